Source: an optimization exercise on an open RTL-to-GDS flow (aim: small area and a short achievable clock period). Production flows keep margins and buffers that such runs may drop.
The RTL was checked by simulation tests, not by an equivalence proof against the original design.
Order is by start time. A run may have started before the one above it ended, and the first run may already hold edits.
Some runs may be left out. An edit can pass the tests and still lose a function that they never use.

==> flow/design.v <==
module Pipeline_reg #(
    parameter WIDTH = 32,
    reset = 32'h13
) (
    input logic clk,
    input logic flush,
    stall,
    input logic [WIDTH-1:0] in,
    output logic [WIDTH-1:0] out
);
  always_ff @(posedge clk) begin
    if (flush) out <= WIDTH'(reset);
    else if (!stall) out <= in;
  end
endmodule
module mux11x1 (
    input  logic [31:0] i1,
    i2,
    i3,
    i4,
    i5,
    i6,
    i7,
    i8,
    i9,
    i10,
    i11,
    input  logic [ 3:0] s,
    output logic [31:0] y
);
  always_comb begin
    case (s)
      4'd0:  y = i1;
      4'd1:  y = i2;
      4'd2:  y = i3;
      4'd3:  y = i4;
      4'd4:  y = i5;
      4'd5:  y = i6;
      4'd6:  y = i7;
      4'd7:  y = i8;
      4'd8:  y = i9;
      4'd9:  y = i10;
      4'd10: y = i11;
      default: y = 32'b0;
    endcase
  end
endmodule
module Regfile (
    input logic rst,
    clk,
    write_en,
    input logic [4:0] rs1_in,
    rs2_in,
    rd,
    input logic [31:0] write_data,
    output logic [31:0] rs1_out,
    rs2_out
);
  logic [31:0] mem[0:31];
  logic [31:0] result;
  assign result = mem[12];
  logic valid_add1, valid_add2, valid_write_en;
  assign valid_add1 = |rs1_in;
  assign valid_add2 = |rs2_in;
  assign valid_write_en = |rd & write_en;
  assign rs1_out = valid_add1 ? mem[rs1_in] : '0;
  assign rs2_out = valid_add2 ? mem[rs2_in] : '0;
  always_ff @(negedge clk)
    if (write_en) mem[rd] <= write_data;
endmodule
module timer #(
    parameter WIDTH = 4
) (
    input clk,
    input rst,
    en,
    output logic ovf
);
  logic [WIDTH-1:0] count;
  assign ovf = count[WIDTH-1];
  always_ff @(posedge clk) begin
    if (rst) count <= '0;
    else if (ovf) count <= '0;
    else if (en) count <= count + 1'b1;
  end
endmodule
module ALU (
    input  logic [31:0] a_in,
    b_in,
    input  logic [ 3:0] ALUctrl,
    output logic [31:0] result_o
);
  logic [31:0]
      and_res, or_res, xor_res, add_sub_res, SLT_res, SLTU_res, t, SLL_res, SRL_res, SRA_res;
  logic [31:0] mux1_o;
  logic C_out, N, V, W, C;   
  assign N = add_sub_res[31];
  assign C = C_out;
  assign V = (add_sub_res[31] ^ a_in[31]) & (~(a_in[31] ^ b_in[31] ^ ALUctrl[0]));
  assign W = add_sub_res[31] ^ V;
  assign t = ~b_in;
  assign mux1_o = ALUctrl[0] ? t : b_in;
  assign {C_out, add_sub_res} = a_in + mux1_o + ALUctrl[0];
  assign and_res = a_in & b_in;
  assign or_res = a_in | b_in;
  assign xor_res = a_in ^ b_in;
  assign SLT_res = {30'd0, W};
  assign SLTU_res = {30'd0, ~C};
  assign SRA_res = a_in >>> b_in;
  assign SRL_res = a_in >> b_in;
  assign SLL_res = a_in << b_in;
  mux11x1 ALU_mux (
      .i1 (add_sub_res),
      .i2 (add_sub_res),
      .i3 (SLL_res),
      .i4 (SLT_res),
      .i5 (xor_res),
      .i6 (SLTU_res),
      .i7 (SRL_res),
      .i8 (SRA_res),
      .i9 (or_res),
      .i10(and_res),
      .i11(b_in),
      .s  (ALUctrl),
      .y  (result_o)
  );
endmodule
module Branch_block (
    input logic [31:0] op_a,
    op_b,
    input logic [2:0] func3,
    output logic branch_taken
);
  logic [31:0] branch_sub;
  logic overflow, not_zero, neg, carry;
  assign branch_sub = op_a - op_b;
  assign not_zero = |branch_sub;
  assign neg = branch_sub[31];
  assign {carry, overflow} = (op_a ^ op_b) && (op_a ^ branch_sub[31]);
  always_comb begin
    case (func3)
      3'b000:  branch_taken = ~not_zero;
      3'b001:  branch_taken = not_zero;
      3'b100:  branch_taken = branch_sub[31];
      3'b101:  branch_taken = ~branch_sub[31];
      3'b110:  branch_taken = ~carry;
      3'b111:  branch_taken = carry;
      default: branch_taken = 1'b0;
    endcase
  end
endmodule
module LS_controller (
    input  logic [ 2:0] func3,
    input  logic [ 1:0] address,
    input  logic [31:0] rdata2,
    output logic [31:0] wdata_mem,
    output logic [ 2:0] load_ctrl,
    output logic [ 3:0] mask
);
  localparam b = 3'b000;
  localparam h = 3'b001;
  localparam w = 3'b010;
  localparam bu = 3'b100;
  localparam hu = 3'b101;
  always_comb begin
    case (func3)
      b: begin
        case (address)
          2'b00: begin
            mask = 4'b0001;
            wdata_mem = {{24{1'b0}}, {rdata2[7:0]}};
          end
          2'b01: begin
            mask = 4'b0010;
            wdata_mem = {{16{1'b0}}, {rdata2[7:0]}, {8{1'b0}}};
          end
          2'b10: begin
            mask = 4'b0100;
            wdata_mem = {{8{1'b0}}, {rdata2[7:0]}, {16{1'b0}}};
          end
          2'b11: begin
            mask = 4'b1000;
            wdata_mem = {{rdata2[7:0]}, {24{1'b0}}};
          end
          default: begin
            mask = '0;
            wdata_mem = '0;
          end
        endcase
        load_ctrl = 3'b000;
      end
      h: begin
        case (address[1])
          0: begin
            mask = 4'b0011;
            wdata_mem = {{16{1'b0}}, {rdata2[15:0]}};
          end
          1: begin
            mask = 4'b1100;
            wdata_mem = {{rdata2[15:0]}, {16{1'b0}}};
          end
          default: begin
            mask = '0;
            wdata_mem = '0;
          end
        endcase
        load_ctrl = 3'b001;
      end
      w: begin
        mask = 4'b1111;
        wdata_mem = rdata2;
        load_ctrl = 3'b010;
      end
      bu: begin
        mask = '0;
        wdata_mem = rdata2;
        load_ctrl = 3'b011;
      end
      hu: begin
        mask = '0;
        wdata_mem = rdata2;
        load_ctrl = 3'b100;
      end
      default: begin
        mask = '0;
        wdata_mem = rdata2;
        load_ctrl = 3'b100;
      end
    endcase
  end
endmodule
module data_mem (
    input clk,
    input rst,
    mem_wr,
    mem_read,
    input logic [31:0] addr,
    data_wr,
    input logic [2:0] func3,
    input logic [1:0] mem_col,
    output logic [31:0] mem_data,
    output logic [31:0] result
);
  logic [ 3:0] mask;
  logic [ 2:0] load_ctrl;
  logic [31:0] data_wr_gen;
  LS_controller LS_controller_instance (
      .func3(func3),
      .address(mem_col),
      .rdata2(data_wr),
      .wdata_mem(data_wr_gen),
      .load_ctrl(load_ctrl),
      .mask(mask)
  );
  logic [31:0] mem_data_read;
  logic [31:0] mem[0:31];
  assign mem_data_read = mem_read ? mem[addr[6:2]] : '0;
  assign result = mem[0];
  always_ff @(posedge clk) begin
    if (rst) begin
      for (int i = 0; i < 32; i++) mem[i] <= '0;
    end
    else if (mem_wr) begin
      if (mask[0]) begin
        mem[addr[6:2]][7:0] <= data_wr_gen[7:0];
      end
      if (mask[1]) begin
        mem[addr[6:2]][15:8] <= data_wr_gen[15:8];
      end
      if (mask[2]) begin
        mem[addr[6:2]][23:16] <= data_wr_gen[23:16];
      end
      if (mask[3]) begin
        mem[addr[6:2]][31:24] <= data_wr_gen[31:24];
      end
    end
  end
  always_comb begin
    case (load_ctrl)
      3'b000: begin
        case (addr[1:0])
          2'b00:   mem_data = {{24{mem_data_read[7]}}, mem_data_read[7:0]};
          2'b01:   mem_data = {{24{mem_data_read[15]}}, mem_data_read[15:8]};
          2'b10:   mem_data = {{24{mem_data_read[23]}}, mem_data_read[23:16]};
          2'b11:   mem_data = {{24{mem_data_read[31]}}, mem_data_read[31:24]};
          default: mem_data = '0;
        endcase
      end
      3'b001: begin
        case (addr[1])
          0: mem_data = {{16{mem_data_read[15]}}, mem_data_read[15:0]};
          1: mem_data = {{16{mem_data_read[31]}}, mem_data_read[31:16]};
          default: mem_data = '0;
        endcase
      end
      3'b010: begin
        mem_data = mem_data_read;
      end
      3'b011: begin
        case (addr[1:0])
          2'b00:   mem_data = {{24{1'b0}}, mem_data_read[7:0]};
          2'b01:   mem_data = {{24{1'b0}}, mem_data_read[15:8]};
          2'b10:   mem_data = {{24{1'b0}}, mem_data_read[23:16]};
          2'b11:   mem_data = {{24{1'b0}}, mem_data_read[31:24]};
          default: mem_data = '0;
        endcase
      end
      3'b100: begin
        case (addr[1])
          1'b0: mem_data = {{16{1'b0}}, mem_data_read[15:0]};
          1'b1: mem_data = {{16{1'b0}}, mem_data_read[31:16]};
          default: mem_data = '0;
        endcase
      end
      default: mem_data = '0;
    endcase
  end
endmodule
module CSR_reg (
    input clk,
    input rst,
    reg_wr,
    reg_r,
    input logic [31:0] PC,
    input logic [11:0] addr,
    input logic [3:0] interrupt,
    input logic [31:0] wdata_csr,
    input logic is_mret,
    output logic [31:0] rdata,
    epc,
    output logic epc_taken
);
  logic mie_wr_flag, interupt_taken, mstatus_wr_flag, mtvec_wr_flag, timer_inter, external_inter;
  logic [31:0] mepc_q, mie_q, mstatus_q, mtvec_q, mcause_q, mip_q, mcause_d, mip_d, ISR_addr;
  localparam mepc_addr = 12'h341;
  localparam mcause_addr = 12'h342;
  localparam mip_addr = 12'h344;
  localparam mtvec_addr = 12'h305;
  localparam mie_addr = 12'h304;
  localparam mstatus_addr = 12'h300;
  assign timer_inter = mip_q[7] & mie_q[7];
  assign external_inter = mip_q[11] & mie_q[11];
  assign interupt_taken = (timer_inter | external_inter) & mstatus_q[3];
  assign epc_taken = is_mret | interupt_taken;
  assign ISR_addr = mtvec_q[0] ? {mtvec_q[31:2], 2'b00} : {mtvec_q[31:2], 2'b00} + {mcause_q[29:0], 2'b00};
  assign epc = is_mret ? mepc_q : ISR_addr;
  always_ff @(posedge clk) begin
    if (rst) mepc_q <= '0;
    else if (interupt_taken) mepc_q <= PC;
  end
  always_ff @(posedge clk) begin
    if (rst) mie_q <= '0;
    else if (mie_wr_flag) mie_q <= wdata_csr;
  end
  always_ff @(posedge clk) begin
    if (rst) mstatus_q <= '0;
    else if (mstatus_wr_flag) mstatus_q <= wdata_csr;
  end
  always_ff @(posedge clk) begin
    if (rst) mtvec_q <= '0;
    else if (mtvec_wr_flag) mtvec_q <= wdata_csr;
  end
  always_ff @(posedge clk) begin
    if (rst) mcause_q <= '0;
    else mcause_q <= mcause_d;
  end
  always_ff @(posedge clk) begin
    if (rst) mip_q <= '0;
    else if (interupt_taken) mip_q <= '0;
    else mip_q <= mip_d;
  end
  always_comb begin
    case (interrupt)
      4'd1: begin
        mip_d = 32'h80;
        mcause_d = 32'd7;
      end
      4'd2: begin
        mip_d = 32'h800;
        mcause_d = 32'd11;
      end
      default: begin
        mcause_d = '0;
        mip_d = '0;
      end
    endcase
  end
  always_comb begin
    rdata = '0;
    if (reg_r) begin
      case (addr)
        mip_addr: begin
          rdata = mip_q;
        end
        mie_addr: begin
          rdata = mie_q;
        end
        mstatus_addr: begin
          rdata = mstatus_q;
        end
        mcause_addr: begin
          rdata = mcause_q;
        end
        mtvec_addr: begin
          rdata = mtvec_q;
        end
        mepc_addr: begin
          rdata = mepc_q;
        end
        default: rdata = '0;
      endcase
    end
  end
  always_comb begin
    mie_wr_flag = 1'b0;
    mstatus_wr_flag = 1'b0;
    mtvec_wr_flag = 1'b0;
    if (reg_wr) begin
      case (addr)
        mie_addr: begin
          mie_wr_flag = 1'b1;
        end
        mstatus_addr: begin
          mstatus_wr_flag = 1'b1;
        end
        mtvec_addr: begin
          mtvec_wr_flag = 1'b1;
        end
      endcase
    end
  end
endmodule
module wb_stage (
    input logic clk,
    rst,
    mem_wr,
    mem_read,
    csr_reg_wr,
    csr_reg_r,
    is_mret,
    input logic [31:0] ALU_o,
    input logic [1:0] wb_sel,
    input logic [31:0] PC,
    data_to_mem,
    instruction,
    rdata1,
    input logic [3:0] interrupt,
    output logic [31:0] wb_data,
    epc,
    output logic epc_taken,
    loaded,
    output logic [31:0] result
);
  logic [31:0] mem_data, csr_read_data;
  logic [ 2:0] func3;
  logic [ 1:0] mem_col;
  logic [11:0] csr_addr;
  localparam I_type = 5'b00100;
  localparam Load_type = 5'b00000;
  localparam B_type = 5'b11000;
  localparam S_type = 5'b01000;
  localparam J_type = 5'b11011;
  localparam Jalr_type = 5'b11001;
  localparam lui_type = 5'b01101;
  localparam auipc_type = 5'b00101;
  assign func3 = instruction[14:12];
  assign mem_col = ALU_o[1:0];
  assign csr_addr = instruction[31:20];
  always_comb begin
    case (wb_sel)
      2'b00:   wb_data = PC + 4;
      2'b01:   wb_data = ALU_o;
      2'b10:   wb_data = mem_data;
      2'b11:   wb_data = csr_read_data;
      default: wb_data = '0;
    endcase
  end
  always_ff @(posedge clk) begin
    if (rst) loaded <= 1'b0;
    else if (wb_sel == 2'b01) loaded <= 1'b0;
    else loaded <= loaded + 1'b1;
  end
  data_mem data_mem_instance (
      .clk(clk),
      .rst(rst),
      .mem_wr(mem_wr),
      .mem_read(mem_read),
      .addr(ALU_o),
      .data_wr(data_to_mem),
      .func3(func3),
      .mem_col(mem_col),
      .mem_data(mem_data),
      .result(result)
  );
  CSR_reg CSR_reg_instance (
      .clk(clk),
      .rst(rst),
      .reg_wr(csr_reg_wr),
      .reg_r(csr_reg_r),
      .PC(PC),
      .addr(csr_addr),
      .interrupt(interrupt),
      .wdata_csr(rdata1),
      .is_mret(is_mret),
      .rdata(csr_read_data),
      .epc(epc),
      .epc_taken(epc_taken)
  );
endmodule
module Hazard_detection (
    input logic reg_wr,
    mem_read,
    loaded,
    PC_sel,
    epc_taken,
    input logic [4:0] raddr1,
    raddr2,
    rd_wb,
    input logic [1:0] wb_sel,
    input logic wait_for_gemm,
    output logic forw_a,
    forw_b,
    flush,
    stall
);
  logic valid, a1, b1;
  assign valid = |rd_wb;
  assign a1 = (raddr1 == rd_wb);
  assign b1 = (raddr2 == rd_wb);
  assign forw_a = ((raddr1 == rd_wb) & reg_wr) & valid & (wb_sel == 2'b01);
  assign forw_b = ((raddr2 == rd_wb) & reg_wr) & valid & (wb_sel == 2'b01);
  assign stall = ((raddr1 == rd_wb) | (raddr2 == rd_wb)) & valid & (wb_sel != 2'b01) & (~loaded) | wait_for_gemm;
  assign flush = PC_sel | epc_taken;
endmodule
module Fetch (
    input clk,
    input rst,
    PC_sel,
    flush,
    stall,
    epc_taken,
    input logic [31:0] epc,
    input logic [31:0] ALU_o,
    output logic [31:0] instruction_ppl,
    PC_ppl,
    output logic [31:0] imem_addr,
    input logic [31:0] imem_rdata
);
  logic not_stalled;
  logic [31:0] PC, PC_mux_o, PC_ppl_in;
  logic [31:0] instruction;
  assign not_stalled = !stall;
  assign imem_addr = PC;
  assign instruction = imem_rdata;
  always_ff @(posedge clk) begin
    if (rst) PC <= 32'd0;
    else if (not_stalled) PC <= PC_mux_o;
  end
  assign PC_mux_o  = epc_taken ? epc : (PC_sel ? ALU_o : PC + 4);
  assign PC_ppl_in = flush ? ALU_o : PC;
  Pipeline_reg Pipieline_reg_instance (
      .clk(clk),
      .flush(rst),   
      .stall(stall),
      .in(PC_ppl_in),
      .out(PC_ppl)
  );
  Pipeline_reg Pipieline_reg_instance2 (
      .clk(clk),
      .flush(flush),
      .stall(stall),
      .in(instruction),
      .out(instruction_ppl)
  );
endmodule
module Decode (
    input clk,
    input rst,
    flush,
    stall,
    reg_wr,
    A_sel,
    B_sel,
    forw_a,
    forw_b,
    input logic [31:0] instruction,
    PC,
    wdata,
    input logic [3:0] ALUctrl,
    output logic br_taken,
    output logic [31:0] PC_ppl,
    ALU_ppl,
    rdata2_forwarded_ppl,
    rdata1_forwarded_ppl,
    instruction_ppl
);
  localparam I_type = 5'b00100;
  localparam Load_type = 5'b00000;
  localparam B_type = 5'b11000;
  localparam S_type = 5'b01000;
  localparam J_type = 5'b11011;
  localparam Jalr_type = 5'b11001;
  localparam lui_type = 5'b01101;
  localparam auipc_type = 5'b00101;
  logic [31:0]
      rdata1, PC_ppl_in, rdata2, rdata1_forwarded, rdata2_forwarded, imm, ALU_op_b, ALU_op_a, ALU_o;
  logic [4:0] raddr1, raddr2, waddr_ppl;
  logic [2:0] func3;
  assign func3 = instruction[14:12];
  assign raddr1 = instruction[19:15];
  assign raddr2 = instruction[24:20];
  assign rdata1_forwarded = forw_a ? ALU_ppl : rdata1;
  assign rdata2_forwarded = forw_b ? ALU_ppl : rdata2;
  assign ALU_op_a = A_sel ? rdata1_forwarded : PC;
  assign ALU_op_b = B_sel ? imm : rdata2_forwarded;
  assign waddr_ppl = instruction_ppl[11:7];
  assign PC_ppl_in = flush ? ALU_ppl : PC;
  Pipeline_reg decode_exec_PC (
      .clk(clk),
      .flush(rst),
      .stall(stall),
      .in(PC_ppl_in),
      .out(PC_ppl)
  );
  Pipeline_reg #(
      .reset(0)
  ) decode_exec_alu (
      .clk(clk),
      .flush(flush),
      .stall(stall),
      .in(ALU_o),
      .out(ALU_ppl)
  );
  Pipeline_reg DecEXE_rdata2_forwarded (
      .clk(clk),
      .flush(flush),
      .stall(stall),
      .in(rdata2_forwarded),
      .out(rdata2_forwarded_ppl)
  );
  Pipeline_reg DecEXE_rdata1_forwarded (
      .clk(clk),
      .flush(flush),
      .stall(stall),
      .in(rdata1_forwarded),
      .out(rdata1_forwarded_ppl)
  );
  Pipeline_reg DecEXE_Instr (
      .clk(clk),
      .flush(flush),
      .stall(stall),
      .in(instruction),
      .out(instruction_ppl)
  );
  Regfile Regfile_instance (
      .rst(1'b0),
      .clk(clk),
      .write_en(reg_wr),
      .rs1_in(raddr1),
      .rs2_in(raddr2),
      .rd(waddr_ppl),
      .write_data(wdata),
      .rs1_out(rdata1),
      .rs2_out(rdata2)
  );
  ALU ALU_instance (
      .a_in(ALU_op_a),
      .b_in(ALU_op_b),
      .ALUctrl(ALUctrl),
      .result_o(ALU_o)
  );
  Branch_block Branch_block_instance (
      .op_a(rdata1_forwarded),
      .op_b(rdata2_forwarded),
      .func3(func3),
      .branch_taken(br_taken)
  );
  always_comb begin
    casex (instruction[6:2])
      Load_type, I_type: imm = {{20{instruction[31]}}, instruction[31:20]};   
      Jalr_type: imm = {{20{instruction[31]}}, instruction[31:20]};
      S_type: imm = {{20{instruction[31]}}, instruction[31:25], instruction[11:7]};   
      J_type:
      imm = {{12{instruction[31]}}, instruction[19:12], instruction[20], instruction[30:21], 1'b0};
      B_type:
      imm = {{20{instruction[31]}}, instruction[7], instruction[30:25], instruction[11:8], 1'b0};
      lui_type, auipc_type: imm = {{instruction[31:12]}, {12{1'b0}}};
      default: begin
        imm = '0;
      end
    endcase
  end
endmodule
module Rocc_Controller (
    input  logic clk,
    rst,
    is_GemmInstr,
    done,
    output logic stall,
    valid
);
  localparam NORMAL = 1'b0;
  localparam WAIT = 1'b1;
  logic cs, ns;
  always_comb begin
    if (cs == NORMAL) begin
      if (is_GemmInstr) begin
        valid = 1'b1;
        stall = 1'b1;
        ns = WAIT;
      end else if (~is_GemmInstr) begin
        valid = 1'b0;
        stall = 1'b0;
        ns = NORMAL;
      end else begin
        valid = 1'b0;
        stall = 1'b0;
        ns = '0;
      end
    end else if (cs == WAIT) begin
      if (done) begin
        valid = 1'b0;
        stall = 1'b0;
        ns = NORMAL;
      end else if (~done) begin
        valid = 1'b0;
        stall = 1'b1;
        ns = WAIT;
      end else begin
        valid = 1'b0;
        stall = 1'b0;
        ns = '0;
      end
    end else begin
      valid = 1'b0;
      stall = 1'b0;
      ns = '0;
    end
  end
  always_ff @(posedge clk) begin : blockName
    if (rst) cs <= NORMAL;
    else cs <= ns;
  end
endmodule
module datapath (
    input logic clk,
    rst,
    reg_wr,
    A_sel,
    B_sel,
    mem_wr,
    mem_read,
    PC_sel,
    csr_reg_r,
    csr_reg_wr,
    is_mret,
    input logic [3:0] interrupt,
    input logic [1:0] wb_sel,
    input logic [3:0] ALUctrl,
    input logic is_GemmInstr,
    gemm_done,
    output logic [31:0] instruction,
    output logic br_taken,
    main_flush,
    stall,
    output logic [31:0] result,
    data_to_mem,
    rdata1_wb,
    output logic gemm_valid,
    output logic [31:0] gemm_instruction,
    output logic [31:0] imem_addr,
    input logic [31:0] imem_rdata
);
  logic [31:0] PC_decode, PC_wb, ALU_wb, wb_data ;
  logic [4:0] rs2, rs1, rd_wb;
  logic forw_a, forw_b, flush;
  logic [31:0] epc;
  logic epc_taken, loaded;
  assign rs1 = instruction[19:15];
  assign rs2 = instruction[24:20];
  assign rd_wb = gemm_instruction[11:7];
  assign main_flush = flush | rst;
  logic wait_for_gemm;
  Fetch Fetch (
      .clk(clk),
      .rst(rst),
      .PC_sel(PC_sel),
      .flush(main_flush),
      .stall(stall),
      .epc_taken(epc_taken),
      .epc(epc),
      .instruction_ppl(instruction),
      .PC_ppl(PC_decode),
      .ALU_o(ALU_wb),
      .imem_addr(imem_addr),
      .imem_rdata(imem_rdata)
  );
  Decode Decode_instance (
      .clk(clk),
      .rst(rst),
      .flush(main_flush),
      .stall(stall),
      .reg_wr(reg_wr),
      .A_sel(A_sel),
      .B_sel(B_sel),
      .forw_a(forw_a),
      .forw_b(forw_b),
      .instruction(instruction),
      .PC(PC_decode),
      .wdata(wb_data),
      .ALUctrl(ALUctrl),
      .br_taken(br_taken),
      .PC_ppl(PC_wb),
      .ALU_ppl(ALU_wb),
      .rdata2_forwarded_ppl(data_to_mem),
      .rdata1_forwarded_ppl(rdata1_wb),
      .instruction_ppl(gemm_instruction)
  );
  wb_stage wb_stage_instance (
      .clk(clk),
      .rst(rst),
      .mem_wr(mem_wr),
      .mem_read(mem_read),
      .csr_reg_wr(csr_reg_wr),
      .csr_reg_r(csr_reg_r),
      .is_mret(is_mret),
      .ALU_o(ALU_wb),
      .wb_sel(wb_sel),
      .PC(PC_wb),
      .rdata1(rdata1_wb),
      .interrupt(interrupt),
      .data_to_mem(data_to_mem),
      .instruction(gemm_instruction),
      .wb_data(wb_data),
      .epc(epc),
      .epc_taken(epc_taken),
      .loaded(loaded),
      .result(result)
  );
  Hazard_detection Hazard_detection_instance (
      .reg_wr(reg_wr),
      .mem_read(mem_read),
      .loaded(loaded),
      .PC_sel(PC_sel),
      .epc_taken(epc_taken),
      .raddr1(rs1),
      .raddr2(rs2),
      .rd_wb(rd_wb),
      .wb_sel(wb_sel),
      .wait_for_gemm(wait_for_gemm),
      .forw_a(forw_a),
      .forw_b(forw_b),
      .flush(flush),
      .stall(stall)
  );
  Rocc_Controller Rocc_Controller_instance (
      .clk(clk),
      .rst(rst),
      .is_GemmInstr(is_GemmInstr),
      .done(gemm_done),
      .stall(wait_for_gemm),
      .valid(gemm_valid)
  );
endmodule
module Controller (
    input clk,
    input rst,
    stall,
    input logic [31:0] instruction,
    input logic br_taken,
    flush,
    gemm_done,
    output logic [3:0] ALUctrl,
    output logic mem_wr_ppl,
    mem_read_ppl,
    output logic A_sel,
    B_sel,
    reg_wr_ppl,
    PC_sel_ppl,
    is_mret_ppl,
    csr_reg_r_ppl,
    csr_reg_wr_ppl,
    is_GemmInstr_ppl,
    output logic [1:0] wb_sel_ppl
);
  localparam R_type = 5'b01100;
  localparam I_type = 5'b00100;
  localparam Load_type = 5'b00000;
  localparam S_type = 5'b01000;
  localparam B_type = 5'b11000;
  localparam J_type = 5'b11011;
  localparam Jalr_type = 5'b11001;
  localparam lui_type = 5'b01101;
  localparam auipc_type = 5'b00101;
  localparam csr_type = 5'b11100;
  localparam GEMM_type = 5'b00010;
  logic [6:0] opcode;
  logic func7, func7_mret, is_mret, csr_reg_r, csr_reg_wr;
  logic [2:0] func3;
  assign func3 = instruction[14:12];
  assign opcode = instruction[6:0];
  assign func7 = instruction[30];
  assign func7_mret = instruction[29];
  logic [1:0] wb_sel;
  logic PC_sel, reg_wr, mem_wr, mem_read;
  logic is_GemmInstr;
  always_comb begin
    case (opcode[6:2])
      R_type: begin
        casex ({
          func7, func3
        })
          4'b0000: ALUctrl = 4'd0;   
          4'b1000: ALUctrl = 4'd1;   
          4'bX001: ALUctrl = 4'd2;   
          4'bX010: ALUctrl = 4'd3;   
          4'bX100: ALUctrl = 4'd4;   
          4'bX011: ALUctrl = 4'd5;   
          4'b0101: ALUctrl = 4'd6;   
          4'b1101: ALUctrl = 4'd7;   
          4'bX110: ALUctrl = 4'd8;   
          4'bX111: ALUctrl = 4'd9;   
          default: ALUctrl = 4'b0000;
        endcase
        A_sel = 1;
        PC_sel = 0;
        mem_wr = 0;
        mem_read = '0;
        B_sel = 0;
        wb_sel = 2'b01;
        reg_wr = 1;
        csr_reg_r = 1'b0;
        csr_reg_wr = 1'b0;
        is_mret = 1'b0;
        is_GemmInstr = 1'b0;
      end
      I_type: begin
        casex ({
          func7, func3
        })
          4'bX000: ALUctrl = 4'd0;   
          4'bX001: ALUctrl = 4'd2;   
          4'bX010: ALUctrl = 4'd3;   
          4'bX100: ALUctrl = 4'd4;   
          4'bX011: ALUctrl = 4'd5;   
          4'b0101: ALUctrl = 4'd6;   
          4'b1101: ALUctrl = 4'd7;   
          4'bX110: ALUctrl = 4'd8;   
          4'bX111: ALUctrl = 4'd9;   
          default: begin
            ALUctrl = 4'b0000;
          end
        endcase
        mem_wr = 0;
        mem_read = '0;
        A_sel = 1;
        PC_sel = 0;
        B_sel = 1;
        wb_sel = 2'b01;
        reg_wr = 1;
        csr_reg_r = 1'b0;
        csr_reg_wr = 1'b0;
        is_mret = 1'b0;
        is_GemmInstr = 1'b0;
      end
      Load_type: begin
        mem_wr = 0;
        mem_read = 1'b1;
        A_sel = 1;
        PC_sel = 0;
        B_sel = 1;
        wb_sel = 2'b10;
        reg_wr = 1;
        ALUctrl = 4'd0;
        csr_reg_r = 1'b0;
        csr_reg_wr = 1'b0;
        is_mret = 1'b0;
        is_GemmInstr = 1'b0;
      end
      S_type: begin
        mem_wr = 1;
        mem_read = '0;
        A_sel = 1;
        PC_sel = 0;
        B_sel = 1;
        wb_sel = '0;
        reg_wr = 0;
        ALUctrl = 4'd0;
        csr_reg_r = 1'b0;
        csr_reg_wr = 1'b0;
        is_mret = 1'b0;
        is_GemmInstr = 1'b0;
      end
      B_type: begin
        mem_wr = 0;
        mem_read = '0;
        A_sel = 0;
        B_sel = 1;
        wb_sel = '0;
        reg_wr = 0;
        ALUctrl = 4'd0;
        csr_reg_r = 1'b0;
        csr_reg_wr = 1'b0;
        is_mret = 1'b0;
        is_GemmInstr = 1'b0;
        case (br_taken)
          0: PC_sel = 0;
          1: PC_sel = 1;
          default: PC_sel = '0;
        endcase
      end
      J_type: begin
        mem_wr = 0;
        mem_read = '0;
        A_sel = 0;
        B_sel = 1;
        wb_sel = 2'b00;
        reg_wr = 1;
        ALUctrl = 4'd0;
        PC_sel = 1'b1;
        csr_reg_r = 1'b0;
        csr_reg_wr = 1'b0;
        is_mret = 1'b0;
        is_GemmInstr = 1'b0;
      end
      Jalr_type: begin
        mem_wr = 0;
        mem_read = '0;
        A_sel = 1;
        B_sel = 1;
        wb_sel = 2'b00;
        reg_wr = 1'b1;
        ALUctrl = 4'd0;
        PC_sel = 1'b1;
        csr_reg_r = 1'b0;
        csr_reg_wr = 1'b0;
        is_mret = 1'b0;
        is_GemmInstr = 1'b0;
      end
      lui_type: begin
        mem_wr = 0;
        mem_read = '0;
        A_sel = 1'b0;
        B_sel = 1;
        wb_sel = 2'b01;
        reg_wr = 1'b1;
        ALUctrl = 4'd10;
        PC_sel = 1'b0;
        csr_reg_r = 1'b0;
        csr_reg_wr = 1'b0;
        is_mret = 1'b0;
        is_GemmInstr = 1'b0;
      end
      auipc_type: begin
        mem_wr = 0;
        mem_read = '0;
        A_sel = 0;
        B_sel = 1;
        wb_sel = 2'b01;
        reg_wr = 1;
        ALUctrl = 4'd0;
        PC_sel = 1'b0;
        csr_reg_r = 1'b0;
        csr_reg_wr = 1'b0;
        is_mret = 1'b0;
        is_GemmInstr = 1'b0;
      end
      csr_type: begin
        mem_wr = 0;
        mem_read = '0;
        A_sel = 1;
        B_sel = 1'b0;
        wb_sel = 2'b11;
        reg_wr = 1'b1;
        ALUctrl = 4'd0;
        PC_sel = 1'b0;
        is_GemmInstr = 1'b0;
        casex ({
          func7_mret, func3
        })
          4'b1000: begin
            csr_reg_r = 1'b0;
            csr_reg_wr = 1'b0;
            is_mret = 1'b1;
          end
          4'bx001: begin
            csr_reg_r = 1'b1;
            csr_reg_wr = 1'b1;
            is_mret = 1'b0;
          end
          default: begin
            csr_reg_r = 1'b0;
            csr_reg_wr = 1'b0;
            is_mret = 1'b0;
          end
        endcase
      end
      GEMM_type: begin
        ALUctrl = 4'b0000;
        A_sel = 1;
        B_sel = 0;
        PC_sel = 0;
        mem_wr = 0;
        mem_read = '0;
        wb_sel = 2'b01;
        reg_wr = 1'b0;
        csr_reg_r = 1'b0;
        csr_reg_wr = 1'b0;
        is_mret = 1'b0;
        is_GemmInstr = 1'b1;
      end
      default: begin
        mem_wr = '0;
        mem_read = '0;
        B_sel = '0;
        A_sel = '0;
        wb_sel = '0;
        reg_wr = '0;
        ALUctrl = '0;
        PC_sel = '0;
        csr_reg_r = 1'b0;
        csr_reg_wr = 1'b0;
        is_mret = 1'b0;
        is_GemmInstr = 1'b0;
      end
    endcase
  end
  Pipeline_reg #(
      .WIDTH(1),
      .reset(0)
  ) Pipeline1 (
      .clk(clk),
      .flush(flush),
      .stall(stall),
      .in(reg_wr),
      .out(reg_wr_ppl)
  );
  Pipeline_reg #(
      .WIDTH(1),
      .reset(0)
  ) pipeline2 (
      .clk(clk),
      .flush(flush),
      .stall(stall),
      .in(mem_wr),
      .out(mem_wr_ppl)
  );
  Pipeline_reg #(
      .WIDTH(2),
      .reset(0)
  ) pipeline3 (
      .clk(clk),
      .flush(flush),
      .stall(stall),
      .in(wb_sel),
      .out(wb_sel_ppl)
  );
  Pipeline_reg #(
      .WIDTH(1),
      .reset(0)
  ) Pipieline4 (
      .clk(clk),
      .flush(flush),
      .stall(stall),
      .in(PC_sel),
      .out(PC_sel_ppl)
  );
  Pipeline_reg #(
      .WIDTH(1),
      .reset(0)
  ) Pipeline_reg_instance (
      .clk(clk),
      .flush(flush),
      .stall(stall),
      .in(mem_read),
      .out(mem_read_ppl)
  );
  Pipeline_reg #(
      .WIDTH(1),
      .reset(0)
  ) Pipeline_ismret (
      .clk(clk),
      .flush(flush),
      .stall(stall),
      .in(is_mret),
      .out(is_mret_ppl)
  );
  Pipeline_reg #(
      .WIDTH(1),
      .reset(0)
  ) Pipeline_csr_reg_wr (
      .clk(clk),
      .flush(flush),
      .stall(stall),
      .in(csr_reg_r),
      .out(csr_reg_r_ppl)
  );
  Pipeline_reg #(
      .WIDTH(1),
      .reset(0)
  ) Pipeline_csr_reg_wr_en (
      .clk(clk),
      .flush(flush),
      .stall(stall),
      .in(csr_reg_wr),
      .out(csr_reg_wr_ppl)
  );
  Pipeline_reg #(
      .WIDTH(1),
      .reset(0)
  ) Pipeline_reg_instance1 (
      .clk(clk),
      .flush(flush),
      .stall(stall),
      .in(is_GemmInstr),
      .out(is_GemmInstr_ppl)
  );
endmodule
module RISC_V (
    input logic clk,
    input logic rst,
    timer_en,
    ext_inter,
    gemm_done,
    output logic gemm_valid,
    output logic [31:0] gemm_rdata1,
    gemm_rdata2,
    gemm_instruction,
    output logic [31:0] result,
    output logic [31:0] imem_addr,
    input logic [31:0] imem_rdata
);
  logic [31:0] instruction;
  logic [ 3:0] interrupt;
  logic
      flush,
      stall,
      ovf,
      mem_read,
      reg_wr,
      A_sel,
      PC_sel,
      B_sel,
      br_taken,
      mem_wr,
      csr_reg_r,
      csr_reg_wr,
      is_mret;
  logic [1:0] wb_sel;
  logic [3:0] ALUctrl;
  logic is_GemmInstr;
  Controller Controller (
      .clk(clk),
      .rst(rst),
      .stall(stall),
      .instruction(instruction),
      .br_taken(br_taken),
      .flush(flush),
      .gemm_done(gemm_done),
      .ALUctrl(ALUctrl),
      .mem_wr_ppl(mem_wr),
      .mem_read_ppl(mem_read),
      .A_sel(A_sel),
      .B_sel(B_sel),
      .reg_wr_ppl(reg_wr),
      .PC_sel_ppl(PC_sel),
      .is_mret_ppl(is_mret),
      .csr_reg_r_ppl(csr_reg_r),
      .csr_reg_wr_ppl(csr_reg_wr),
      .is_GemmInstr_ppl(is_GemmInstr),
      .wb_sel_ppl(wb_sel)
  );
  datapath datapath (
      .clk(clk),
      .rst(rst),
      .reg_wr(reg_wr),
      .A_sel(A_sel),
      .B_sel(B_sel),
      .mem_wr(mem_wr),
      .mem_read(mem_read),
      .PC_sel(PC_sel),
      .csr_reg_r(csr_reg_r),
      .csr_reg_wr(csr_reg_wr),
      .is_mret(is_mret),
      .interrupt(interrupt),
      .wb_sel(wb_sel),
      .ALUctrl(ALUctrl),
      .is_GemmInstr(is_GemmInstr),
      .gemm_done(gemm_done),
      .instruction(instruction),
      .br_taken(br_taken),
      .main_flush(flush),
      .stall(stall),
      .result(result),
      .data_to_mem(gemm_rdata2),
      .rdata1_wb(gemm_rdata1),
      .gemm_valid(gemm_valid),
      .gemm_instruction(gemm_instruction),
      .imem_addr(imem_addr),
      .imem_rdata(imem_rdata)
  );
  always_comb begin
    case ({
      ext_inter, ovf
    })
      2'b00: interrupt = 4'b0000;
      2'b01: interrupt = 4'b0001;
      2'b10: interrupt = 4'b0010;
      2'b11: interrupt = 4'b0001;
    endcase
  end
  timer #(
      .WIDTH(4)
  ) timer_instance (
      .clk(clk),
      .rst(rst),
      .en (timer_en),
      .ovf(ovf)
  );
endmodule
==> flow/run.sh <==
#!/bin/bash
# synth_recipe.tcl (not shown) runs the flow's synth.tcl, then flattens the netlist and writes it again
# the make line also repeats each setting of config.mk as NAME=value (left out here)
make -C /OpenROAD-flow-scripts/flow DESIGN_CONFIG=/design/flow/config.mk WORK_HOME=/design/flow/orfs CLKGATE_MAP_FILE= SYNTH_SCRIPT=/design/flow/synth_recipe.tcl finish
==> flow/config.mk <==
export PLATFORM = sky130hd
export DESIGN_NAME = RISC_V
export DESIGN_NICKNAME = RISC_V
export VERILOG_FILES = /design/flow/design.v
export SDC_FILE = /design/flow/constraint.sdc
export NUM_CORES = 4
export LEC_CHECK = 0
export CAP_MARGIN = 20
export CORE_MARGIN = 2
export CORE_UTILIZATION = 40
export SLEW_MARGIN = 20
==> flow/constraint.sdc <==
create_clock -name core_clock -period 14.0 [get_ports {clk}]
set_input_delay 2.8000 -clock core_clock [delete_from_list [all_inputs] [get_ports {clk}]]
set_output_delay 2.8000 -clock core_clock [all_outputs]
set_load 0.01 [all_outputs]
==> flow_summary.ini, run 1 <==
[outcome]
status = complete, no violations

[logic_synthesis]
synth-main-ff-cell = edfxtp_1
synth_area_um2 = 123400
synth_compound_area_share_pct = 8.603
synthMuxAreaShare_pct = 18.06
yosysTopAreaCellShare_pct = 49.85
async_flop_share_pct = 0
ys_types = 101
synthXorXnorAreaFrac_pct = 1.122
yosysWarningCount = 17
synth_area_leaders = edfxtp_1 (50%), mux4_2 (14%), dfxtp_1 (6.6%)
synth_cells = 9748
postSynthAreaPerCell_um2 = 12.65
ys_seq_elements = 2457
ys_seq_area_share_pct = 56.49
synth_edf_count = 2048
synth_top_family_by_area = multiplexers
yosysTopAreaCell = edfxtp_1
synth_nets = 9919
yosys.area_share.simple_pct = 11.21
synth-adder-area-share_pct = 1.377

[route]
post-route-drc-count = 0
vias = 94400
finalWirelength_um = 487400
wl_per_cell_um = 32.00
drt.antenna.violating_nets = 0
first_iter_violations = 12880
viasPerCell = 6.198
drtPass1Iterations = 8

[setup_path]
reg2reg_to = Controller.Pipieline4.out
crit_slowest_cell = a2111oi_0
criticalPathCategory = flip-flop to flip-flop
cp.required_ns = 14.80
path_cells = mux4_2 -> mux2_2 -> mux4_2 -> a31oi_1 -> ha_1 -> nand3_1 -> a2111oi_0 -> o31ai_1 -> a311o_1 -> a31oi_1 -> a21oi_1 -> a2111o_1 -> nor4_1 -> a41oi_1 -> mux2i_1 -> o21ai_0
endpoint_kind = flip-flop
cp-start-kind = flip-flop
arrival_ns = 14.15
crit_path_max_fanout = 10
r2r_slack_ns = 0.65
r2r_cells = 16
max_stage_delay_ns = 0.68

[timing]
slew_headroom_pct = 9.463
hold_viol_final = 0
slew_violations = 0
finalClockSkew_ns = 0.07185
setup-tns-final_ns = 0
rsz0062_at_grt = no
setup_viol = 0
tightestPinTransition_ns = 1.344

[worst_hold_path]
min_to = datapath.wb_stage_instance.loaded
min_from = datapath.wb_stage_instance.loaded
min_path_cells = 1
hold_path_class = flip-flop to flip-flop

[cells_and_area]
nNetsFinal = 11060
drive_gt1_share_pct = 17.14
area_growth_pct = 17.11
n_fill_cell = 27320
utilization_pct = 47.16
finalInstanceArea_um2 = 144500

[die]
start_util_pct = 40.27
dieArea_um2 = 312900
die_x_um = 559.3
core_area_um2 = 306300
pin_count = 198
rows = 203
die_h_um = 559.3

[placed_design]
dp_hpwl_um = 331100
port_buffers = 197
gp_congestion = 1.009
dpl_cell_area_um2 = 131000

[grt]
grt_first_pass_wirelength_um = 684800
grt.overflow.total = 0
antenna_found_initial = 22
grt_util_all_layers_pct = 30.36
grt_pass1_vias = 93670
grt_max_degree = 163

[clock_tree]
cts_max_level = 5
cts_hold_buffers = 0
cts_root_buffer = clkbuf_16
clock_latency_ns = 0.95
cts_buffers = 286
cts_buffer_depth = 4
cts_tree = done
clkTransAtPathRegs_ns = 0.06
cts_sinks = 2457
cts_resized = 0
post_cts_buffers = 0

[flow_run]
drv_cap = 0
[worst max-delay path by stage]
stage / start / to / slack [ns]
6_report: flip-flop / Controller.Pipieline4.out / 0.65
5_1_grt: flip-flop / Controller.Pipieline4.out / 0.43
4_1_cts: flip-flop / Controller.Pipieline4.out / 0.79
3_5_place_dp: flip-flop / Controller.Pipieline4.out / 0.85
3_3_place_gp: flip-flop / Controller.Pipieline4.out / 0.45
2_1_floorplan: flip-flop / flip-flop / 1.68
[cell usage in the layout, fill, tap and decap left out, types with 188 or more instances in the layout]
cell             netlist  final
edfxtp_1            2048   2048
buf_4                 31    359
a21oi_1              487    461
clkbuf_16              0    292
a211oi_1             188    188
o21ai_0              249    246
clkdlybuf4s50_1        0    196
mux2i_1              354    354
inv_1                144   1190
dfxtp_1              409    390
nor2_1              1561   1512
nand2_1              953    951
mux4_2               770    770
[registers in the layout, summed over array words and instances, names as in the netlist, 2 cells and up, named ones only]
| name | count |
|---|---|
| datapath.Fetch.PC | 32 |
| datapath.wb_stage_instance.CSR_reg_instance.mstatus_q | 32 |
| Controller.pipeline3.out | 2 |
| timer_instance.count | 4 |
| datapath.Decode_instance.DecEXE_Instr.out | 32 |
| datapath.Fetch.Pipieline_reg_instance.out | 32 |
| datapath.wb_stage_instance.CSR_reg_instance.mie_q | 32 |
| datapath.Decode_instance.decode_exec_alu.out | 32 |
| datapath.Fetch.Pipieline_reg_instance2.out | 32 |
| datapath.wb_stage_instance.CSR_reg_instance.mtvec_q | 32 |
| datapath.Decode_instance.DecEXE_rdata2_forwarded.out | 32 |
| datapath.wb_stage_instance.data_mem_instance.mem | 1024 |
| datapath.wb_stage_instance.CSR_reg_instance.mcause_q | 3 |
| datapath.wb_stage_instance.CSR_reg_instance.mip_q | 2 |
| datapath.Decode_instance.DecEXE_rdata1_forwarded.out | 32 |
| datapath.wb_stage_instance.CSR_reg_instance.mepc_q | 32 |
| datapath.Decode_instance.Regfile_instance.mem | 1024 |
| datapath.Decode_instance.decode_exec_PC.out | 32 |
[layer usage]
metal	GRT usage, %	up-vias	wire (um)
met5	0	-	80
met4	20.32	12	36570
met3	7.241	1316	51990
met2	47.03	6104	221500
met1	37.87	47580	177200
li1	-	39400	-
[stage by stage]
step	std cells	hold WS [ns]	worst slack, ns
finish	15230	0.4269	0.6482
global route	15220	0.4572	0.4280
CTS	15220	0.4261	0.7915
detailed placement	13680	0.4175	0.8537
global placement	13670	0.4086	0.4462
floorplan	9748	0.3982	1.684
[final cells by class]
type	count	area, um2	area share (%)
diodes	15	37.54	0.02598
repair buffers	576	5042	3.490
multi-input cells	6395	50590	35.02
flip-flops and latches	2457	69740	48.27
well taps	4100	5130	3.551
inverters	150	565.5	0.3915
clock inverters	1201	5756	3.984
clock buffers	338	7600	5.261
[worst max-delay path, delay by kind of cell (launching register included)]
family / cells / cell delay (ns)
flops: 1 / 0.39
compound gates: 9 / 3.35
fa+ha+maj: 1 / 0.44
simple gates: 2 / 0.48
mux: 4 / 1.59
[cells in the mapped netlist, drive strengths merged, types with 16 or more instances]
cell and number:
a21oi 489, xor2 58, nand2 954, o22ai 37, o21ai 252, a21o 29
a31oi 35, a22oi 124, o211ai 56, nand2b 160, mux2 124, buf 271
and3 32, nor4 23, nor2b 34, nand3 148, mux4 770, a211o 17
dfxtp 409, mux2i 354, a221oi 85, xnor2 100, o41ai 16, o221ai 36
a211oi 188, or2 18, nand4 39, nor2 1562, and2 28, nor3 188
inv 149, edfxtp 2048, clkbuf 474, ha 131, a221o 34, or3 24
[cell families (layout without fill, tap and decap cells)]
| group | after synthesis | in the layout |
|---|---|---|
| XOR/XNOR | 158 | 158 |
| adder cells (fa/ha/maj) | 134 | 134 |
| flip-flops | 2457 | 2457 |
| buffers and inverters | 896 | 2265 |
| multiplexers | 1248 | 1248 |
| other | 0 | 15 |
| AND/OR/NAND/NOR | 3262 | 3262 |
| AO/OA/AOI/OAI | 1593 | 1593 |
Power of run 1 is not shown: the default activity estimate is doubtful for this run.
==> run 2, diff against run 1 <==
==> flow/design.v (replaced) <==
module RISC_V (
    input logic clk,
    input logic rst,
    timer_en,
    ext_inter,
    gemm_done,
    output logic gemm_valid,
    output logic [31:0] gemm_rdata1,
    gemm_rdata2,
    gemm_instruction,
    output logic [31:0] result,
    output logic [31:0] imem_addr,
    input logic [31:0] imem_rdata
);
  localparam R_type = 5'b01100;
  localparam I_type = 5'b00100;
  localparam Load_type = 5'b00000;
  localparam S_type = 5'b01000;
  localparam B_type = 5'b11000;
  localparam J_type = 5'b11011;
  localparam Jalr_type = 5'b11001;
  localparam lui_type = 5'b01101;
  localparam auipc_type = 5'b00101;
  localparam csr_type = 5'b11100;
  localparam GEMM_type = 5'b00010;
  logic [31:0] pc;   
  logic [31:0] d_pc, d_ins;   
  logic [31:0] e_pc, e_alu, e_rs1, e_rs2, e_ins;   
  logic e_reg_wr, e_mem_wr, e_pc_sel, e_mem_read, e_mret, e_csr_r, e_csr_wr, e_gemm;
  logic [1:0] e_wb_sel;
  logic loaded, cs;
  logic [3:0] tcount;
  logic [31:0] mepc, mie, mstatus, mtvec;
  logic mc_t, mc_e, mip_t, mip_e;   
  logic [4:0] rd;
  logic rd_nz, stall, flush, mflush, wait_gemm, hz;
  logic int_taken, epc_taken;
  logic [31:0] epc, isr_addr;
  logic [4:0] rs1, rs2;
  assign rd = e_ins[11:7];
  assign rd_nz = |rd;
  assign rs1 = d_ins[19:15];
  assign rs2 = d_ins[24:20];
  assign hz = ((rs1 == rd) | (rs2 == rd)) & rd_nz & (e_wb_sel != 2'b01) & ~loaded;
  assign wait_gemm = cs ? ~gemm_done : e_gemm;
  assign stall = hz | wait_gemm;
  assign gemm_valid = ~cs & e_gemm;
  assign int_taken = ((mip_t & mie[7]) | (mip_e & mie[11])) & mstatus[3];
  assign epc_taken = e_mret | int_taken;
  assign isr_addr = mtvec[0] ? {mtvec[31:2], 2'b00} :
      {mtvec[31:2], 2'b00} + {26'd0, mc_e, mc_t, mc_t | mc_e, mc_t | mc_e, 2'b00};
  assign epc = e_mret ? mepc : isr_addr;
  assign flush = e_pc_sel | epc_taken;
  assign mflush = flush | rst;
  logic ovf;
  assign ovf = tcount[3];
  always_ff @(posedge clk) begin
    if (rst) tcount <= '0;
    else if (ovf) tcount <= '0;
    else if (timer_en) tcount <= tcount + 1'b1;
  end
  logic [11:0] csr_addr;
  logic [31:0] csr_rdata;
  assign csr_addr = e_ins[31:20];
  always_ff @(posedge clk) begin
    if (rst) begin
      mc_t  <= 1'b0;
      mc_e  <= 1'b0;
      mip_t <= 1'b0;
      mip_e <= 1'b0;
    end else begin
      mc_t  <= ovf;
      mc_e  <= ext_inter & ~ovf;
      mip_t <= ovf & ~int_taken;
      mip_e <= ext_inter & ~ovf & ~int_taken;
    end
  end
  always_ff @(posedge clk) begin
    if (rst) mepc <= '0;
    else if (int_taken) mepc <= e_pc;
  end
  always_ff @(posedge clk) begin
    if (rst) mie <= '0;
    else if (e_csr_wr && csr_addr == 12'h304) mie <= e_rs1;
  end
  always_ff @(posedge clk) begin
    if (rst) mstatus <= '0;
    else if (e_csr_wr && csr_addr == 12'h300) mstatus <= e_rs1;
  end
  always_ff @(posedge clk) begin
    if (rst) mtvec <= '0;
    else if (e_csr_wr && csr_addr == 12'h305) mtvec <= e_rs1;
  end
  always_comb begin
    csr_rdata = '0;
    if (e_csr_r) begin
      case (csr_addr)
        12'h344: csr_rdata = {20'd0, mip_e, 3'd0, mip_t, 7'd0};
        12'h304: csr_rdata = mie;
        12'h300: csr_rdata = mstatus;
        12'h342: csr_rdata = {28'd0, mc_e, mc_t, mc_t | mc_e, mc_t | mc_e};
        12'h305: csr_rdata = mtvec;
        12'h341: csr_rdata = mepc;
        default: csr_rdata = '0;
      endcase
    end
  end
  logic [31:0] dmem[0:31];
  logic [31:0] dv;
  logic [4:0] wi;
  logic [1:0] col;
  logic [2:0] f3e;
  logic [3:0] mask;
  logic [31:0] wdata;
  assign wi  = e_alu[6:2];
  assign col = e_alu[1:0];
  assign f3e = e_ins[14:12];
  always_comb begin
    case (f3e)
      3'b000: begin
        mask  = 4'b0001 << col;
        wdata = {4{e_rs2[7:0]}};
      end
      3'b001: begin
        mask  = col[1] ? 4'b1100 : 4'b0011;
        wdata = {2{e_rs2[15:0]}};
      end
      3'b010: begin
        mask  = 4'b1111;
        wdata = e_rs2;
      end
      default: begin
        mask  = 4'b0000;
        wdata = e_rs2;
      end
    endcase
  end
  always_ff @(posedge clk) begin
    if (rst) dv <= '0;
    else if (e_mem_wr) dv[wi] <= 1'b1;
  end
  always_ff @(posedge clk) begin
    if (e_mem_wr) begin
      for (int b = 0; b < 4; b++)
        if (mask[b] | ~dv[wi]) dmem[wi][8*b+:8] <= mask[b] ? wdata[8*b+:8] : 8'd0;
    end
  end
  assign result = dv[0] ? dmem[0] : 32'd0;
  logic [31:0] mrd, mem_data;
  assign mrd = (e_mem_read & dv[wi]) ? dmem[wi] : 32'd0;
  always_comb begin
    case (f3e)
      3'b000: begin
        case (col)
          2'b00: mem_data = {{24{mrd[7]}}, mrd[7:0]};
          2'b01: mem_data = {{24{mrd[15]}}, mrd[15:8]};
          2'b10: mem_data = {{24{mrd[23]}}, mrd[23:16]};
          default: mem_data = {{24{mrd[31]}}, mrd[31:24]};
        endcase
      end
      3'b001: mem_data = col[1] ? {{16{mrd[31]}}, mrd[31:16]} : {{16{mrd[15]}}, mrd[15:0]};
      3'b010: mem_data = mrd;
      3'b100: begin
        case (col)
          2'b00: mem_data = {24'd0, mrd[7:0]};
          2'b01: mem_data = {24'd0, mrd[15:8]};
          2'b10: mem_data = {24'd0, mrd[23:16]};
          default: mem_data = {24'd0, mrd[31:24]};
        endcase
      end
      default: mem_data = col[1] ? {16'd0, mrd[31:16]} : {16'd0, mrd[15:0]};
    endcase
  end
  logic [31:0] wb_data, byp_data;
  always_comb begin
    case (e_wb_sel)
      2'b00:   wb_data = e_pc + 32'd4;
      2'b01:   wb_data = e_alu;
      2'b10:   wb_data = mem_data;
      default: wb_data = csr_rdata;
    endcase
  end
  assign byp_data = e_wb_sel[1] ? (e_wb_sel[0] ? csr_rdata : mem_data) : e_alu;
  always_ff @(posedge clk) begin
    if (rst) loaded <= 1'b0;
    else if (e_wb_sel == 2'b01) loaded <= 1'b0;
    else loaded <= ~loaded;
  end
  always_ff @(posedge clk) begin
    if (rst) cs <= 1'b0;
    else cs <= cs ? ~gemm_done : e_gemm;
  end
  logic [31:0] rf[1:31];
  always_ff @(posedge clk) begin
    if (e_reg_wr && rd_nz) rf[rd] <= wb_data;
  end
  logic byp1, byp2;
  logic [31:0] rdata1, rdata2;
  assign byp1 = e_reg_wr & rd_nz & (rs1 == rd);
  assign byp2 = e_reg_wr & rd_nz & (rs2 == rd);
  assign rdata1 = (rs1 == 5'd0) ? 32'd0 : byp1 ? byp_data : rf[rs1];
  assign rdata2 = (rs2 == 5'd0) ? 32'd0 : byp2 ? byp_data : rf[rs2];
  logic [4:0] op;
  logic [2:0] f3;
  logic f7, f7m;
  assign op  = d_ins[6:2];
  assign f3  = d_ins[14:12];
  assign f7  = d_ins[30];
  assign f7m = d_ins[29];
  logic [3:0] ALUctrl;
  logic A_sel, B_sel, PC_sel, reg_wr, mem_wr, mem_read, csr_r, csr_wr, is_mret, is_gemm;
  logic [1:0] wb_sel;
  logic br_taken;
  logic [3:0] alu_f;
  always_comb begin
    casex ({f7, f3})
      4'b0000: alu_f = 4'd0;
      4'b1000: alu_f = 4'd1;
      4'bX001: alu_f = 4'd2;
      4'bX010: alu_f = 4'd3;
      4'bX100: alu_f = 4'd4;
      4'bX011: alu_f = 4'd5;
      4'b0101: alu_f = 4'd6;
      4'b1101: alu_f = 4'd7;
      4'bX110: alu_f = 4'd8;
      default: alu_f = 4'd9;
    endcase
  end
  always_comb begin
    ALUctrl = 4'd0;
    A_sel = 1'b0;
    B_sel = 1'b0;
    PC_sel = 1'b0;
    reg_wr = 1'b0;
    mem_wr = 1'b0;
    mem_read = 1'b0;
    wb_sel = 2'b00;
    csr_r = 1'b0;
    csr_wr = 1'b0;
    is_mret = 1'b0;
    is_gemm = 1'b0;
    case (op)
      R_type: begin
        ALUctrl = alu_f;
        A_sel = 1'b1;
        wb_sel = 2'b01;
        reg_wr = 1'b1;
      end
      I_type: begin
        ALUctrl = (f3 == 3'b000) ? 4'd0 : alu_f;
        A_sel = 1'b1;
        B_sel = 1'b1;
        wb_sel = 2'b01;
        reg_wr = 1'b1;
      end
      Load_type: begin
        A_sel = 1'b1;
        B_sel = 1'b1;
        mem_read = 1'b1;
        wb_sel = 2'b10;
        reg_wr = 1'b1;
      end
      S_type: begin
        A_sel = 1'b1;
        B_sel = 1'b1;
        mem_wr = 1'b1;
      end
      B_type: begin
        B_sel = 1'b1;
        PC_sel = br_taken;
      end
      J_type: begin
        B_sel = 1'b1;
        reg_wr = 1'b1;
        PC_sel = 1'b1;
      end
      Jalr_type: begin
        A_sel = 1'b1;
        B_sel = 1'b1;
        reg_wr = 1'b1;
        PC_sel = 1'b1;
      end
      lui_type: begin
        B_sel = 1'b1;
        wb_sel = 2'b01;
        reg_wr = 1'b1;
        ALUctrl = 4'd10;
      end
      auipc_type: begin
        B_sel = 1'b1;
        wb_sel = 2'b01;
        reg_wr = 1'b1;
      end
      csr_type: begin
        A_sel = 1'b1;
        wb_sel = 2'b11;
        reg_wr = 1'b1;
        is_mret = (f7m && f3 == 3'b000);
        csr_r = (f3 == 3'b001);
        csr_wr = (f3 == 3'b001);
      end
      GEMM_type: begin
        A_sel = 1'b1;
        wb_sel = 2'b01;
        is_gemm = 1'b1;
      end
      default: ;
    endcase
  end
  logic [31:0] imm;
  always_comb begin
    case (op)
      Load_type, I_type, Jalr_type: imm = {{20{d_ins[31]}}, d_ins[31:20]};
      S_type: imm = {{20{d_ins[31]}}, d_ins[31:25], d_ins[11:7]};
      J_type: imm = {{12{d_ins[31]}}, d_ins[19:12], d_ins[20], d_ins[30:21], 1'b0};
      B_type: imm = {{20{d_ins[31]}}, d_ins[7], d_ins[30:25], d_ins[11:8], 1'b0};
      lui_type, auipc_type: imm = {d_ins[31:12], 12'd0};
      default: imm = '0;
    endcase
  end
  logic [31:0] bsub;
  assign bsub = rdata1 - rdata2;
  always_comb begin
    case (f3)
      3'b000: br_taken = (rdata1 == rdata2);
      3'b001: br_taken = (rdata1 != rdata2);
      3'b100: br_taken = bsub[31];
      3'b101: br_taken = ~bsub[31];
      3'b110: br_taken = 1'b1;
      default: br_taken = 1'b0;
    endcase
  end
  logic [31:0] a, b, bx, sum, alu_o;
  logic cout, ovfl, slt;
  assign a = A_sel ? rdata1 : d_pc;
  assign b = B_sel ? imm : rdata2;
  assign bx = ALUctrl[0] ? ~b : b;
  assign {cout, sum} = a + bx + ALUctrl[0];
  assign ovfl = (sum[31] ^ a[31]) & ~(a[31] ^ b[31] ^ ALUctrl[0]);
  assign slt = sum[31] ^ ovfl;
  always_comb begin
    case (ALUctrl)
      4'd0, 4'd1: alu_o = sum;
      4'd2: alu_o = a << b;
      4'd3: alu_o = {31'd0, slt};
      4'd4: alu_o = a ^ b;
      4'd5: alu_o = {31'd0, ~cout};
      4'd6, 4'd7: alu_o = a >> b;
      4'd8: alu_o = a | b;
      4'd9: alu_o = a & b;
      4'd10: alu_o = b;
      default: alu_o = 32'd0;
    endcase
  end
  always_ff @(posedge clk) begin
    if (rst) pc <= 32'd0;
    else if (!stall) pc <= epc_taken ? epc : (e_pc_sel ? e_alu : pc + 32'd4);
  end
  always_ff @(posedge clk) begin
    if (rst) begin
      d_pc <= 32'h13;
      e_pc <= 32'h13;
    end else if (!stall) begin
      d_pc <= flush ? e_alu : pc;
      e_pc <= flush ? e_alu : d_pc;
    end
  end
  always_ff @(posedge clk) begin
    if (mflush) begin
      d_ins <= 32'h13;
      e_ins <= 32'h13;
      e_rs1 <= 32'h13;
      e_rs2 <= 32'h13;
      e_alu <= 32'd0;
      e_reg_wr <= 1'b0;
      e_mem_wr <= 1'b0;
      e_wb_sel <= 2'b00;
      e_pc_sel <= 1'b0;
      e_mem_read <= 1'b0;
      e_mret <= 1'b0;
      e_csr_r <= 1'b0;
      e_csr_wr <= 1'b0;
      e_gemm <= 1'b0;
    end else if (!stall) begin
      d_ins <= imem_rdata;
      e_ins <= d_ins;
      e_rs1 <= rdata1;
      e_rs2 <= rdata2;
      e_alu <= alu_o;
      e_reg_wr <= reg_wr;
      e_mem_wr <= mem_wr;
      e_wb_sel <= wb_sel;
      e_pc_sel <= PC_sel;
      e_mem_read <= mem_read;
      e_mret <= is_mret;
      e_csr_r <= csr_r;
      e_csr_wr <= csr_wr;
      e_gemm <= is_gemm;
    end
  end
  assign imem_addr = pc;
  assign gemm_instruction = e_ins;
  assign gemm_rdata1 = e_rs1;
  assign gemm_rdata2 = e_rs2;
endmodule
==> flow_summary.ini, run 2 <==
[outcome]
status = complete, no violations

[setup_path]
criticalPathCategory = flip-flop to flip-flop
r2r_slack_ns = 4.46
crit_path_end = e_alu[28]
endpoint_kind = flip-flop
crit_path_max_fanout = 39
r2r_cells = 28
cp_common_cell = a21oi_1
max_stage_delay_ns = 0.72
arrival_ns = 10.33
cp.required_ns = 14.79
reg2reg_to = e_alu[28]
cp-start-kind = flip-flop
crit_slowest_cell = buf_4

[grt]
grtUsageMet1_pct = 41.32
grtUsageMet2_pct = 45.85
met3_usage_pct = 7.152
grt_first_pass_wirelength_um = 650500
grt_max_degree = 127
antenna_found_initial = 37
grt.busiest_layer = met2
grt_pass1_vias = 80910
grt_util_all_layers_pct = 30.61
grt.overflow.total = 0

[logic_synthesis]
ys_seq_elements = 2466
yosysTopAreaCell = edfxtp_1
ys_types = 103
yosysTopAreaCellShare_pct = 51.00
synth_edf_count = 2016
synth_cells = 8801
synth-main-ff-cell = edfxtp_1
ys_seq_area_share_pct = 58.59
synth_common_cells = edfxtp_1 (2016), nand2_1 (824), mux4_2 (688), nor2_1 (686), a21oi_1 (588)
postSynthAreaPerCell_um2 = 13.49
async_flop_share_pct = 0
yosysWarningCount = 1
yosysMostFrequentCell = edfxtp_1
synth_area_um2 = 118700
synth_nets = 8978
synth_area_leaders = edfxtp_1 (51%), mux4_2 (13%), dfxtp_1 (7.6%)

[route]
post-route-drc-count = 0
wl_per_cell_um = 36.12
viasPerCell = 6.548
finalWirelength_um = 473000
vias = 85740
first_iter_violations = 13170
drt.antenna.violating_nets = 0
drtPass1Iterations = 10

[timing]
hold_viol_final = 0
fmax_ghz = 0.1049
rsz0062_at_grt = no
setup-tns-final_ns = 0
fin_crit_ns = 9.537
slew_violations = 0
slew_headroom_pct = 16.99
finalClockSkew_ns = 0.1110
setup_viol = 0
tightestPinTransition_ns = 1.238
fin_crit_sh_pct = 68.12

[die]
dieArea_um2 = 301100
core_area_um2 = 296000
pin_count = 198
rows = 200
die_x_um = 548.7
die_h_um = 548.7
start_util_pct = 40.10

[clock_tree]
post_cts_buffers = 0
cts_buffers = 274
cts_root_buffer = clkbuf_16
clkTransAtPathRegs_ns = 0.06
cts_tree = done
cts_hold_buffers = 0
cts_sinks = 2466
cts_resized = 0
clock_latency_ns = 0.93
cts_max_level = 5
cts_buffer_depth = 4

[cells_and_area]
largest_reg_flops = 1024
nNetsFinal = 9106
final_cell_mix = edfxtp_1 (2016), nand2_1 (824), mux4_2 (688)
drive_gt1_share_pct = 18.46
final_common_cell = edfxtp_1
area_growth_pct = 14.11
reg_top3 = dmem: 1024 flops, rf: 992 flops
top_register = dmem
finalInstanceArea_um2 = 135400

[placed_design]
dp_hpwl_um = 325300
dpl_cell_area_um2 = 126200
port_buffers = 197
gp_congestion = 1.057

[worst_hold_path]
hold_path_class = flip-flop to flip-flop

[flow_run]
drv_cap = 0
run 2: cell count changes in the layout (fill, tap and decap cells not counted), sizes merged, moves of 93 or more:
cell / change
a21oi: +99
inv: -1113
mux2i: +93
nand2: -127
nand2b: -122
nor2: -875
run 2: layer usage:
layer,part of all wire [%],up-vias
li1,-,34740
met1,38,44140
met2,44,5747
met4,6.4,24
met3,11,1091
met5,0.039,-
run 2: per-stage QoR:
stage               util, %  instances  worst slack (ns)  hold slack [ns]
global placement      42.58      12580             4.617           0.4369
floorplan                 -       8801             6.827           0.4273
finish                45.75      13090             4.463           0.4515
CTS                   45.69      13070             4.594           0.4506
detailed placement    42.63      12590             4.641           0.4425
global route          45.74      13080             3.918           0.4672
run 2: worst min-delay path by stage:
| stage | cells past startpoint | startpoint | to |
|---|---|---|---|
| finish | 2 | mie[13] | mie[13] |
| global route | 2 | mie[13] | mie[13] |
| CTS | 2 | mie[13] | mie[13] |
| detailed placement | 2 | mie[16] | mie[16] |
| global placement | 2 | mie[26] | mie[26] |
| floorplan | 2 | mstatus[6] | mstatus[6] |
run 2: final cells by class:
class | instances | area, um2
Sequential cell | 2466 | 69600
Clock inverter | 148 | 1658
Timing Repair Buffer | 521 | 4549
Multi-Input combinational cell | 5566 | 46900
Fill cell | 25860 | 160600
Antenna cell | 16 | 40.04
Clock buffer | 338 | 7397
Tap cell | 3939 | 4928
Inverter | 100 | 377.9
run 2: cell families (layout without fill, tap and decap cells):
kind of cell / after synthesis / in the layout / share of synthesized area [%]
other: 0 / 16 / 0
adders and majority gates: 140 / 140 / 1.488
DFF: 2466 / 2466 / 58.59
and+or+nand+nor: 2272 / 2272 / 8.566
buffers and inverters: 769 / 1107 / 2.759
muxes: 1173 / 1173 / 17.18
AOI/OAI and AO/OA: 1832 / 1832 / 10.31
xor gates and xnor gates: 149 / 149 / 1.099
run 2: critical path: cells and delay by family (launching register included):
kind / cells / cell delay [ns]
buffers and inverters: 3 / 1.51
AND/OR/NAND/NOR: 3 / 0.58
adder cells (fa/ha/maj): 1 / 0.47
AO/OA/AOI/OAI: 19 / 5.44
flip-flops: 1 / 0.58
multiplexers: 1 / 0.60
XOR/XNOR: 1 / 0.16
Power of run 2 is not shown: the default activity estimate is doubtful for this run.
==> run 3, diff against run 2 <==
==> flow/design.v (replaced) <==
module RISC_V (
    input logic clk,
    input logic rst,
    timer_en,
    ext_inter,
    gemm_done,
    output logic gemm_valid,
    output logic [31:0] gemm_rdata1,
    gemm_rdata2,
    gemm_instruction,
    output logic [31:0] result,
    output logic [31:0] imem_addr,
    input logic [31:0] imem_rdata
);
  localparam R_type = 5'b01100;
  localparam I_type = 5'b00100;
  localparam Load_type = 5'b00000;
  localparam S_type = 5'b01000;
  localparam B_type = 5'b11000;
  localparam J_type = 5'b11011;
  localparam Jalr_type = 5'b11001;
  localparam lui_type = 5'b01101;
  localparam auipc_type = 5'b00101;
  localparam csr_type = 5'b11100;
  localparam GEMM_type = 5'b00010;
  function automatic logic [5:0] dec_alu(input logic [31:0] ins);
    logic [3:0] f;
    casex ({ins[30], ins[14:12]})
      4'b0000: f = 4'd0;
      4'b1000: f = 4'd1;
      4'bX001: f = 4'd2;
      4'bX010: f = 4'd3;
      4'bX100: f = 4'd4;
      4'bX011: f = 4'd5;
      4'b0101: f = 4'd6;
      4'b1101: f = 4'd7;
      4'bX110: f = 4'd8;
      default: f = 4'd9;
    endcase
    case (ins[6:2])
      R_type: dec_alu = {2'b10, f};
      I_type: dec_alu = {2'b11, (ins[14:12] == 3'b000) ? 4'd0 : f};
      Load_type, S_type, Jalr_type: dec_alu = {2'b11, 4'd0};
      B_type, J_type, auipc_type: dec_alu = {2'b01, 4'd0};
      lui_type: dec_alu = {2'b01, 4'd10};
      csr_type, GEMM_type: dec_alu = {2'b10, 4'd0};
      default: dec_alu = 6'd0;
    endcase
  endfunction
  function automatic logic ld_eq(input logic [6:0] xa, input logic [6:0] xb, input logic [4:0] k);
    logic [6:0] c;
    logic ok;
    c[2] = (xa[1] & xb[1]) | ((xa[1] | xb[1]) & xa[0] & xb[0]);
    for (int j = 3; j < 7; j++) c[j] = (xa[j-1] & xb[j-1]) | ((xa[j-1] ^ xb[j-1]) & ~k[j-3]);
    ok = 1'b1;
    for (int j = 2; j < 7; j++) ok = ok & ~(xa[j] ^ xb[j] ^ k[j-2] ^ c[j]);
    ld_eq = ok;
  endfunction
  logic [31:0] pc;   
  logic [31:0] d_pc, d_ins;   
  logic [31:0] e_pc, e_alu, e_rs1, e_rs2, e_ins;   
  logic e_reg_wr, e_mem_wr, e_pc_sel, e_mret, e_gemm;
  logic [5:0] e_csel;
  logic [1:0] e_wb_sel;
  logic loaded, cs;
  logic [3:0] tcount;
  logic [31:0] mepc, mie, mstatus, mtvec;
  logic mc_t, mc_e, mip_t, mip_e;   
  logic [31:0] a, b, bx, sum, alu_o;   
  logic [2:0] f3;   
  logic [31:0] rdata1, rdata2, rf1, rf2;   
  logic [4:0] rd;
  logic rd_nz, stall, flush, mflush, wait_gemm, hz;
  logic int_taken, epc_taken;
  logic [31:0] epc, isr_addr;
  assign rd = e_ins[11:7];
  assign rd_nz = |rd;
  logic d_hm;   
  assign hz = d_hm & (e_wb_sel != 2'b01) & ~loaded;
  assign wait_gemm = cs ? ~gemm_done : e_gemm;
  assign stall = hz | wait_gemm;
  assign int_taken = ((mip_t & mie[7]) | (mip_e & mie[11])) & mstatus[3];
  assign epc_taken = e_mret | int_taken;
  assign isr_addr = mtvec[0] ? {mtvec[31:2], 2'b00} :
      {mtvec[31:2], 2'b00} + {26'd0, mc_e, mc_t, mc_t | mc_e, mc_t | mc_e, 2'b00};
  assign epc = e_mret ? mepc : isr_addr;
  assign flush = e_pc_sel | epc_taken;
  assign mflush = flush | rst;
  logic ovf;
  assign ovf = tcount[3];
  always_ff @(posedge clk) begin
    if (rst) tcount <= '0;
    else if (ovf) tcount <= '0;
    else if (timer_en) tcount <= tcount + 1'b1;
  end
  logic [31:0] csr_rdata, e_crd;
  logic [31:0] mepc_d, mie_d, mstatus_d, mtvec_d;
  logic mc_t_d, mc_e_d, mip_t_d, mip_e_d;
  logic [5:0] csel_d;
  assign mc_t_d = ~rst & ovf;
  assign mc_e_d = ~rst & ext_inter & ~ovf;
  assign mip_t_d = ~rst & ovf & ~int_taken;
  assign mip_e_d = ~rst & ext_inter & ~ovf & ~int_taken;
  assign mepc_d = rst ? 32'd0 : int_taken ? e_pc : mepc;
  assign mie_d = rst ? 32'd0 : e_csel[1] ? e_rs1 : mie;
  assign mstatus_d = rst ? 32'd0 : e_csel[0] ? e_rs1 : mstatus;
  assign mtvec_d = rst ? 32'd0 : e_csel[2] ? e_rs1 : mtvec;
  always_ff @(posedge clk) begin
    mc_t <= mc_t_d;
    mc_e <= mc_e_d;
    mip_t <= mip_t_d;
    mip_e <= mip_e_d;
    mepc <= mepc_d;
    mie <= mie_d;
    mstatus <= mstatus_d;
    mtvec <= mtvec_d;
  end
  assign csel_d = mflush ? 6'd0 : stall ? e_csel :
      {csr_r & (d_ins[31:20] == 12'h344), csr_r & (d_ins[31:20] == 12'h342),
       csr_r & (d_ins[31:20] == 12'h341), csr_r & (d_ins[31:20] == 12'h305),
       csr_r & (d_ins[31:20] == 12'h304), csr_r & (d_ins[31:20] == 12'h300)};
  always_ff @(posedge clk) begin
    e_csel <= csel_d;
    e_crd <= (mstatus_d & {32{csel_d[0]}}) | (mie_d & {32{csel_d[1]}}) |
        (mtvec_d & {32{csel_d[2]}}) | (mepc_d & {32{csel_d[3]}}) |
        ({28'd0, mc_e_d, mc_t_d, mc_t_d | mc_e_d, mc_t_d | mc_e_d} & {32{csel_d[4]}}) |
        ({20'd0, mip_e_d, 3'd0, mip_t_d, 7'd0} & {32{csel_d[5]}});
  end
  assign csr_rdata = e_crd;
  logic [31:0] dmem0;
  logic [31:0] dmem[1:31];
  logic [31:1] dv;
  logic [31:0] dvw;
  assign dvw = {dv, 1'b1};
  logic [1:0] col;
  logic [2:0] f3e;
  logic [3:0] mask;
  logic [31:0] wdata;
  assign col = e_alu[1:0];
  assign f3e = e_ins[14:12];
  always_comb begin
    case (f3e)
      3'b000: begin
        mask  = 4'b0001 << col;
        wdata = {4{e_rs2[7:0]}};
      end
      3'b001: begin
        mask  = col[1] ? 4'b1100 : 4'b0011;
        wdata = {2{e_rs2[15:0]}};
      end
      3'b010: begin
        mask  = 4'b1111;
        wdata = e_rs2;
      end
      default: begin
        mask  = 4'b0000;
        wdata = e_rs2;
      end
    endcase
  end
  logic [31:0] e_asel;
  always_comb for (int i = 0; i < 32; i++) e_asel[i] = (e_alu[6:2] == i[4:0]);
  always_ff @(posedge clk) begin
    if (rst) dv <= '0;
    else if (e_mem_wr) dv <= dv | e_asel[31:1];
  end
  always_ff @(posedge clk) begin
    for (int i = 1; i < 32; i++)
      for (int b = 0; b < 4; b++)
        if (e_mem_wr && e_asel[i] && (mask[b] || !dv[i]))
          dmem[i][8*b+:8] <= mask[b] ? wdata[8*b+:8] : 8'd0;
  end
  always_ff @(posedge clk) begin
    for (int b = 0; b < 4; b++)
      if (rst) dmem0[8*b+:8] <= 8'd0;
      else if (e_mem_wr && e_asel[0] && mask[b]) dmem0[8*b+:8] <= wdata[8*b+:8];
  end
  assign result = dmem0;
  logic [31:0] e_ld, mrd, mfw, ld_data;
  logic [31:0] lsel_n;
  logic [6:0] laddr;
  logic [1:0] col_n;
  logic fwd;
  assign laddr = rdata1[6:0] + d_ins[26:20];
  assign col_n = laddr[1:0];
  always_comb begin
    for (int i = 0; i < 32; i++) lsel_n[i] = ld_eq(rdata1[6:0], d_ins[26:20], i[4:0]);
    mrd = 32'd0;
    mrd = dmem0 & {32{lsel_n[0]}};
    for (int i = 1; i < 32; i++) mrd = mrd | (dmem[i] & {32{lsel_n[i] & dv[i]}});
  end
  assign fwd = e_mem_wr & (laddr[6:2] == e_alu[6:2]);
  always_comb begin
    for (int b = 0; b < 4; b++) mfw[8*b+:8] = (fwd & mask[b]) ? wdata[8*b+:8] : mrd[8*b+:8];
  end
  always_comb begin
    case (f3)
      3'b000: begin
        case (col_n)
          2'b00: ld_data = {{24{mfw[7]}}, mfw[7:0]};
          2'b01: ld_data = {{24{mfw[15]}}, mfw[15:8]};
          2'b10: ld_data = {{24{mfw[23]}}, mfw[23:16]};
          default: ld_data = {{24{mfw[31]}}, mfw[31:24]};
        endcase
      end
      3'b001: ld_data = col_n[1] ? {{16{mfw[31]}}, mfw[31:16]} : {{16{mfw[15]}}, mfw[15:0]};
      3'b010: ld_data = mfw;
      3'b100: begin
        case (col_n)
          2'b00: ld_data = {24'd0, mfw[7:0]};
          2'b01: ld_data = {24'd0, mfw[15:8]};
          2'b10: ld_data = {24'd0, mfw[23:16]};
          default: ld_data = {24'd0, mfw[31:24]};
        endcase
      end
      default: ld_data = col_n[1] ? {16'd0, mfw[31:16]} : {16'd0, mfw[15:0]};
    endcase
  end
  logic [31:0] wb_data;
  always_comb begin
    case (e_wb_sel)
      2'b00:   wb_data = e_pc + 32'd4;
      2'b01:   wb_data = e_alu;
      2'b10:   wb_data = e_ld;
      default: wb_data = csr_rdata;
    endcase
  end
  always_ff @(posedge clk) begin
    if (rst) loaded <= 1'b0;
    else if (e_wb_sel == 2'b01) loaded <= 1'b0;
    else loaded <= ~loaded;
  end
  logic cs_d, e_gemm_d;
  assign cs_d = ~rst & (cs ? ~gemm_done : e_gemm);
  assign e_gemm_d = ~mflush & (stall ? e_gemm : is_gemm);
  always_ff @(posedge clk) begin
    cs <= cs_d;
    e_gemm <= e_gemm_d;
    gemm_valid <= ~cs_d & e_gemm_d;
  end
  logic [31:0] rf[1:31];
  always_ff @(posedge clk) begin
    if (e_reg_wr && rd_nz) rf[rd] <= wb_data;
  end
  logic d_b1, d_b2;
  logic d_b1a, d_b1l, d_b1c, d_b2a, d_b2l, d_b2c, m1_n, m2_n;
  logic [31:0] d_rv1, d_rv2, rv1_n, rv2_n;
  logic [4:0] rs1_n, rs2_n;
  logic wt1, wt2;
  assign rs1_n = imem_rdata[19:15];
  assign rs2_n = imem_rdata[24:20];
  always_comb begin
    rf1 = 32'd0;
    rf2 = 32'd0;
    for (int i = 1; i < 32; i++) begin
      rf1 = rf1 | (rf[i] & {32{rs1_n == i[4:0]}});
      rf2 = rf2 | (rf[i] & {32{rs2_n == i[4:0]}});
    end
  end
  assign wt1 = e_reg_wr & rd_nz & (rd == rs1_n);
  assign wt2 = e_reg_wr & rd_nz & (rd == rs2_n);
  assign rv1_n = wt1 ? wb_data : rf1;
  assign rv2_n = wt2 ? wb_data : rf2;
  assign rdata1 = (d_rv1 & {32{~d_b1}}) | (e_alu & {32{d_b1a}}) | (e_ld & {32{d_b1l}}) |
      (csr_rdata & {32{d_b1c}});
  assign rdata2 = (d_rv2 & {32{~d_b2}}) | (e_alu & {32{d_b2a}}) | (e_ld & {32{d_b2l}}) |
      (csr_rdata & {32{d_b2c}});
  assign m1_n = reg_wr & (|d_ins[11:7]) & (imem_rdata[19:15] == d_ins[11:7]);
  assign m2_n = reg_wr & (|d_ins[11:7]) & (imem_rdata[24:20] == d_ins[11:7]);
  logic [4:0] op;
  logic f7, f7m;
  assign op  = d_ins[6:2];
  assign f3  = d_ins[14:12];
  assign f7  = d_ins[30];
  assign f7m = d_ins[29];
  logic [3:0] ALUctrl;
  logic [5:0] d_ctl;
  logic A_sel, B_sel, PC_sel, reg_wr, mem_wr, mem_read, csr_r, csr_wr, is_mret, is_gemm;
  logic [1:0] wb_sel;
  logic br_taken;
  always_comb begin
    PC_sel = 1'b0;
    reg_wr = 1'b0;
    mem_wr = 1'b0;
    mem_read = 1'b0;
    wb_sel = 2'b00;
    csr_r = 1'b0;
    csr_wr = 1'b0;
    is_mret = 1'b0;
    is_gemm = 1'b0;
    case (op)
      R_type: begin
        wb_sel = 2'b01;
        reg_wr = 1'b1;
      end
      I_type: begin
        wb_sel = 2'b01;
        reg_wr = 1'b1;
      end
      Load_type: begin
        mem_read = 1'b1;
        wb_sel = 2'b10;
        reg_wr = 1'b1;
      end
      S_type: begin
        mem_wr = 1'b1;
      end
      B_type: begin
        PC_sel = br_taken;
      end
      J_type: begin
        reg_wr = 1'b1;
        PC_sel = 1'b1;
      end
      Jalr_type: begin
        reg_wr = 1'b1;
        PC_sel = 1'b1;
      end
      lui_type: begin
        wb_sel = 2'b01;
        reg_wr = 1'b1;
      end
      auipc_type: begin
        wb_sel = 2'b01;
        reg_wr = 1'b1;
      end
      csr_type: begin
        wb_sel = 2'b11;
        reg_wr = 1'b1;
        is_mret = (f7m && f3 == 3'b000);
        csr_r = (f3 == 3'b001);
        csr_wr = (f3 == 3'b001);
      end
      GEMM_type: begin
        wb_sel = 2'b01;
        is_gemm = 1'b1;
      end
      default: ;
    endcase
  end
  logic [31:0] imm;
  always_comb begin
    case (op)
      Load_type, I_type, Jalr_type: imm = {{20{d_ins[31]}}, d_ins[31:20]};
      S_type: imm = {{20{d_ins[31]}}, d_ins[31:25], d_ins[11:7]};
      J_type: imm = {{12{d_ins[31]}}, d_ins[19:12], d_ins[20], d_ins[30:21], 1'b0};
      B_type: imm = {{20{d_ins[31]}}, d_ins[7], d_ins[30:25], d_ins[11:8], 1'b0};
      lui_type, auipc_type: imm = {d_ins[31:12], 12'd0};
      default: imm = '0;
    endcase
  end
  logic [31:0] bsub;
  assign bsub = rdata1 - rdata2;
  always_comb begin
    case (f3)
      3'b000: br_taken = (rdata1 == rdata2);
      3'b001: br_taken = (rdata1 != rdata2);
      3'b100: br_taken = bsub[31];
      3'b101: br_taken = ~bsub[31];
      3'b110: br_taken = 1'b1;
      default: br_taken = 1'b0;
    endcase
  end
  logic cout, ovfl, slt;
  assign {A_sel, B_sel, ALUctrl} = d_ctl;
  logic [4:0] d_sa, d_sb, sa_n, sb_n;
  logic [5:0] ctl_n;
  assign ctl_n = dec_alu(imem_rdata);
  assign sa_n = {ctl_n[5] & m1_n & (wb_sel == 2'b11),
                 ctl_n[5] & m1_n & (wb_sel == 2'b10),
                 ctl_n[5] & m1_n & ~wb_sel[1],
                 ctl_n[5] & ~m1_n, ~ctl_n[5]};
  assign sb_n = {~ctl_n[4] & m2_n & (wb_sel == 2'b11),
                 ~ctl_n[4] & m2_n & (wb_sel == 2'b10),
                 ~ctl_n[4] & m2_n & ~wb_sel[1],
                 ~ctl_n[4] & ~m2_n, ctl_n[4]};
  assign a = (d_pc & {32{d_sa[0]}}) | (d_rv1 & {32{d_sa[1]}}) | (e_alu & {32{d_sa[2]}}) |
      (e_ld & {32{d_sa[3]}}) | (csr_rdata & {32{d_sa[4]}});
  assign b = (imm & {32{d_sb[0]}}) | (d_rv2 & {32{d_sb[1]}}) | (e_alu & {32{d_sb[2]}}) |
      (e_ld & {32{d_sb[3]}}) | (csr_rdata & {32{d_sb[4]}});
  assign bx = ALUctrl[0] ? ~b : b;
  assign {cout, sum} = a + bx + ALUctrl[0];
  assign ovfl = (sum[31] ^ a[31]) & ~(a[31] ^ b[31] ^ ALUctrl[0]);
  assign slt = sum[31] ^ ovfl;
  always_comb begin
    case (ALUctrl)
      4'd0, 4'd1: alu_o = sum;
      4'd2: alu_o = a << b;
      4'd3: alu_o = {31'd0, slt};
      4'd4: alu_o = a ^ b;
      4'd5: alu_o = {31'd0, ~cout};
      4'd6, 4'd7: alu_o = a >> b;
      4'd8: alu_o = a | b;
      4'd9: alu_o = a & b;
      4'd10: alu_o = b;
      default: alu_o = 32'd0;
    endcase
  end
  always_ff @(posedge clk) begin
    if (rst) pc <= 32'd0;
    else if (!stall) pc <= epc_taken ? epc : (e_pc_sel ? e_alu : pc + 32'd4);
  end
  always_ff @(posedge clk) begin
    if (rst) begin
      d_pc <= 32'h13;
      e_pc <= 32'h13;
    end else if (!stall) begin
      d_pc <= flush ? e_alu : pc;
      e_pc <= flush ? e_alu : d_pc;
    end
  end
  always_ff @(posedge clk) begin
    if (mflush) begin
      d_ins <= 32'h13;
      d_ctl <= dec_alu(32'h13);
      d_sa <= 5'b00010;
      e_ld <= 32'd0;
      d_sb <= 5'b00001;
      d_rv1 <= '0;
      d_rv2 <= '0;
      d_b1 <= 1'b0;
      d_b2 <= 1'b0;
      {d_b1a, d_b1l, d_b1c, d_b2a, d_b2l, d_b2c} <= 6'd0;
      d_hm <= 1'b0;
      e_ins <= 32'h13;
      e_rs1 <= 32'h13;
      e_rs2 <= 32'h13;
      e_alu <= 32'd0;
      e_reg_wr <= 1'b0;
      e_mem_wr <= 1'b0;
      e_wb_sel <= 2'b00;
      e_pc_sel <= 1'b0;
      e_mret <= 1'b0;
    end else if (!stall) begin
      d_ins <= imem_rdata;
      d_ctl <= ctl_n;
      d_sa <= sa_n;
      e_ld <= ld_data;
      d_sb <= sb_n;
      d_rv1 <= rv1_n;
      d_rv2 <= rv2_n;
      d_b1 <= m1_n;
      d_b2 <= m2_n;
      d_b1a <= m1_n & ~wb_sel[1];
      d_b1l <= m1_n & (wb_sel == 2'b10);
      d_b1c <= m1_n & (wb_sel == 2'b11);
      d_b2a <= m2_n & ~wb_sel[1];
      d_b2l <= m2_n & (wb_sel == 2'b10);
      d_b2c <= m2_n & (wb_sel == 2'b11);
      d_hm <= (|d_ins[11:7]) & ((imem_rdata[19:15] == d_ins[11:7]) | (imem_rdata[24:20] == d_ins[11:7]));
      e_ins <= d_ins;
      e_rs1 <= rdata1;
      e_rs2 <= rdata2;
      e_alu <= alu_o;
      e_reg_wr <= reg_wr;
      e_mem_wr <= mem_wr;
      e_wb_sel <= wb_sel;
      e_pc_sel <= PC_sel;
      e_mret <= is_mret;
    end
  end
  assign imem_addr = pc;
  assign gemm_instruction = e_ins;
  assign gemm_rdata1 = e_rs1;
  assign gemm_rdata2 = e_rs2;
endmodule
--- a/flow/config.mk
+++ b/flow/config.mk
@@ -8,4 +8,5 @@
 export CAP_MARGIN = 20
 export CORE_MARGIN = 2
 export CORE_UTILIZATION = 40
+export SETUP_SLACK_MARGIN = 5
 export SLEW_MARGIN = 20
==> flow_summary.ini, run 3 <==
[timing]
hold_viol_final = 0
setup-tns-final_ns = 0
slew_headroom_pct = 15.65
fmax_ghz = 0.1339
fin_crit_ns = 7.467
tightestPinTransition_ns = 1.261
fin_ws_ns = 6.533
slew_violations = 0
rsz0062_at_grt = no
fin_crit_sh_pct = 53.33
setup_viol = 0
finalClockSkew_ns = 0.1006

[placed_design]
dp_slack_ns = 6.753
place_inst = 13790
dp_hpwl_um = 395500
gp_congestion = 1.025
port_buffers = 197

[die]
dieArea_um2 = 300400
rows = 199
pin_count = 198
die_x_um = 548.1
start_util_pct = 40.23
core_area_um2 = 294300
die_h_um = 548.1

[logic_synthesis]
ys_types = 100
yosysTopAreaCellShare_pct = 50.32
ys_seq_area_share_pct = 60.84
ys_seq_elements = 2606
async_flop_share_pct = 0
synth-main-ff-cell = edfxtp_1
synth_area_um2 = 118400
synth_area_leaders = edfxtp_1 (50%), dfxtp_1 (11%), a22oi_1 (5.4%)
synth_edf_count = 1984
yosysTopAreaCell = edfxtp_1
yosysWarningCount = 2
postSynthAreaPerCell_um2 = 11.83
synth_cells = 10010
yosysMostFrequentCell = edfxtp_1
synth_common_cells = edfxtp_1 (1984), a22oi_1 (846), nor2_1 (777), nand2_1 (770), dfxtp_1 (622)
synth_nets = 10200

[cells_and_area]
final_common_cell = edfxtp_1
multi_input_area_um2 = 43990
final_cell_mix = edfxtp_1 (1984), a22oi_1 (846), nand2_1 (766)
area_growth_pct = 15.18
utilization_pct = 46.34
n_fill_cell = 26450
drive_gt1_share_pct = 11.92
reg_top3 = dmem: 992 flops, rf: 992 flops
seqCellArea_um2 = 72040
fin_cells = 14340
nNetsFinal = 10350

[setup_path]
crit_slowest_cell = nor4_1
cp.required_ns = 14.78
cp.depth = 18
path_cells = nor4_1 -> o21ai_0 -> a21oi_1 -> or2_2 -> inv_2 -> buf_4 -> xnor2_1 -> fa_1 -> a21o_1 -> a21o_1 -> a2111oi_0 -> o21ai_0 -> a21boi_0 -> o221ai_1 -> a211oi_1 -> xnor2_1 -> a211oi_1 -> a221oi_1
criticalPathCategory = flip-flop to flip-flop
cp-start-kind = flip-flop
critical_path_buf_inv_count = 2
arrival_ns = 8.25
cp_top_family = compound AO/OA/AOI/OAI gates
crit_path_max_fanout = 41
r2r_cells = 18
endpoint_kind = flip-flop
max_stage_delay_ns = 0.89

[route]
viasPerCell = 7.158
post-route-drc-count = 0
vias = 102600
wl_per_cell_um = 42.47
first_iter_violations = 21920
drt.antenna.violating_nets = 0
drtPass1Iterations = 12
finalWirelength_um = 608800

[clock_tree]
cts_root_buffer = clkbuf_16
cts_tree = done
cts_sinks = 2606
post_cts_buffers = 0
cts_buffers = 288
cts_buffer_depth = 4
clock_latency_ns = 0.94
clkTransAtPathRegs_ns = 0.06
cts_resized = 0
cts_max_level = 5
cts_hold_buffers = 0

[grt]
grt.overflow.total = 0
antenna_found_initial = 51
grt_max_degree = 200
grt_first_pass_wirelength_um = 812600
grt_util_all_layers_pct = 39.01
grt_pass1_vias = 93690

[worst_hold_path]
hold_path_class = flip-flop to flip-flop
min_path_cells = 2

[flow_run]
drv_cap = 0

[outcome]
status = complete, no violations
[run 3: layout make-up]
type / instances / area share, %
Clock buffer: 387 / 5.878
Multi-Input combinational cell: 6433 / 32.26
Tap cell: 3919 / 3.596
Antenna cell: 20 / 0.03670
Sequential cell: 2606 / 52.82
Timing Repair Buffer: 640 / 3.911
Clock inverter: 135 / 0.9560
Inverter: 196 / 0.5395
[run 3: stage by stage]
step | area, um2 | hold WS (ns)
floorplan | 118400 | 0.4404
global placement | 126700 | 0.4467
detailed placement | 126900 | 0.4494
CTS | 136200 | 0.4607
global route | 136400 | 0.4865
finish | 136400 | 0.4646
[run 3: cells by family (layout without fill, tap and decap cells)]
kind of cell / Yosys count / in the layout / synth area share, %
compound gates: 3120 / 3120 / 19.54
xor+xnor: 178 / 178 / 1.328
fa+ha+maj: 150 / 150 / 1.623
buf+inv: 973 / 1358 / 3.247
flops: 2606 / 2606 / 60.84
mux: 261 / 261 / 2.696
other cells: 0 / 20 / 0
simple gates: 2724 / 2724 / 10.73
[run 3: worst min-delay path: stages, from the launching register on]
cell,delay [ns]
dfxtp_1,0.31
nand2_1,0.06
a21oi_1,0.05
[run 3: worst paths after layout]
path	start	slack [ns]	end
max	d_ins[3]	6.53	e_alu[22]
min reg2reg	e_ins[29]	0.46	e_ins[29]
min	e_ins[29]	0.46	e_ins[29]
max reg2reg	d_ins[3]	6.53	e_alu[22]
[run 3: layer usage]
layer | vias to the layer above | GRT usage [%] | routed length [um]
li1 | 39930 | - | -
met1 | 50650 | 52.17 | 222600
met2 | 9897 | 54.19 | 244700
met3 | 2122 | 14.50 | 98590
met4 | 16 | 21.91 | 42870
met5 | - | 0 | 146
Power of run 3 is not shown: the default activity estimate is doubtful for this run.

## static timing again, ports no longer ideal
Ports are ideal in the flow. The routed layouts listed here were re-timed in OpenROAD.
Step 1: set_driving_cell puts a clkbuf_16 on clk and a buf_2 on each other input, an assumption about the parent block.
Step 2, shift: input delay + t, output delay - t, t = (earliest + latest rising clock arrival at the registers) / 2. This alone moves slack from input paths to output paths.
a / b / c = no drivers / after step 1 / after step 2; a / b = the first two.
run	shift t [ns]	slack for setup (ns)	clock arrival spread, ns	pins driven straight from the clock port
run 2	0.969	4.463 / 4.463 / 4.463	0.111 / 0.111	1
run 3	0.997	6.533 / 6.533 / 6.421	0.109 / 0.108	1
After both steps every run listed still meets setup and hold. The setup slack of run 3, which loses most, moves by 0.000 ns with the drivers and by -0.112 ns with both steps.
